This design comes from an exercise in tuning for small area, a short achievable clock period and few clock cycles on the open sky130 flow, not from production work. The RTL was checked by simulation tests, not by an equivalence proof against the original design. Runs are listed by start time; runs that overlapped did not see each other's results, and the first one shown may already differ from the original design. Some runs may be left out. An edit can pass the tests and still lose a function that they never use.

### flow/run.sh
#!/bin/bash
# synth_recipe.tcl (not shown) runs the flow's synth.tcl, then flattens the netlist and writes it again
# the make line also repeats each setting of config.mk as NAME=value (left out here)
make -C /OpenROAD-flow-scripts/flow DESIGN_CONFIG=/design/flow/config.mk WORK_HOME=/design/flow/orfs CLKGATE_MAP_FILE= SYNTH_SCRIPT=/design/flow/synth_recipe.tcl finish
### flow/config.mk
export PLATFORM = sky130hd
export DESIGN_NAME = core
export DESIGN_NICKNAME = core
export VERILOG_FILES = /design/flow/design.v
export SDC_FILE = /design/flow/constraint.sdc
export NUM_CORES = 4
export LEC_CHECK = 0
export CAP_MARGIN = 20
export CELL_PAD_IN_SITES_DETAIL_PLACEMENT = 1
export CELL_PAD_IN_SITES_GLOBAL_PLACEMENT = 2
export CORE_MARGIN = 2
export CORE_UTILIZATION = 35
export PLACE_DENSITY = 0.55
export SETUP_SLACK_MARGIN = 1.0
export SLEW_MARGIN = 20
### flow/constraint.sdc
create_clock -name core_clock -period 11.0 [get_ports {clk_i}]
set_input_delay 2.2000 -clock core_clock [delete_from_list [all_inputs] [get_ports {clk_i}]]
set_output_delay 2.2000 -clock core_clock [all_outputs]
set_load 0.01 [all_outputs]
### flow/design.v
package rv32i_pkg;
  parameter REG_WIDTH = 32;
  parameter [6:0] OP_LUI     = 7'b0110111;  
  parameter [6:0] OP_AUIPC   = 7'b0010111;  
  parameter [6:0] OP_JAL     = 7'b1101111;  
  parameter [6:0] OP_BRANCH  = 7'b1100011;  
  parameter [6:0] OP_STORE   = 7'b0100011;  
  parameter [6:0] OP_ALU     = 7'b0110011;  
  parameter [6:0] OP_JALR    = 7'b1100111;  
  parameter [6:0] OP_LOAD    = 7'b0000011;  
  parameter [6:0] OP_ALUI    = 7'b0010011;  
  parameter [6:0] OP_FENCE   = 7'b0001111;  
  parameter [6:0] OP_SYSTEM  = 7'b1110011;  
  parameter [5:0] OP_ALU_NOP  = 6'b000000;
  parameter [5:0] OP_ALU_ADD  = 6'b011001;  
  parameter [5:0] OP_ALU_SUB  = 6'b011011;  
  parameter [5:0] OP_ALU_AND  = 6'b011101;  
  parameter [5:0] OP_ALU_OR   = 6'b011111;  
  parameter [5:0] OP_ALU_XOR  = 6'b100001;  
  parameter [5:0] OP_ALU_SLT  = 6'b100011;  
  parameter [5:0] OP_ALU_SLTU = 6'b100101;  
  parameter [5:0] OP_ALU_SLL  = 6'b100111;  
  parameter [5:0] OP_ALU_SRL  = 6'b101001;  
  parameter [5:0] OP_ALU_SRA  = 6'b101011;  
  parameter [2:0] BRANCH_BEQ      = 3'b000;  
  parameter [2:0] BRANCH_BNE      = 3'b001;  
  parameter [2:0] BRANCH_BLT      = 3'b100;  
  parameter [2:0] BRANCH_BGE      = 3'b101;  
  parameter [2:0] BRANCH_BLTU     = 3'b110;  
  parameter [2:0] BRANCH_BGEU     = 3'b111;  
  parameter [2:0] BRANCH_JAL_JALR = 3'b010;  
endpackage
import rv32i_pkg::*;
module alu (
    input   logic [5:0]           op_i,
    input   logic [REG_WIDTH-1:0] a_i,   
    input   logic [REG_WIDTH-1:0] b_i,   
    output  logic [REG_WIDTH-1:0] res_o
);
  always_comb begin : calculate_result
    case (op_i)
      OP_ALU_ADD: res_o = a_i           +   b_i;
      OP_ALU_SUB: res_o = a_i           -   b_i;
      OP_ALU_AND: res_o = a_i           &   b_i;
      OP_ALU_OR : res_o = a_i           |   b_i;
      OP_ALU_XOR: res_o = a_i           ^   b_i;
      OP_ALU_SLL: res_o = a_i           <<  b_i[4:0];
      OP_ALU_SRL: res_o = a_i           >>  b_i[4:0];
      OP_ALU_SRA: res_o = $signed(a_i)  >>> b_i[4:0];
      OP_ALU_SLT: res_o = ($signed(a_i) < $signed(b_i)) ? 32'd1 : 32'd0;
      OP_ALU_SLTU:res_o = (a_i          <         b_i)  ? 32'd1 : 32'd0;
      default:    res_o = {REG_WIDTH{1'b0}};
    endcase
  end
endmodule
import rv32i_pkg::*;
module branch_unit (
    input   logic [2:0]           op_i,
    input   logic                 branch,
    input   logic [REG_WIDTH-1:0] a_i,       
    input   logic [REG_WIDTH-1:0] b_i,       
    output  logic                 branch_o
);
  always_comb begin : calculate_result
    branch_o = 1'b0;
    if (branch) begin
      case (op_i)
        BRANCH_BEQ      : branch_o =         a_i  ==          b_i;
        BRANCH_BNE      : branch_o =         a_i  !=          b_i;
        BRANCH_BLT      : branch_o = $signed(a_i) <   $signed(b_i);
        BRANCH_BGE      : branch_o = $signed(a_i) >=  $signed(b_i);
        BRANCH_BLTU     : branch_o =         a_i  <           b_i;
        BRANCH_BGEU     : branch_o =         a_i  >=          b_i;
        BRANCH_JAL_JALR : branch_o = 1'b1;
        default         : branch_o = 1'b0;
      endcase
    end
  end
endmodule
import rv32i_pkg::*;
module controller (
    input   logic                 clk_i,
    input   logic                 rstn_i,
    input   logic [REG_WIDTH-1:0] inst_i,
    input   logic                 branch_taken_i,
    output  logic [2:0]           funct3_o,
    output  logic [REG_WIDTH-1:0] inst_o,
    output  logic                 read_inst,
    output  logic                 pc_en_o,
    output  logic [6:0]           op_o,
    output  logic                 branch_o,
    output  logic [1:0]           result_mux_o,  
    output  logic [2:0]           branch_op_o,
    output  logic                 mem_write_o,
    output  logic                 alu_src_a_o,   
    output  logic                 alu_src_b_o,   
    output  logic                 reg_write_o,
    output  logic [5:0]           alu_op_o,
    output  logic [4:0]           rs1_addr_o,
    output  logic [4:0]           rs2_addr_o,
    output  logic [4:0]           rd_addr_o
  );
  typedef enum logic [2:0] {
    STATE_FETCH,
    STATE_EXE_1,
    STATE_EXE_2,
    STATE_BOOT
  } state_t;
  state_t cur_state, nxt_state;
  always_ff @( posedge clk_i or negedge rstn_i ) begin
    if (!rstn_i) begin
      cur_state <= STATE_BOOT;
    end
    else begin
      cur_state <= nxt_state;
    end
  end
  always_comb begin
    nxt_state = STATE_FETCH;
    case (cur_state)
      STATE_FETCH : nxt_state = STATE_EXE_1;
      STATE_EXE_1 : begin
        if (op == OP_LOAD || op == OP_JAL || op == OP_JALR ||
            (op == OP_BRANCH && branch_taken_i)) begin
          nxt_state = STATE_EXE_2;
        end else begin
          nxt_state = STATE_FETCH;
        end
      end
      STATE_EXE_2 : nxt_state = STATE_FETCH;
      STATE_BOOT  : nxt_state = STATE_FETCH;
      default     : nxt_state = STATE_FETCH;
    endcase
  end
  logic [31:0] inst;
  logic [6:0] op;
  logic [2:0] funct3;
  logic [2:0] funct3_reg;
  /*verilator lint_off UNUSEDSIGNAL*/
  logic [6:0] funct7;
  /*verilator lint_on UNUSEDSIGNAL*/
  assign op         = inst[6:0];
  assign funct3     = inst[14:12];
  assign funct7     = inst[31:25];
  assign op_o       = op;
  assign rs2_addr_o = inst[24:20];
  assign rd_addr_o  = inst[11:7];
  assign funct3_o   = funct3_reg;
  always_ff @( posedge clk_i ) begin
    if (cur_state == STATE_FETCH) begin
      inst <= inst_i;
      funct3_reg <= inst_i[14:12];
    end
  end
  assign inst_o = inst;
  always_comb begin
    pc_en_o = 1'b0;
    read_inst = 1'b0;
    case (cur_state)
      STATE_FETCH:
      begin
        pc_en_o = 1'b0;
        read_inst = 1'b1;
      end
      STATE_EXE_1:
      begin
        if (op == OP_LOAD) begin
          pc_en_o = 1'b0;
        end
        else begin
          pc_en_o   = 1'b1;
        end
      end
      STATE_EXE_2:
      begin
        pc_en_o   = 1'b1;
      end
      STATE_BOOT:
      begin
        pc_en_o   = 1'b1;
      end
      default:
      begin
        pc_en_o = 1'b0;
      end
    endcase
  end
  always_comb begin
    branch_o      = '0;
    result_mux_o  = '0;
    branch_op_o   = '0;
    mem_write_o   = '0;
    alu_src_a_o   = '0;
    alu_src_b_o   = '0;
    reg_write_o   = '0;
    alu_op_o      = '0;
    rs1_addr_o    = inst[19:15];
    case (cur_state)
      STATE_FETCH:
      begin
        result_mux_o  = 2'b00;
        reg_write_o   = 1'b0;
        alu_src_a_o   = 1'b0;
        alu_src_b_o   = 1'b0;
        alu_op_o      = OP_ALU_ADD;
      end
      STATE_EXE_1:
      begin
        case (op)
          OP_ALU:
          begin
            result_mux_o  = 2'b00;  
            reg_write_o   = 1'b1;
            alu_src_a_o   = 1'b0;   
            alu_src_b_o   = 1'b0;   
            case ({funct7[5], funct3})
              4'b0000:  alu_op_o = OP_ALU_ADD;
              4'b1000:  alu_op_o = OP_ALU_SUB;
              4'b0001:  alu_op_o = OP_ALU_SLL;
              4'b0010:  alu_op_o = OP_ALU_SLT;
              4'b0011:  alu_op_o = OP_ALU_SLTU;
              4'b0100:  alu_op_o = OP_ALU_XOR;
              4'b0101:  alu_op_o = OP_ALU_SRL;
              4'b1101:  alu_op_o = OP_ALU_SRA;
              4'b0110:  alu_op_o = OP_ALU_OR;
              4'b0111:  alu_op_o = OP_ALU_AND;
              default:  alu_op_o = OP_ALU_NOP;
            endcase
          end
          OP_BRANCH:
          begin
            result_mux_o  = 2'b00;   
            alu_src_a_o   = 1'b1;    
            alu_src_b_o   = 1'b1;    
            branch_o      = 1'b1;
            alu_op_o      = OP_ALU_ADD;
            case (funct3)
              3'b000:   branch_op_o = BRANCH_BEQ;
              3'b001:   branch_op_o = BRANCH_BNE;
              3'b100:   branch_op_o = BRANCH_BLT;
              3'b101:   branch_op_o = BRANCH_BGE;
              3'b110:   branch_op_o = BRANCH_BLTU;
              3'b111:   branch_op_o = BRANCH_BGEU;
              default:  branch_op_o = BRANCH_BEQ;
            endcase
          end
        OP_STORE:
        begin
          mem_write_o = 1'b1;
          alu_src_a_o = 1'b0;  
          alu_src_b_o = 1'b1;  
          alu_op_o    = OP_ALU_ADD;
        end
        OP_JALR:
        begin
          result_mux_o  = 2'b01;   
          reg_write_o   = 1'b1;
          alu_src_a_o   = 1'b0;    
          alu_src_b_o   = 1'b1;    
          alu_op_o      = OP_ALU_ADD;
          branch_o      = 1'b1;
          branch_op_o   = BRANCH_JAL_JALR;
        end
        OP_JAL:
        begin
          result_mux_o  = 2'b01;   
          reg_write_o   = 1'b1;
          alu_src_a_o   = 1'b1;    
          alu_src_b_o   = 1'b1;    
          alu_op_o      = OP_ALU_ADD;
          branch_o      = 1'b1;
          branch_op_o   = BRANCH_JAL_JALR;
        end
        OP_LOAD:
        begin
          result_mux_o  = 2'b10;   
          reg_write_o   = 1'b0;
          alu_src_a_o   = 1'b0;    
          alu_src_b_o   = 1'b1;    
          alu_op_o      = OP_ALU_ADD;
        end
        OP_ALUI:
        begin
            result_mux_o  = 2'b00;  
            reg_write_o   = 1'b1;
            alu_src_a_o   = 1'b0;   
            alu_src_b_o   = 1'b1;   
            case (funct3)
              3'b000:   alu_op_o = OP_ALU_ADD;
              3'b010:   alu_op_o = OP_ALU_SLT;
              3'b011:   alu_op_o = OP_ALU_SLTU;
              3'b100:   alu_op_o = OP_ALU_XOR;
              3'b110:   alu_op_o = OP_ALU_OR;
              3'b111:   alu_op_o = OP_ALU_AND;
              3'b001:   alu_op_o = OP_ALU_SLL;
              3'b101: begin
                if (funct7[5] == 1'b0) begin
                  alu_op_o = OP_ALU_SRL;
                end else begin
                  alu_op_o = OP_ALU_SRA;
                end
              end
              default:  alu_op_o = OP_ALU_NOP;
            endcase
        end
        OP_FENCE:
        begin
          result_mux_o  = 2'b00;   
        end
        OP_LUI:
        begin
          result_mux_o  = 2'b00;   
          reg_write_o   = 1'b1;
          alu_src_a_o   = 1'b0;    
          alu_src_b_o   = 1'b1;    
          alu_op_o      = OP_ALU_ADD;
          rs1_addr_o    = '0;
        end
        OP_AUIPC:
        begin
          result_mux_o  = 2'b00;   
          reg_write_o   = 1'b1;
          alu_src_a_o   = 1'b1;    
          alu_src_b_o   = 1'b1;    
          alu_op_o      = OP_ALU_ADD;
        end
        OP_SYSTEM:
        begin
          result_mux_o  = 2'b00;
          reg_write_o   = 1'b0;
          alu_src_a_o   = 1'b0;
          alu_src_b_o   = 1'b0;
          alu_op_o      = OP_ALU_ADD;
        end
        default:
        begin
          result_mux_o  = 2'b00;
          reg_write_o   = 1'b0;
          alu_src_a_o   = 1'b0;
          alu_src_b_o   = 1'b0;
          alu_op_o      = OP_ALU_ADD;
        end
        endcase
      end
      STATE_EXE_2:
      begin
        if (op == OP_LOAD) begin
          result_mux_o  = 2'b10;   
          reg_write_o   = 1'b1;
          alu_src_a_o   = 1'b0;    
          alu_src_b_o   = 1'b1;    
          alu_op_o      = OP_ALU_ADD;
        end
        else begin
          result_mux_o  = 2'b00;
          reg_write_o   = 1'b0;
          alu_src_a_o   = 1'b0;
          alu_src_b_o   = 1'b0;
          alu_op_o      = OP_ALU_ADD;
        end
      end
      default:
      begin
        result_mux_o  = 2'b00;
        reg_write_o   = 1'b0;
        alu_src_a_o   = 1'b0;
        alu_src_b_o   = 1'b0;
        alu_op_o      = OP_ALU_ADD;
      end
    endcase
  end
endmodule
module rf (
    input   logic                     clk_i,
    input   logic                     rstn_i,
    input   logic                     chip_en_i,
    input   logic                     we_i,
    input   logic [31:0]              data_i,
    input   logic [4:0]               rd_addr_i,
    input   logic [4:0]               rs1_addr_i,
    input   logic [4:0]               rs2_addr_i,
    output  logic [31:0]              rs1_o,
    output  logic [31:0]              rs2_o
);
  localparam WIDTH = 32;
  localparam DEPTH = 32;
  logic [WIDTH-1:0] regs [DEPTH-1:0];
  logic [WIDTH-1:0] mux_out_1;
  logic [WIDTH-1:0] mux_out_2;
  always_ff @( posedge clk_i or negedge rstn_i ) begin : write_ff
    if (!rstn_i) begin
      for (int i = 0; i < DEPTH; i++) begin
        regs[i] <= 0;
      end
    end else begin
      if (we_i && chip_en_i) begin
        if (rd_addr_i != '0) begin
          regs[rd_addr_i] <= data_i;
        end
      end
    end
  end
  assign mux_out_1 = regs[rs1_addr_i];
  assign mux_out_2 = regs[rs2_addr_i];
  always_comb begin : output_comb
    rs1_o = '0;
    rs2_o = '0;
    if (chip_en_i) begin
      rs1_o = mux_out_1;
      rs2_o = mux_out_2;
    end
  end
endmodule
import rv32i_pkg::*;
module sign_ext_unit (
    /*verilator lint_off UNUSEDSIGNAL*/
    input   logic [REG_WIDTH-1:0] inst_i,
    /*verilator lint_on UNUSEDSIGNAL*/
    input   logic [6:0]           op_i,
    output  logic [REG_WIDTH-1:0] imm_ext_o
);
  always_comb begin
    imm_ext_o = 32'd0;
    case (op_i)
      OP_LUI, OP_AUIPC:
        imm_ext_o = {inst_i[31:12], 12'd0};
      OP_JAL:
        imm_ext_o =  {{11{inst_i[31]}},
                          inst_i[31],      
                          inst_i[19:12],   
                          inst_i[20],      
                          inst_i[30:21],   
                          1'b0};
      OP_BRANCH:
        imm_ext_o =  {{19{inst_i[31]}},
                          inst_i[31],      
                          inst_i[7],       
                          inst_i[30:25],   
                          inst_i[11:8],    
                          1'b0};
      OP_STORE:
        imm_ext_o = {{20{inst_i[31]}}, inst_i[31:25], inst_i[11:7]};
      OP_JALR, OP_LOAD, OP_ALUI:
        imm_ext_o = {{20{inst_i[31]}}, inst_i[31:20]};
      default:
        imm_ext_o = 32'd0;
    endcase
  end
endmodule
import rv32i_pkg::*;
module mem_ext_unit (
    input   logic [2:0]           op_i,    
    input   logic [REG_WIDTH-1:0] d_i,     
    input   logic [1:0]           addr_i,  
    output  logic [REG_WIDTH-1:0] d_o      
);
  always_comb begin : extend
    case (op_i)
      3'b000: begin
        case (addr_i)
          2'b00: d_o = {{24{d_i[7]}}, d_i[7:0]};      
          2'b01: d_o = {{24{d_i[15]}}, d_i[15:8]};    
          2'b10: d_o = {{24{d_i[23]}}, d_i[23:16]};   
          2'b11: d_o = {{24{d_i[31]}}, d_i[31:24]};   
        endcase
      end
      3'b001: begin
        case (addr_i[1])
          1'b0: d_o = {{16{d_i[15]}}, d_i[15:0]};     
          1'b1: d_o = {{16{d_i[31]}}, d_i[31:16]};    
        endcase
      end
      3'b010: begin
        d_o = d_i;
      end
      3'b100: begin
        case (addr_i)
          2'b00: d_o = {24'b0, d_i[7:0]};      
          2'b01: d_o = {24'b0, d_i[15:8]};     
          2'b10: d_o = {24'b0, d_i[23:16]};    
          2'b11: d_o = {24'b0, d_i[31:24]};    
        endcase
      end
      3'b101: begin
        case (addr_i[1])
          1'b0: d_o = {16'b0, d_i[15:0]};      
          1'b1: d_o = {16'b0, d_i[31:16]};     
        endcase
      end
      default: begin
        d_o = d_i;
      end
    endcase
  end
endmodule
import rv32i_pkg::*;
module mem_store_unit (
    input   logic [2:0]           op_i,      
    input   logic [REG_WIDTH-1:0] d_i,       
    input   logic [1:0]           addr_i,    
    input   logic                 we_i,
    output  logic [3:0]           we_o,      
    output  logic [REG_WIDTH-1:0] d_o        
);
  always_comb begin : store_alignment
    d_o = d_i;
    we_o = 4'b0000;
    if (we_i) begin
      case (op_i)
        3'b000: begin
          case (addr_i)
            2'b00: begin
              d_o = {24'h0, d_i[7:0]};
              we_o = 4'b0001;
            end
            2'b01: begin
              d_o = {16'h0, d_i[7:0], 8'h0};
              we_o = 4'b0010;
            end
            2'b10: begin
              d_o = {8'h0, d_i[7:0], 16'h0};
              we_o = 4'b0100;
            end
            2'b11: begin
              d_o = {d_i[7:0], 24'h0};
              we_o = 4'b1000;
            end
          endcase
        end
        3'b001: begin
          case (addr_i[1])
            1'b0: begin
              d_o = {16'h0, d_i[15:0]};
              we_o = 4'b0011;
            end
            1'b1: begin
              d_o = {d_i[15:0], 16'h0};
              we_o = 4'b1100;
            end
          endcase
        end
        3'b010: begin
          d_o = d_i;
          we_o = 4'b1111;
        end
        default: begin
          d_o = d_i;
          we_o = 4'b0000;
        end
      endcase
    end
  end
endmodule
module core (
    input   logic         clk_i,
    input   logic         rstn_i,
    output  logic [31:0]  imem_addr_o,
    input   logic [31:0]  imem_rdata_i,
    output  logic [31:0]  dmem_addr_o,
    output  logic [3:0]   dmem_we_o,
    output  logic [31:0]  dmem_wdata_o,
    input   logic [31:0]  dmem_rdata_i,
    output  logic [31:0]  reg_o
  );
  logic       mem_write;
  logic [3:0] mem_we;
  logic alu_src_a;
  logic alu_src_b;
  logic [5:0] alu_op;
  logic branch_en;
  logic branch;
  logic [2:0] branch_op;
  logic [6:0] op;
  logic [1:0] result_mux;
  logic reg_write;
  logic read_inst;
  logic [2:0] funct3;
  logic [31:0]  alu_result;
  logic [31:0]  rs1;
  logic [31:0]  rs2;
  logic [4:0]   rs1_addr;
  logic [4:0]   rs2_addr;
  logic [4:0]   rd_addr;
  logic [31:0]  result;
  logic [31:0]  res_mux_d [2:0];
  logic [31:0]  imm;
  logic [31:0]  pc;
  logic [31:0]  pc_next;
  logic [31:0]  pc_update;
  logic [31:0]  pc_last;
  logic [31:0]  inst;
  logic [31:0]  inst_mem;
  logic [31:0]  mem_raw;
  logic [31:0]  mem_ext;
  logic         pc_en;
  logic [31:0]  rs2_store;
  assign imem_addr_o  = pc;
  assign inst_mem     = imem_rdata_i;
  assign dmem_addr_o  = alu_result;
  assign dmem_we_o    = mem_we;
  assign dmem_wdata_o = rs2_store;
  assign mem_raw      = dmem_rdata_i;
  logic mem_sel_io;
  logic [31:0] out_reg;
  assign reg_o      = out_reg;
  assign mem_sel_io = (alu_result == 32'h10000);
  always_ff @(posedge clk_i or negedge rstn_i) begin
    if (!rstn_i) begin
      out_reg <= 32'd0;
    end
    else if (mem_write && mem_sel_io) begin
      out_reg <= rs2;
    end
  end
  assign res_mux_d[0] = pc;   
  assign res_mux_d[1] = mem_ext;
  assign res_mux_d[2] = alu_result;
  always_comb begin
    result = 32'd0;
    case (result_mux)
      2'b00: result = res_mux_d[2];  
      2'b01: result = res_mux_d[0];  
      2'b10: result = res_mux_d[1];  
      2'b11: result = res_mux_d[2];  
    endcase
  end
  assign pc_next    = pc + 32'd4;
  assign pc_update  = branch ? alu_result : pc_next;
  always_ff @( posedge clk_i or negedge rstn_i ) begin : program_counter
    if (!rstn_i) begin
      pc      <= 32'd0;
      pc_last <= 32'd0;
    end
    else begin
      if (pc_en) begin
        pc      <= pc_update;
        pc_last <= pc;
      end
    end
  end
  controller controller_0 (
    .clk_i        ( clk_i       ),
    .rstn_i       ( rstn_i      ),
    .inst_i       ( inst_mem    ),
    .branch_taken_i ( branch    ),
    .funct3_o     ( funct3      ),
    .inst_o       ( inst        ),
    .read_inst    ( read_inst   ),
    .pc_en_o      ( pc_en       ),
    .op_o         ( op          ),
    .branch_o     ( branch_en   ),
    .result_mux_o ( result_mux  ),
    .branch_op_o  ( branch_op   ),
    .mem_write_o  ( mem_write   ),
    .alu_src_a_o  ( alu_src_a   ),
    .alu_src_b_o  ( alu_src_b   ),
    .reg_write_o  ( reg_write   ),
    .alu_op_o     ( alu_op      ),
    .rs1_addr_o   ( rs1_addr    ),
    .rs2_addr_o   ( rs2_addr    ),
    .rd_addr_o    ( rd_addr     )
  );
  rf rf_0 (
    .clk_i      ( clk_i       ),
    .rstn_i     ( rstn_i      ),
    .chip_en_i  ( 1'b1        ),
    .we_i       ( reg_write   ),
    .data_i     ( result      ),
    .rd_addr_i  ( rd_addr     ),
    .rs1_addr_i ( rs1_addr    ),
    .rs2_addr_i ( rs2_addr    ),
    .rs1_o      ( rs1         ),
    .rs2_o      ( rs2         )
  );
  mem_store_unit mem_store_unit_0 (
    .op_i   ( funct3          ),   
    .d_i    ( rs2             ),    
    .addr_i ( alu_result[1:0] ),
    .we_i   ( mem_write       ),
    .we_o   ( mem_we          ),
    .d_o    ( rs2_store       )     
  );
  mem_ext_unit mem_ext_unit_0 (
    .op_i   ( funct3          ),
    .d_i    ( mem_raw         ),
    .addr_i ( alu_result[1:0] ),
    .d_o    ( mem_ext         )
  );
  alu alu_0 (
    .op_i       ( alu_op                      ),
    .a_i        ( alu_src_a ? pc_last   : rs1 ),
    .b_i        ( alu_src_b ? imm       : rs2 ),
    .res_o      ( alu_result                  )
  );
  branch_unit branch_unit_0 (
    .op_i       ( branch_op   ),
    .branch     ( branch_en   ),
    .a_i        ( rs1         ),
    .b_i        ( rs2         ),
    .branch_o   ( branch      )
  );
  sign_ext_unit sign_ext_unit_0 (
    .inst_i     ( inst        ),
    .op_i       ( op          ),
    .imm_ext_o  ( imm         )
  );
endmodule
==> results.sh, run 1 <==
export IMPL_dieHeight_um=468.0
export IMPL_cts_max_level=4
export IMPL_gr_total_overflow=0
export IMPL_timing_rr_start="controller_0.inst[16]"
export IMPL_critPathRequiredTime_ps=8800
export IMPL_dp_worst_setup_slack_ps=-146.7
export IMPL_slew_headroom_pct=10.97
export IMPL_cts_buffers=142
export IMPL_hp_class="register to register"
export IMPL_nets=8624
export IMPL_synth_cell_types=121
export IMPL_final_common_cell="dfrtp_1"
export IMPL_wl_per_cell_um=49.96
export IMPL_ant_nets=0
export IMPL_drc=0
export IMPL_finalClockSkew_ps=104.0
export IMPL_fill_cells=23720
export IMPL_ys_seq_area_share_pct=38.70
export IMPL_netlist_instances=8058
export IMPL_synthFlopType="dfrtp_1"
export IMPL_rsz0062_at_grt="true"
export IMPL_placementRows=170
export IMPL_die_area_um2=219000
export IMPL_timing_critical_path_fanout_max=18
export IMPL_cp_data_arrival_time_ps=8150
export IMPL_grt_usage_pct=50.59
export IMPL_fin_ws_ps=650.5
export IMPL_finalWirelength_um=571100
export IMPL_worstMarginPinSlew_ps=1325
export IMPL_core_area_um2=214400
export IMPL_synth_warnings=10
export IMPL_period_needed_ps=10350
export IMPL_fin_tns_setup_ps=0
export IMPL_rr_endpoint="rf_0.regs[27][13]"
export IMPL_postLayoutCoreUtil_pct=43.01
export IMPL_instances_no_fill=11430
export IMPL_ios=198
export IMPL_post_drt_via_cell_ratio=7.337
export IMPL_numClockSinks=1160
export IMPL_synth_async_reset_ratio_pct=96.72
export IMPL_cts_buffer_depth=3
export IMPL_min_from="rf_0.regs[0][24]"
export IMPL_holdBufCountCts=0
export IMPL_outcome="complete, no violations"
export IMPL_synth_top_cell_by_area="dfrtp_1"
export IMPL_cts_root_buffer="clkbuf_16"
export IMPL_grt_first_pass_wirelength_um=749200
export IMPL_cp_start_kind="register"
export IMPL_reg2reg_slack_ps=2000
export IMPL_finalHoldViolCount=0
export IMPL_grt_start_max_net_pins=162
export IMPL_die_width_um=468.0
export IMPL_synth_top_cell_area_share_pct=37.19
export IMPL_final_cell_mix="1120 x dfrtp_1, 784 x nand2_1, 721 x mux2_2"
export IMPL_maxSlewViolCount=0
export IMPL_drv_cap=0
export IMPL_gp_congestion=1.077
export IMPL_initial_utilization_pct=35.15
export IMPL_numPortBuffers=197
export IMPL_hold_path_depth=0
export IMPL_setup_viol_count_final=0
export IMPL_period_share_pct=94.09
export IMPL_synth_area_per_cell_um2=9.352
export IMPL_synth_area_leaders="dfrtp_1 37%, mux2_2 11%, nand2_1 4.0%, a22oi_1 3.6%, o21ai_0 3.1%"
export IMPL_holdPathEnd="rf_0.regs[0][24]"
export IMPL_drtPass1Iterations=8
export IMPL_cts_tree="yes"
export IMPL_antenna_found_initial=80
export IMPL_fmax_mhz=96.62
export IMPL_grt_pass1_vias=79740
export IMPL_rr_worst_depth=28
export IMPL_area_delta_synth_final_pct=22.38
export IMPL_largest_register="rf_0.regs"
export IMPL_largest_register_ffs=1024
export IMPL_path_clk_slew_ps=70
export IMPL_drtIter0Drc=12550
export IMPL_detailed_place_hpwl_um=404300
export IMPL_drive_gt1_share_pct=26.16
export IMPL_insertion_delay_ps=880
export IMPL_num_vias=83870
export IMPL_path_class="register to primary output"
export IMPL_synth_seq_cells=1160
export IMPL_end_kind="primary output"
export IMPL_syn_area_um2=75360
export IMPL_synth_edf_count=32
export IMPL_dp_cells=10860
worst max-delay path, cell delays in order (launching register included):
cell and delay, ps:
edfxtp_1 390, buf_4 190, buf_6 190, nand4bb_1 670, nor3_4 800, buf_4 380, a22oi_1 90, and4_1 270
a31oi_1 580, ha_1 490, nor2_1 170, nor2_1 50, o21ai_0 340, a2111oi_4 100, buf_4 170, o41ai_4 210
buf_4 210, a21oi_2 60, o211a_1 250, nor4_4 250, or2_4 210, nand2_4 70, nand2_2 120, buf_12 150
a21oi_4 70, buf_6 150, nor2_1 80, clkdlybuf4s50_1 540
kinds of logic after synthesis:
group,after synthesis,synth area share (%)
AO/OA/AOI/OAI,2627,25.04
AND/OR/NAND/NOR,2206,14.13
buffers and inverters,976,5.849
XOR/XNOR,10,0.1162
multiplexers,936,13.77
adder cells (fa/ha/maj),143,2.394
flip-flops,1160,38.70
cell usage after synthesis (31+ instances only):
| cell | number |
|---|---|
| a22o_1 | 148 |
| nand2_1 | 794 |
| a22oi_1 | 364 |
| o211ai_1 | 60 |
| nor2b_1 | 36 |
| nor2_1 | 493 |
| buf_1 | 33 |
| nor3_1 | 110 |
| mux2_1 | 31 |
| ha_1 | 141 |
| nand3_1 | 230 |
| edfxtp_1 | 32 |
| a2111oi_0 | 40 |
| a211oi_1 | 91 |
| inv_1 | 179 |
| o22ai_1 | 52 |
| nand4_1 | 87 |
| mux2i_1 | 177 |
| o21ai_0 | 464 |
| a32oi_1 | 44 |
| buf_6 | 53 |
| o31ai_1 | 121 |
| a31oi_1 | 295 |
| dfrtp_1 | 1120 |
| mux2_2 | 723 |
| nor4_1 | 47 |
| and3_1 | 117 |
| buf_4 | 36 |
| a21oi_1 | 319 |
| a221o_1 | 42 |
| a32o_1 | 39 |
| nand3b_1 | 35 |
| a21o_1 | 38 |
| nand2b_1 | 38 |
| buf_2 | 139 |
| a221oi_1 | 163 |
| clkbuf_1 | 516 |
worst max-delay path by stage:
stage / to / startpoint / slack, ps / cells after the start
5_1_grt: dmem_wdata_o[3] / controller_0.inst[3] / 740 / 32
3_3_place_gp: dmem_wdata_o[5] / controller_0.inst[23] / -220 / 30
2_1_floorplan: dmem_wdata_o[24] / controller_0.inst[24] / 1600 / 33
3_5_place_dp: dmem_wdata_o[6] / controller_0.cur_state[0] / -150 / 31
4_1_cts: dmem_wdata_o[3] / controller_0.inst[18] / 940 / 35
6_report: dmem_wdata_o[3] / controller_0.inst[16] / 650 / 27
layer usage:
metal	vias to the layer above	global-route usage (%)	part of all wire (%)
li1	31440	-	-
met1	43100	60.64	37
met2	7030	70.78	41
met4	38	42.34	10
met3	2262	19.70	12
met5	-	1.405	0.11
cell type report:
cell class / count / area, um^2 / share of cell area [%]
diodes: 68 / 170.2 / 0.1845
well taps: 2838 / 3551 / 3.850
multi-input cells: 5924 / 44450 / 48.20
flip-flops and latches: 1160 / 29160 / 31.62
inverters: 185 / 699.4 / 0.7584
repair buffers: 1002 / 9311 / 10.10
clock inverters: 50 / 817.0 / 0.8860
clock buffers: 204 / 4056 / 4.399
per-stage QoR:
step | instance area, um^2 | hold WS, ps
after global placement | 82660 | 367.5
after floorplan | 75360 | 429.0
after global routing | 92080 | 404.2
after CTS | 90780 | 388.7
final | 92220 | 388.6
after detailed placement | 82780 | 376.3
what timing repair did:
| item | 4_1_cts | 5_1_grt |
|---|---|---|
| cloned | 9 | 1 |
| pin swaps | 58 | 54 |
| buffers inserted | 188 | 46 |
| resized for setup | 284 | 194 |
| setup endpoints to repair | 68 | 62 |
Testbench counts, summed over its fixed seeds: cycles 656,029.
Power of run 1 is not shown: the default activity estimate is doubtful for this run.
==> run 2, diff against run 1 <==
==> flow/design.v (replaced) <==
module core (
    input   logic         clk_i,
    input   logic         rstn_i,
    output  logic [31:0]  imem_addr_o,
    input   logic [31:0]  imem_rdata_i,
    output  logic [31:0]  dmem_addr_o,
    output  logic [3:0]   dmem_we_o,
    output  logic [31:0]  dmem_wdata_o,
    input   logic [31:0]  dmem_rdata_i,
    output  logic [31:0]  reg_o
  );
  localparam logic [6:0] OP_LUI    = 7'b0110111;
  localparam logic [6:0] OP_AUIPC  = 7'b0010111;
  localparam logic [6:0] OP_JAL    = 7'b1101111;
  localparam logic [6:0] OP_JALR   = 7'b1100111;
  localparam logic [6:0] OP_BRANCH = 7'b1100011;
  localparam logic [6:0] OP_LOAD   = 7'b0000011;
  localparam logic [6:0] OP_STORE  = 7'b0100011;
  localparam logic [6:0] OP_ALUI   = 7'b0010011;
  localparam logic [6:0] OP_ALU    = 7'b0110011;
  logic [31:2] pc_d;         
  logic        d_valid;      
  logic [31:0] ex_a, ex_b, ex_c;
  logic        ex_cin;
  logic        ex_we, ex_load, ex_store, ex_branch, ex_jump, ex_jalr;
  logic [4:0]  ex_rd;
  logic [2:0]  ex_f3;
  logic        ex_sel_add, ex_sel_slt, ex_sel_sltu, ex_sel_xor, ex_sel_or, ex_sel_and;
  logic        ex_sel_sr, ex_sel_sl, ex_sel_link, ex_sra;
  logic        wb_we, wb_load;
  logic [4:0]  wb_rd;
  logic [2:0]  wb_f3;
  logic [31:0] wb_res;
  logic [31:0] rf_q [31:1];
  logic [31:1] rf_v;
  logic [32:0] sum;
  logic        eq, ltu, lt, cond, redirect;
  logic [31:0] shr, shl, alu_res, ex_res;
  logic [31:2] target;
  assign sum = {1'b0, ex_a} + {1'b0, ex_b} + {32'd0, ex_cin};
  assign eq  = &(ex_a ^ ex_b);                          
  assign ltu = ~sum[32];
  assign lt  = (ex_a[31] == ex_b[31]) ? ex_a[31] : ltu;
  assign cond     = (ex_f3[2] ? (ex_f3[1] ? ltu : lt) : eq) ^ ex_f3[0];
  assign redirect = ex_jump | (ex_branch & cond);
  assign target   = ex_jalr ? sum[31:2] : ex_c[31:2];
  assign shr = 32'($signed({ex_sra & ex_a[31], ex_a}) >>> ex_b[4:0]);
  always_comb
    for (int i = 0; i < 32; i++) shl[i] = shr[31-i];
  assign alu_res = ({32{ex_sel_add}}  & sum[31:0])
                 | ({32{ex_sel_slt}}  & {31'd0, lt})
                 | ({32{ex_sel_sltu}} & {31'd0, ltu})
                 | ({32{ex_sel_xor}}  & (ex_a ^ ex_b))
                 | ({32{ex_sel_or}}   & (ex_a | ex_b))
                 | ({32{ex_sel_and}}  & (ex_a & ex_b))
                 | ({32{ex_sel_sr}}   & shr)
                 | ({32{ex_sel_sl}}   & shl);
  assign ex_res  = ex_sel_link ? ex_c : alu_res;
  assign dmem_addr_o = sum[31:0];
  always_comb begin
    dmem_we_o = 4'b0000;
    if (ex_store && !ex_f3[2]) begin
      case (ex_f3[1:0])
        2'b00:   dmem_we_o = 4'b0001 << sum[1:0];
        2'b01:   dmem_we_o = sum[1] ? 4'b1100 : 4'b0011;
        2'b10:   dmem_we_o = 4'b1111;
        default: dmem_we_o = 4'b0000;
      endcase
    end
  end
  always_comb begin
    case (ex_f3[1:0])
      2'b00:   dmem_wdata_o = {4{ex_c[7:0]}};
      2'b01:   dmem_wdata_o = {2{ex_c[15:0]}};
      default: dmem_wdata_o = ex_c;
    endcase
  end
  always_ff @(posedge clk_i or negedge rstn_i) begin
    if (!rstn_i)
      reg_o <= 32'd0;
    else if (ex_store && sum[31:0] == 32'h00010000)
      reg_o <= ex_c;
  end
  logic [31:0] ld_word, wb_data;
  logic [15:0] ld_half;
  logic [7:0]  ld_byte;
  assign ld_half = wb_res[1] ? dmem_rdata_i[31:16] : dmem_rdata_i[15:0];
  assign ld_byte = wb_res[0] ? ld_half[15:8] : ld_half[7:0];
  always_comb begin
    case (wb_f3)
      3'b000:  ld_word = {{24{ld_byte[7]}}, ld_byte};
      3'b001:  ld_word = {{16{ld_half[15]}}, ld_half};
      3'b100:  ld_word = {24'd0, ld_byte};
      3'b101:  ld_word = {16'd0, ld_half};
      default: ld_word = dmem_rdata_i;
    endcase
  end
  assign wb_data = wb_load ? ld_word : wb_res;
  always_ff @(posedge clk_i)
    if (wb_we) rf_q[wb_rd] <= wb_data;
  always_ff @(posedge clk_i or negedge rstn_i) begin
    if (!rstn_i)
      rf_v <= '0;
    else if (wb_we)
      rf_v[wb_rd] <= 1'b1;
  end
  logic [31:0] inst;
  logic [6:0]  op;
  logic [2:0]  f3;
  logic [4:0]  rs1, rs2, rd;
  logic        is_lui, is_auipc, is_jal, is_jalr, is_branch, is_load, is_store, is_alui, is_alu;
  logic        uses_rs1, uses_rs2, writes_rd, stall, go;
  assign inst = imem_rdata_i;
  assign op   = inst[6:0];
  assign f3   = inst[14:12];
  assign rs1  = inst[19:15];
  assign rs2  = inst[24:20];
  assign rd   = inst[11:7];
  assign is_lui    = (op == OP_LUI);
  assign is_auipc  = (op == OP_AUIPC);
  assign is_jal    = (op == OP_JAL);
  assign is_jalr   = (op == OP_JALR);
  assign is_branch = (op == OP_BRANCH);
  assign is_load   = (op == OP_LOAD);
  assign is_store  = (op == OP_STORE);
  assign is_alui   = (op == OP_ALUI);
  assign is_alu    = (op == OP_ALU);
  assign uses_rs1  = is_jalr | is_branch | is_load | is_store | is_alui | is_alu;
  assign uses_rs2  = is_branch | is_store | is_alu;
  assign writes_rd = (is_lui | is_auipc | is_jal | is_jalr | is_load | is_alui | is_alu) &&
                     (rd != 5'd0);
  assign stall = ex_load && ex_we &&
                 ((uses_rs1 && rs1 == ex_rd) || (uses_rs2 && rs2 == ex_rd));
  assign go    = d_valid && !stall && !redirect;
  logic [31:0] r1, r2;
  always_comb begin
    if (ex_we && rs1 == ex_rd)
      r1 = ex_res;
    else if (wb_we && rs1 == wb_rd)
      r1 = wb_data;
    else if (rs1 != 5'd0 && rf_v[rs1])
      r1 = rf_q[rs1];
    else
      r1 = 32'd0;
  end
  always_comb begin
    if (ex_we && rs2 == ex_rd)
      r2 = ex_res;
    else if (wb_we && rs2 == wb_rd)
      r2 = wb_data;
    else if (rs2 != 5'd0 && rf_v[rs2])
      r2 = rf_q[rs2];
    else
      r2 = 32'd0;
  end
  logic [31:0] imm_i, imm_s, imm_b, imm_u, imm_j, imm;
  assign imm_i = {{20{inst[31]}}, inst[31:20]};
  assign imm_s = {{20{inst[31]}}, inst[31:25], inst[11:7]};
  assign imm_b = {{19{inst[31]}}, inst[31], inst[7], inst[30:25], inst[11:8], 1'b0};
  assign imm_u = {inst[31:12], 12'd0};
  assign imm_j = {{11{inst[31]}}, inst[31], inst[19:12], inst[20], inst[30:21], 1'b0};
  always_comb begin
    if (is_store)                imm = imm_s;
    else if (is_lui || is_auipc) imm = imm_u;
    else                         imm = imm_i;
  end
  logic sub, slt, sltu, xor_, or_, and_, sr, sl, sra, add;
  logic f7b5;
  assign f7b5 = inst[30];
  always_comb begin
    sub = 1'b0; slt = 1'b0; sltu = 1'b0; xor_ = 1'b0; or_ = 1'b0; and_ = 1'b0;
    sr = 1'b0; sl = 1'b0; sra = 1'b0;
    if (is_alu || is_alui) begin
      case (f3)
        3'b000: sub  = is_alu && f7b5;
        3'b001: sl   = 1'b1;
        3'b010: slt  = 1'b1;
        3'b011: sltu = 1'b1;
        3'b100: xor_ = 1'b1;
        3'b101: begin sr = 1'b1; sra = f7b5; end
        3'b110: or_  = 1'b1;
        3'b111: and_ = 1'b1;
      endcase
    end
  end
  assign add = !(slt || sltu || xor_ || or_ || and_ || sr || sl || is_jalr);
  logic        inv;
  logic [31:2] pc_inc, pc_tgt;
  logic [31:0] a_n, b_n, c_n, r1_rev;
  assign inv    = sub || slt || sltu || is_branch;
  assign pc_inc = pc_d + 30'd1;
  assign pc_tgt = pc_d + (is_jal ? imm_j[31:2] : imm_b[31:2]);
  always_comb
    for (int i = 0; i < 32; i++) r1_rev[i] = r1[31-i];
  always_comb begin
    if (is_lui)                 a_n = 32'd0;
    else if (is_auipc || is_jal) a_n = {pc_d, 2'b00};
    else if (sl)                a_n = r1_rev;
    else                        a_n = r1;
    if (is_jal)                 b_n = 32'd4;
    else if (is_alu || is_branch) b_n = r2 ^ {32{inv}};
    else                        b_n = imm ^ {32{inv}};
    if (is_store)               c_n = r2;
    else if (is_jalr)           c_n = {pc_inc, 2'b00};
    else                        c_n = {pc_tgt, 2'b00};
  end
  logic [31:2] fa;
  always_comb begin
    if (!d_valid)      fa = pc_d;
    else if (redirect) fa = target;
    else               fa = pc_inc;
  end
  assign imem_addr_o = {fa, 2'b00};
  always_ff @(posedge clk_i or negedge rstn_i) begin
    if (!rstn_i) begin
      pc_d      <= '0;
      d_valid   <= 1'b0;
      ex_we     <= 1'b0;
      ex_load   <= 1'b0;
      ex_store  <= 1'b0;
      ex_branch <= 1'b0;
      ex_jump   <= 1'b0;
      wb_we     <= 1'b0;
    end else begin
      if (!stall) pc_d <= fa;
      d_valid   <= !stall;
      ex_we     <= go && writes_rd;
      ex_load   <= go && is_load;
      ex_store  <= go && is_store;
      ex_branch <= go && is_branch;
      ex_jump   <= go && (is_jal || is_jalr);
      wb_we     <= ex_we;
    end
  end
  always_ff @(posedge clk_i) begin
    ex_a        <= a_n;
    ex_b        <= b_n;
    ex_c        <= c_n;
    ex_cin      <= inv;
    ex_rd       <= rd;
    ex_f3       <= f3;
    ex_jalr     <= is_jalr;
    ex_sel_add  <= add;
    ex_sel_slt  <= slt;
    ex_sel_sltu <= sltu;
    ex_sel_xor  <= xor_;
    ex_sel_or   <= or_;
    ex_sel_and  <= and_;
    ex_sel_sr   <= sr;
    ex_sel_sl   <= sl;
    ex_sel_link <= is_jalr;
    ex_sra      <= sra;
    wb_rd       <= ex_rd;
    wb_f3       <= ex_f3;
    wb_load     <= ex_load;
    wb_res      <= ex_res;
  end
endmodule
==> run 2 against run 1 <==
Compared with the run above: first-iteration DRC count decreased by 64%; sequential share of layout area is 13 points higher; global-route usage shrank 19 points; critical path depth fell by 14; clock-buffer cell count decreased by 10; synthesized area shrank 9.0%; hold slack got worse by 1.6 ps; non-clock buffer count is 624 lower.
==> results.sh, run 2 <==
export IMPL_synth_area_leaders="edfxtp_1 43%, mux4_2 18%, dfxtp_1 4.6%, mux2i_1 4.0%, dfrtp_1 3.6%"
export IMPL_numClockSinks=1248
export IMPL_syn_area_um2=68590
export IMPL_synth_seq_cells=1248
export IMPL_drtIter0Drc=4536
export IMPL_ant_nets=0
export IMPL_core_area_um2=194800
export IMPL_dieHeight_um=446.7
export IMPL_antenna_found_initial=18
export IMPL_crit_chain="buf_4, inv_1, ha_1, o21ai_0, a211oi_1, nand2_1, a211oi_2, nor4_1, nor3_1, a211oi_1, a31o_2, a21oi_1, clkdlybuf4s50_1"
export IMPL_outcome="complete, no violations"
export IMPL_insertion_delay_ps=820
export IMPL_fin_tns_setup_ps=0
export IMPL_nets=5414
export IMPL_grt_start_max_net_pins=99
export IMPL_detailed_place_hpwl_um=208000
export IMPL_cts_tree="yes"
export IMPL_drv_cap=0
export IMPL_period_needed_ps=8325
export IMPL_path_clk_slew_ps=60
export IMPL_num_vias=49200
export IMPL_cts_setup_buffers=0
export IMPL_synth_area_per_cell_um2=13.43
export IMPL_critPathRequiredTime_ps=8800
export IMPL_busiest_layer="met2"
export IMPL_grt_use_met3_pct=3.818
export IMPL_synth_async_reset_ratio_pct=8.013
export IMPL_initial_utilization_pct=35.21
export IMPL_grt_first_pass_wirelength_um=431500
export IMPL_netlist_instances=5107
export IMPL_met2_usage_pct=52.41
export IMPL_cts_buffers=151
export IMPL_timing_critical_path_fanout_max=33
export IMPL_numPortBuffers=195
export IMPL_cpPeakStageDelay_ps=940
export IMPL_finalWirelength_um=313700
export IMPL_worstMarginPinSlew_ps=1294
export IMPL_largest_register="rf_q"
export IMPL_ys_seq_area_share_pct=51.63
export IMPL_drtPass1Iterations=5
export IMPL_rsz0062_at_grt="false"
export IMPL_holdBufCountCts=0
export IMPL_ios=198
export IMPL_cpMostUsedCell="a211oi_1"
export IMPL_crit_buf_inv=3
export IMPL_fill_cells=19790
export IMPL_synthTopCellsByCount="992 x edfxtp_1, 553 x mux4_2, 337 x a21oi_1, 328 x nand2_1, 296 x nor2_1"
export IMPL_synth_top_cell_area_share_pct=43.43
export IMPL_area_delta_synth_final_pct=15.30
export IMPL_reg2reg_slack_ps=5090
export IMPL_synth_most_common_cell="edfxtp_1"
export IMPL_cp_data_arrival_time_ps=6120
export IMPL_post_drt_via_cell_ratio=6.162
export IMPL_drc=0
export IMPL_rr_endpoint="reg_o[29]"
export IMPL_path_class="register to primary output"
export IMPL_synthFlopType="edfxtp_1"
export IMPL_hold_ws_ps=387.1
export IMPL_slowest_stage="nor3_1"
export IMPL_met1_usage_pct=40.17
export IMPL_maxSlewViolCount=0
export IMPL_synth_cell_types=91
export IMPL_gr_total_overflow=0
export IMPL_crit_start="ex_b[4]"
export IMPL_cts_buffer_depth=3
export IMPL_wl_per_cell_um=39.29
export IMPL_hp_class="register to register"
export IMPL_drive_gt1_share_pct=21.89
export IMPL_grt_pass1_vias=50410
export IMPL_synth_warnings=1
export IMPL_finalHoldViolCount=0
export IMPL_die_area_um2=199500
export IMPL_gp_congestion=0.9324
export IMPL_final_cell_mix="992 x edfxtp_1, 553 x mux4_2, 335 x a21oi_1"
export IMPL_placementRows=162
export IMPL_post_cts_resized=0
export IMPL_end_kind="primary output"
export IMPL_path_depth=13
export IMPL_slew_headroom_pct=13.08
export IMPL_largest_register_ffs=992
export IMPL_rr_worst_depth=14
export IMPL_synth_top_cell_by_area="edfxtp_1"
export IMPL_fmax_mhz=120.1
export IMPL_cts_root_buffer="clkbuf_16"
export IMPL_postLayoutCoreUtil_pct=40.60
export IMPL_grt_usage_pct=31.40
export IMPL_timing_rr_start="ex_b[4]"
export IMPL_finalClockSkew_ps=33.13
export IMPL_setup_viol_count_final=0
export IMPL_synth_edf_count=992
export IMPL_cts_max_level=4
export IMPL_die_width_um=446.7
export IMPL_setup_worst_path_end="imem_addr_o[29]"
export IMPL_period_share_pct=75.68
export IMPL_cp_start_kind="register"
export IMPL_cp_top_family="compound AO/OA/AOI/OAI gates"
export IMPL_final_common_cell="edfxtp_1"
## run 2: routing by layer
layer  up-vias  share of wire (%)
met5         -             0.0080
met4         4                5.8
met3       502                4.8
met2      1745                 49
met1     26430                 41
li1      20530                  -
## run 2: worst reg2reg max path: stages (launching register included)
cell and delay (ps):
dfxtp_1 300, buf_4 350, inv_1 500, ha_1 560, a21oi_1 290, o221ai_1 180
a211oi_1 390, o2111ai_1 260, or4_1 440, or4b_1 550, nor4_2 350, nand4b_1 250
nor4_4 440, buf_4 570, mux2_4 380
## run 2: worst min-delay path by stage
| stage | from | to | slack, ps | depth (start not counted) |
|---|---|---|---|---|
| 5_1_grt | ex_load | wb_load | 390 | 0 |
| 3_5_place_dp | ex_load | wb_load | 370 | 0 |
| 6_report | ex_load | wb_load | 390 | 0 |
| 4_1_cts | ex_load | wb_load | 380 | 0 |
| 2_1_floorplan | ex_f3[1] | wb_f3[1] | 330 | 0 |
| 3_3_place_gp | ex_load | wb_load | 380 | 0 |
## run 2: kinds of logic after synthesis
logic type	share of synthesized area (%)
fa+ha+maj	2.058
compound gates	11.14
mux	23.83
simple gates	6.653
xor+xnor	1.354
flops	51.63
buf+inv	3.331
other cells	0.005467
## run 2: layout make-up
class | instances | area, um^2 | area share, %
clock buffers | 194 | 4106 | 5.192
flip-flops and latches | 1248 | 35420 | 44.78
inverters | 158 | 593.1 | 0.7499
repair buffers | 378 | 3485 | 4.406
multi-input cells | 3300 | 31270 | 39.54
well taps | 2624 | 3283 | 4.151
clock inverters | 75 | 908.4 | 1.149
diodes | 8 | 20.02 | 0.02531
## run 2: per-stage QoR
stage | instance area (um^2) | std cells | setup slack [ps]
after floorplan | 68590 | 5108 | 4151
after global placement | 73930 | 7703 | 3310
after detailed placement | 74010 | 7706 | 3325
after CTS | 79020 | 7975 | 2711
after global routing | 79070 | 7980 | 2540
final | 79080 | 7985 | 2675
Testbench counts for the RTL of run 2, summed over its fixed seeds: cycles 335,727.
Power of run 2 is not shown: the default activity estimate is doubtful for this run.
==> run 3, diff against run 2 <==
--- a/flow/design.v
+++ b/flow/design.v
@@ -134,2 +134,11 @@
   assign go    = d_valid && !stall && !redirect;
+  logic [31:0] rf1, rf2;
+  always_comb begin
+    rf1 = 32'd0;
+    rf2 = 32'd0;
+    for (int i = 1; i < 32; i++) begin
+      rf1 = rf1 | ({32{rf_v[i] && rs1 == 5'(i)}} & rf_q[i]);
+      rf2 = rf2 | ({32{rf_v[i] && rs2 == 5'(i)}} & rf_q[i]);
+    end
+  end
   logic [31:0] r1, r2;
@@ -140,6 +149,4 @@
       r1 = wb_data;
-    else if (rs1 != 5'd0 && rf_v[rs1])
-      r1 = rf_q[rs1];
     else
-      r1 = 32'd0;
+      r1 = rf1;
   end
@@ -150,6 +157,4 @@
       r2 = wb_data;
-    else if (rs2 != 5'd0 && rf_v[rs2])
-      r2 = rf_q[rs2];
     else
-      r2 = 32'd0;
+      r2 = rf2;
   end
--- a/flow/config.mk
+++ b/flow/config.mk
@@ -13,3 +13,3 @@
 export PLACE_DENSITY = 0.55
-export SETUP_SLACK_MARGIN = 1.0
+export SETUP_SLACK_MARGIN = 5.0
 export SLEW_MARGIN = 20
==> run 3 against run 2 <==
Compared with the run above: still clean on timing, DRC and antenna; non-clock buffer count increased by 276; sequential cell count unchanged; maximum frequency increased by 26%; synthesized area decreased by 4.7%; global-route usage increased by 14 points; clock-buffer cell count decreased by 11; cell count increased by 9.8%; synthesized cell count increased by 13%; clock skew decreased by 1.1 ps; sequential share of layout area decreased by 0.31 points; critical path depth increased by 1.
==> results.sh, run 3 <==
export IMPL_fmax_mhz=151.1
export IMPL_fin_ws_ps=4383
export IMPL_drtIter0Drc=10660
export IMPL_detailed_place_hpwl_um=293100
export IMPL_outcome="complete, no violations"
export IMPL_die_width_um=436.1
export IMPL_finalHoldViolCount=0
export IMPL_numClockSinks=1248
export IMPL_largest_register="rf_q"
export IMPL_final_cell_mix="992 x edfxtp_1, 718 x a22oi_1, 407 x buf_4"
export IMPL_gr_total_overflow=0
export IMPL_rsz0062_at_grt="true"
export IMPL_setup_viol_count_final=0
export IMPL_antenna_found_initial=46
export IMPL_nets=6304
export IMPL_gp_congestion=1.010
export IMPL_timing_critical_path_fanout_max=7
export IMPL_critPathRequiredTime_ps=8800
export IMPL_die_area_um2=190200
export IMPL_num_vias=63270
export IMPL_dieHeight_um=436.1
export IMPL_holdBufCountCts=0
export IMPL_finalClockSkew_ps=31.98
export IMPL_dp_worst_setup_slack_ps=3204
export IMPL_grt_usage_pct=45.57
export IMPL_drtPass1Iterations=9
export IMPL_cts_tree="yes"
export IMPL_cp_start_kind="register"
export IMPL_ant_nets=0
export IMPL_drive_gt1_share_pct=21.11
export IMPL_synth_area_per_cell_um2=11.29
export IMPL_largest_register_ffs=992
export IMPL_cp_data_arrival_time_ps=4420
export IMPL_fin_tns_setup_ps=0
export IMPL_maxSlewViolCount=0
export IMPL_hp_class="register to register"
export IMPL_area_delta_synth_final_pct=22.29
export IMPL_final_common_cell="edfxtp_1"
export IMPL_numPortBuffers=195
export IMPL_path_class="register to primary output"
export IMPL_core_area_um2=185400
export IMPL_synth_most_common_cell="edfxtp_1"
export IMPL_cts_root_buffer="clkbuf_16"
export IMPL_grt_pass1_vias=60860
export IMPL_synth_warnings=1
export IMPL_worstMarginPinSlew_ps=1366
export IMPL_ys_seq_area_share_pct=54.18
export IMPL_cts_max_level=4
export IMPL_synth_seq_cells=1248
export IMPL_synth_area_leaders="edfxtp_1 46%, a22oi_1 8.3%, dfxtp_1 4.8%, dfrtp_1 3.8%, nand3_1 2.5%"
export IMPL_placementRows=158
export IMPL_syn_area_um2=65360
export IMPL_synthTopCellsByCount="992 x edfxtp_1, 725 x a22oi_1, 360 x clkbuf_1, 358 x nand2_1, 332 x nand3_1"
export IMPL_grt_start_max_net_pins=61
export IMPL_cts_buffer_depth=3
export IMPL_wl_per_cell_um=50.90
export IMPL_netlist_instances=5791
export IMPL_synth_top_cell_by_area="edfxtp_1"
export IMPL_insertion_delay_ps=850
export IMPL_path_clk_slew_ps=60
export IMPL_drv_cap=0
export IMPL_period_needed_ps=6617
export IMPL_drc=0
export IMPL_cts_buffers=150
export IMPL_synth_async_reset_ratio_pct=8.013
export IMPL_slew_headroom_pct=8.551
export IMPL_synth_edf_count=992
export IMPL_post_drt_via_cell_ratio=7.219
export IMPL_synth_cell_types=103
export IMPL_synthFlopType="edfxtp_1"
export IMPL_ios=198
export IMPL_synth_top_cell_area_share_pct=45.57
export IMPL_grt_first_pass_wirelength_um=582800
export IMPL_end_kind="primary output"
export IMPL_period_share_pct=60.15
export IMPL_initial_utilization_pct=35.25
export IMPL_finalWirelength_um=446100
[run 3: cell types whose count changed after synthesis, moves of 53 or more]
| cell | delta |
|---|---|
| and2_1 | +55 |
| o21ai_0 | -82 |
| clkbuf_1 | +81 |
| a21oi_1 | -164 |
| nand4_1 | +93 |
| and3_1 | +184 |
| nor4_1 | +53 |
| nand3_1 | +269 |
| mux4_2 | -502 |
| mux2i_1 | -167 |
| a22oi_1 | +665 |
[run 3: kinds of logic after synthesis]
group,synth area share (%)
AO/OA/AOI/OAI,19.61
AND/OR/NAND/NOR,13.76
flip-flops,54.18
buffers and inverters,3.769
multiplexers,5.360
adder cells (fa/ha/maj),2.121
XOR/XNOR,1.193
other,0.005737
[run 3: layout make-up]
type                    instances  area (um^2)
flip-flops and latches       1248        35550
repair buffers                654         6002
fillers                     19620       105500
diodes                         31        77.57
repair inverters                2        10.01
inverters                     141        551.8
well taps                    2480         3103
multi-input cells            3932        29510
clock inverters                93         1089
clock buffers                 183         4041
[run 3: per-layer routing]
layer	vias up	wire length (um)	track usage (%)
met5	-	518	0.9325
met4	44	42810	36.04
met3	1630	51180	13.49
met2	5467	193800	68.80
met1	32430	157800	54.07
li1	23700	-	-
[run 3: timing repair]
item	in CTS	in global routing
gates cloned	13	1
buffers inserted	85	40
setup endpoints to repair	107	84
pin swaps	36	33
gates resized for setup	466	135
[run 3: stage by stage]
step	std cells	hold WS (ps)	utilization (%)	area, um^2
2_1_floorplan	5792	329.0	-	65370
3_3_place_gp	8309	389.8	38.54	71460
3_5_place_dp	8317	392.8	38.63	71630
4_1_cts	8691	401.4	42.56	78920
5_1_grt	8741	406.2	43.08	79880
6_report	8764	403.2	43.11	79930
[run 3: final timing paths]
kind	from	to	slack, ps	cells after the start
worst max-delay path	ex_a[9]	imem_addr_o[13]	4380	14
max in group asynchronous	rstn_i	pc_d[2]	8200	2
worst max register to register	ex_b[0]	ex_b[7]	5820	12
worst min-delay path	ex_rd[0]	wb_rd[0]	400	0
worst min register to register	ex_rd[0]	wb_rd[0]	400	0
min in group asynchronous	rstn_i	reg_o[2]	1400	1
[run 3: critical path, stage by stage, from the launching register on]
cell and delay, ps:
dfxtp_4 470, inv_4 60, ha_4 260, and4_4 190, and4_4 200, or4_4 450
o21ai_4 190, o21ai_4 100, or4b_4 520, nand3_4 130, buf_12 150, buf_16 140
mux2_4 320, a22oi_2 180, buf_2 180
Testbench counts for the RTL of run 3, summed over its fixed seeds: cycles 335,727.
Power of run 3 is not shown: the default activity estimate is doubtful for this run.
==> run 4, diff against run 3 <==
--- a/flow/design.v
+++ b/flow/design.v
@@ -21,2 +21,3 @@
   logic [31:2] pc_d;         
+  logic [31:2] pc_seq;       
   logic        d_valid;      
@@ -24,6 +25,7 @@
   logic        ex_cin;
-  logic        ex_we, ex_load, ex_store, ex_branch, ex_jump, ex_jalr;
+  logic        ex_we, ex_load, ex_store, ex_jal, ex_jalr;
+  logic        ex_t_eq, ex_t_ne, ex_t_lt, ex_t_ge;
   logic [4:0]  ex_rd;
   logic [2:0]  ex_f3;
-  logic        ex_sel_add, ex_sel_slt, ex_sel_sltu, ex_sel_xor, ex_sel_or, ex_sel_and;
+  logic        ex_sel_add, ex_sel_slt, ex_sel_xor, ex_sel_or, ex_sel_and;
   logic        ex_sel_sr, ex_sel_sl, ex_sel_link, ex_sra;
@@ -35,26 +37,46 @@
   logic [31:1] rf_v;
-  logic [32:0] sum;
-  logic        eq, ltu, lt, cond, redirect;
-  logic [31:0] shr, shl, alu_res, ex_res;
-  logic [31:2] target;
-  assign sum = {1'b0, ex_a} + {1'b0, ex_b} + {32'd0, ex_cin};
-  assign eq  = &(ex_a ^ ex_b);                          
-  assign ltu = ~sum[32];
-  assign lt  = (ex_a[31] == ex_b[31]) ? ex_a[31] : ltu;
-  assign cond     = (ex_f3[2] ? (ex_f3[1] ? ltu : lt) : eq) ^ ex_f3[0];
-  assign redirect = ex_jump | (ex_branch & cond);
-  assign target   = ex_jalr ? sum[31:2] : ex_c[31:2];
-  assign shr = 32'($signed({ex_sra & ex_a[31], ex_a}) >>> ex_b[4:0]);
+  logic [31:0] g0, p0, gk, pk, gn, pn;
+  logic [32:0] cy;
+  logic [31:0] sum;
+  assign g0 = ex_a & ex_b;
+  assign p0 = ex_a ^ ex_b;
+  always_comb begin
+    gk = g0;
+    pk = p0;
+    gk[0] = g0[0] | (p0[0] & ex_cin);
+    for (int d = 1; d < 32; d = d * 2) begin
+      gn = gk;
+      pn = pk;
+      for (int i = d; i < 32; i++) begin
+        gn[i] = gk[i] | (pk[i] & gk[i-d]);
+        pn[i] = pk[i] & pk[i-d];
+      end
+      gk = gn;
+      pk = pn;
+    end
+    cy = {gk, ex_cin};
+  end
+  assign sum = p0 ^ cy[31:0];
+  logic eq, ltu, taken, redirect;
+  assign eq  = &p0;
+  assign ltu = ~cy[32];
+  assign taken    = ex_jal | (ex_t_eq & eq) | (ex_t_ne & ~eq) | (ex_t_lt & ltu) | (ex_t_ge & ~ltu);
+  assign redirect = taken | ex_jalr;
+  logic [31:0] a_rev, sh_in, shr, shl;
+  always_comb
+    for (int i = 0; i < 32; i++) a_rev[i] = ex_a[31-i];
+  assign sh_in = ex_sel_sl ? a_rev : ex_a;
+  assign shr   = 32'($signed({ex_sra & ex_a[31], sh_in}) >>> ex_b[4:0]);
   always_comb
     for (int i = 0; i < 32; i++) shl[i] = shr[31-i];
-  assign alu_res = ({32{ex_sel_add}}  & sum[31:0])
-                 | ({32{ex_sel_slt}}  & {31'd0, lt})
-                 | ({32{ex_sel_sltu}} & {31'd0, ltu})
-                 | ({32{ex_sel_xor}}  & (ex_a ^ ex_b))
-                 | ({32{ex_sel_or}}   & (ex_a | ex_b))
-                 | ({32{ex_sel_and}}  & (ex_a & ex_b))
-                 | ({32{ex_sel_sr}}   & shr)
-                 | ({32{ex_sel_sl}}   & shl);
-  assign ex_res  = ex_sel_link ? ex_c : alu_res;
-  assign dmem_addr_o = sum[31:0];
+  logic [31:0] ex_res;
+  assign ex_res = ({32{ex_sel_add}}  & sum)
+                | ({32{ex_sel_slt}}  & {31'd0, ltu})
+                | ({32{ex_sel_xor}}  & p0)
+                | ({32{ex_sel_or}}   & (ex_a | ex_b))
+                | ({32{ex_sel_and}}  & g0)
+                | ({32{ex_sel_sr}}   & shr)
+                | ({32{ex_sel_sl}}   & shl)
+                | ({32{ex_sel_link}} & ex_c);
+  assign dmem_addr_o = sum;
   always_comb begin
@@ -80,3 +102,3 @@
       reg_o <= 32'd0;
-    else if (ex_store && sum[31:0] == 32'h00010000)
+    else if (ex_store && sum == 32'h00010000)
       reg_o <= ex_c;
@@ -131,3 +153,3 @@
                      (rd != 5'd0);
-  assign stall = ex_load && ex_we &&
+  assign stall = d_valid && ex_load && ex_we &&
                  ((uses_rs1 && rs1 == ex_rd) || (uses_rs2 && rs2 == ex_rd));
@@ -145,16 +167,8 @@
   always_comb begin
-    if (ex_we && rs1 == ex_rd)
-      r1 = ex_res;
-    else if (wb_we && rs1 == wb_rd)
-      r1 = wb_data;
-    else
-      r1 = rf1;
-  end
-  always_comb begin
-    if (ex_we && rs2 == ex_rd)
-      r2 = ex_res;
-    else if (wb_we && rs2 == wb_rd)
-      r2 = wb_data;
-    else
-      r2 = rf2;
+    if (ex_we && rs1 == ex_rd)      r1 = ex_res;
+    else if (wb_we && rs1 == wb_rd) r1 = wb_data;
+    else                            r1 = rf1;
+    if (ex_we && rs2 == ex_rd)      r2 = ex_res;
+    else if (wb_we && rs2 == wb_rd) r2 = wb_data;
+    else                            r2 = rf2;
   end
@@ -191,21 +205,25 @@
   assign add = !(slt || sltu || xor_ || or_ || and_ || sr || sl || is_jalr);
+  logic br_eq, br_ne, br_lt, br_ge, scmp;
+  assign br_eq = is_branch && f3[2:1] == 2'b00 && !f3[0];
+  assign br_ne = is_branch && f3[2:1] == 2'b00 &&  f3[0];
+  assign br_lt = is_branch && f3[2] && !f3[0];
+  assign br_ge = is_branch && f3[2] &&  f3[0];
+  assign scmp  = slt || (is_branch && f3[2] && !f3[1]);
   logic        inv;
-  logic [31:2] pc_inc, pc_tgt;
-  logic [31:0] a_n, b_n, c_n, r1_rev;
+  logic [31:2] pc_tgt;
+  logic [31:0] a_n, b_n, c_n;
   assign inv    = sub || slt || sltu || is_branch;
-  assign pc_inc = pc_d + 30'd1;
   assign pc_tgt = pc_d + (is_jal ? imm_j[31:2] : imm_b[31:2]);
-  always_comb
-    for (int i = 0; i < 32; i++) r1_rev[i] = r1[31-i];
-  always_comb begin
-    if (is_lui)                 a_n = 32'd0;
-    else if (is_auipc || is_jal) a_n = {pc_d, 2'b00};
-    else if (sl)                a_n = r1_rev;
-    else                        a_n = r1;
-    if (is_jal)                 b_n = 32'd4;
+  always_comb begin
+    if (is_lui)                   a_n = 32'd0;
+    else if (is_auipc || is_jal)  a_n = {pc_d, 2'b00};
+    else                          a_n = r1;
+    a_n[31] = a_n[31] ^ scmp;
+    if (is_jal)                   b_n = 32'd4;
     else if (is_alu || is_branch) b_n = r2 ^ {32{inv}};
-    else                        b_n = imm ^ {32{inv}};
-    if (is_store)               c_n = r2;
-    else if (is_jalr)           c_n = {pc_inc, 2'b00};
-    else                        c_n = {pc_tgt, 2'b00};
+    else                          b_n = imm ^ {32{inv}};
+    b_n[31] = b_n[31] ^ scmp;
+    if (is_store)                 c_n = r2;
+    else if (is_jalr)             c_n = {pc_seq, 2'b00};
+    else                          c_n = {pc_tgt, 2'b00};
   end
@@ -213,5 +231,5 @@
   always_comb begin
-    if (!d_valid)      fa = pc_d;
-    else if (redirect) fa = target;
-    else               fa = pc_inc;
+    if (taken)                         fa = ex_c[31:2];
+    else if (ex_jalr)                  fa = sum[31:2];
+    else                               fa = pc_seq;
   end
@@ -220,3 +238,3 @@
     if (!rstn_i) begin
-      pc_d      <= '0;
+      pc_seq    <= '0;
       d_valid   <= 1'b0;
@@ -225,7 +243,11 @@
       ex_store  <= 1'b0;
-      ex_branch <= 1'b0;
-      ex_jump   <= 1'b0;
+      ex_jal    <= 1'b0;
+      ex_jalr   <= 1'b0;
+      ex_t_eq   <= 1'b0;
+      ex_t_ne   <= 1'b0;
+      ex_t_lt   <= 1'b0;
+      ex_t_ge   <= 1'b0;
       wb_we     <= 1'b0;
     end else begin
-      if (!stall) pc_d <= fa;
+      pc_seq    <= stall ? pc_d : fa + 30'd1;
       d_valid   <= !stall;
@@ -234,4 +256,8 @@
       ex_store  <= go && is_store;
-      ex_branch <= go && is_branch;
-      ex_jump   <= go && (is_jal || is_jalr);
+      ex_jal    <= go && is_jal;
+      ex_jalr   <= go && is_jalr;
+      ex_t_eq   <= go && br_eq;
+      ex_t_ne   <= go && br_ne;
+      ex_t_lt   <= go && br_lt;
+      ex_t_ge   <= go && br_ge;
       wb_we     <= ex_we;
@@ -240,2 +266,3 @@
   always_ff @(posedge clk_i) begin
+    if (!stall) pc_d <= fa;
     ex_a        <= a_n;
@@ -246,6 +273,4 @@
     ex_f3       <= f3;
-    ex_jalr     <= is_jalr;
     ex_sel_add  <= add;
-    ex_sel_slt  <= slt;
-    ex_sel_sltu <= sltu;
+    ex_sel_slt  <= slt || sltu;
     ex_sel_xor  <= xor_;
==> run 4 against run 3 <==
Compared with the run above: cell count shrank 4.7%; first-iteration DRC count down 16%; still clean on timing, DRC and antenna; largest cell class unchanged; critical endpoint is now imem_addr_o[19]; maximum frequency up 4.7%.
==> results.sh, run 4 <==
export IMPL_placementRows=157
export IMPL_drive_gt1_share_pct=21.56
export IMPL_core_area_um2=182700
export IMPL_ys_seq_area_share_pct=56.73
export IMPL_period_needed_ps=6317
export IMPL_gp_congestion=0.9538
export IMPL_synthFlopType="edfxtp_1"
export IMPL_period_share_pct=57.43
export IMPL_dieHeight_um=432.1
export IMPL_area_delta_synth_final_pct=22.77
export IMPL_insertion_delay_ps=850
export IMPL_synth_cell_types=109
export IMPL_antenna_found_initial=17
export IMPL_gr_total_overflow=0
export IMPL_die_width_um=432.1
export IMPL_cts_max_level=4
export IMPL_synth_top_cell_by_area="edfxtp_1"
export IMPL_maxSlewViolCount=0
export IMPL_synthTopCellsByCount="1022 x edfxtp_1, 385 x clkbuf_1, 367 x a22oi_1, 320 x nand2_1, 288 x a221oi_1"
export IMPL_critPathRequiredTime_ps=8800
export IMPL_nets=5998
export IMPL_fill_cells=18870
export IMPL_postLayoutCoreUtil_pct=43.12
export IMPL_grt_usage_pct=42.12
export IMPL_fmax_mhz=158.3
export IMPL_cp_data_arrival_time_ps=4120
export IMPL_detailed_place_hpwl_um=255700
export IMPL_wl_per_cell_um=48.38
export IMPL_timing_rr_start="ex_b[0]"
export IMPL_cts_tree="yes"
export IMPL_cts_root_buffer="clkbuf_16"
export IMPL_setup_viol_count_final=0
export IMPL_drc=0
export IMPL_path_clk_slew_ps=70
export IMPL_grt_pass1_vias=57310
export IMPL_slew_headroom_pct=17.45
export IMPL_cp_start_kind="register"
export IMPL_end_kind="primary output"
export IMPL_grt_first_pass_wirelength_um=531000
export IMPL_synth_area_leaders="edfxtp_1 48%, dfxtp_1 4.8%, a22oi_1 4.3%, dfrtp_1 4.1%, a221oi_1 3.9%"
export IMPL_min_from="ex_f3[2]"
export IMPL_fin_tns_setup_ps=0
export IMPL_drv_cap=0
export IMPL_holdBufCountCts=0
export IMPL_reg2reg_slack_ps=5140
export IMPL_finalClockSkew_ps=84.87
export IMPL_synth_area_per_cell_um2=11.74
export IMPL_synth_top_cell_area_share_pct=47.84
export IMPL_numClockSinks=1281
export IMPL_final_cell_mix="1022 x edfxtp_1, 403 x buf_4, 367 x a22oi_1"
export IMPL_synth_seq_cells=1281
export IMPL_grt_start_max_net_pins=64
export IMPL_netlist_instances=5463
export IMPL_path_class="register to primary output"
export IMPL_post_drt_via_cell_ratio=7.042
export IMPL_rr_worst_depth=16
export IMPL_cts_buffers=152
export IMPL_hold_path_depth=0
export IMPL_ant_nets=0
export IMPL_num_vias=58790
export IMPL_drtPass1Iterations=7
export IMPL_rsz0062_at_grt="true"
export IMPL_outcome="complete, no violations"
export IMPL_numPortBuffers=195
export IMPL_largest_register_ffs=992
export IMPL_drtIter0Drc=8906
export IMPL_hp_class="register to register"
export IMPL_synth_warnings=1
export IMPL_rr_endpoint="reg_o[24]"
export IMPL_holdPathEnd="wb_f3[2]"
export IMPL_synth_most_common_cell="edfxtp_1"
export IMPL_syn_area_um2=64160
export IMPL_timing_critical_path_fanout_max=6
export IMPL_synth_async_reset_ratio_pct=8.119
export IMPL_finalWirelength_um=403900
export IMPL_final_common_cell="edfxtp_1"
export IMPL_largest_register="rf_q"
export IMPL_die_area_um2=186700
export IMPL_initial_utilization_pct=35.12
export IMPL_finalHoldViolCount=0
export IMPL_worstMarginPinSlew_ps=1238
export IMPL_cts_buffer_depth=3
export IMPL_ios=198
export IMPL_synth_edf_count=1022
export IMPL_hold_ws_ps=355.4
run 4: stage by stage:
| stage | std cells | instance area [um^2] | setup slack, ps |
|---|---|---|---|
| after floorplan | 5464 | 64180 | 4999 |
| after global placement | 7835 | 69720 | 2802 |
| after detailed placement | 7836 | 69750 | 2736 |
| after CTS | 8290 | 77900 | 4619 |
| after global routing | 8337 | 78740 | 4549 |
| final | 8349 | 78770 | 4683 |
run 4: critical path, cell delays in order (launching register included):
cell and delay, ps:
dfxtp_4 350, buf_12 130, fa_2 360, inv_2 70, fa_2 200, nand2b_4 140
a211oi_4 60, buf_6 150, o21a_4 190, o311a_4 410, or3_4 490, nand2_8 160
buf_12 130, mux2i_4 230, inv_2 80, buf_6 120
run 4: final cells by class:
type	count	area (um^2)	area share [%]
tap	2385	2984	3.789
sequential	1281	36510	46.35
clock inverter	95	1096	1.392
timing repair inverter	2	10.01	0.01271
inverter	172	660.6	0.8387
antenna	12	30.03	0.03812
multi-input combinational	3543	27350	34.72
clock buffer	188	4083	5.183
timing repair buffer	671	6050	7.680
run 4: what timing repair did:
| action | 4_1_cts | 5_1_grt |
|---|---|---|
| buffers inserted | 161 | 46 |
| pin swaps | 83 | 52 |
| resized for setup | 545 | 128 |
| setup endpoints to repair | 159 | 75 |
| cloned | 10 | 0 |
run 4: how the worst max path moves through the flow:
stage	startpoint	endpoint	slack, ps	cells past startpoint
floorplan	ex_b[3]	imem_addr_o[2]	5000	17
global placement	ex_b[4]	imem_addr_o[14]	2800	12
detailed placement	ex_b[4]	imem_addr_o[14]	2740	12
CTS	ex_b[0]	imem_addr_o[28]	4620	16
global route	ex_a[10]	imem_addr_o[25]	4550	15
finish	ex_b[0]	imem_addr_o[19]	4680	15
run 4: cell families after synthesis:
group | Yosys count | synth area share [%]
AO/OA/AOI/OAI | 1878 | 21.99
adder cells (fa/ha/maj) | 109 | 2.161
other | 1 | 0.005845
multiplexers | 190 | 4.047
XOR/XNOR | 101 | 1.391
AND/OR/NAND/NOR | 1259 | 9.640
flip-flops | 1281 | 56.73
buffers and inverters | 644 | 4.037
run 4: metal layers:
layer	wire, um	GRT usage, %	vias to the layer above
met1	148500	50.72	30570
met3	38800	9.779	1277
met4	34850	30.51	10
li1	-	-	22600
met2	181700	66.17	4341
met5	57	0	-
Testbench counts for the RTL of run 4, summed over its fixed seeds: cycles 335,727.
Power of run 4 is not shown: the default activity estimate is doubtful for this run.
==> run 5, diff against run 4 <==
--- a/flow/config.mk
+++ b/flow/config.mk
@@ -12,2 +12,4 @@
 export CORE_UTILIZATION = 35
+export CTS_CLUSTER_DIAMETER = 80
+export CTS_CLUSTER_SIZE = 30
 export PLACE_DENSITY = 0.55
==> run 5 against run 4 <==
Compared with the run above: still clean; wire length shrank 0.47%; hold slack gained 2.1 ps; synthesized cell count is the same.
==> results.sh, run 5 <==
export IMPL_outcome="complete, no violations"
export IMPL_num_vias=58290
export IMPL_min_from="ex_f3[2]"
export IMPL_cts_buffers=98
export IMPL_numClockSinks=1281
export IMPL_initial_utilization_pct=35.12
export IMPL_fmax_mhz=157.5
export IMPL_synthTopCellsByCount="1022 x edfxtp_1, 385 x clkbuf_1, 367 x a22oi_1, 320 x nand2_1, 288 x a221oi_1"
export IMPL_worstMarginPinSlew_ps=1224
export IMPL_ys_seq_area_share_pct=56.73
export IMPL_core_area_um2=182700
export IMPL_numPortBuffers=195
export IMPL_syn_area_um2=64160
export IMPL_slew_headroom_pct=18.39
export IMPL_finalHoldViolCount=0
export IMPL_ant_nets=0
export IMPL_placementRows=157
export IMPL_multi_input_area_um2=27050
export IMPL_period_needed_ps=6348
export IMPL_synth_most_common_cell="edfxtp_1"
export IMPL_cts_root_buffer="clkbuf_16"
export IMPL_post_drt_via_cell_ratio=7.066
export IMPL_rr_worst_depth=21
export IMPL_synth_cell_types=109
export IMPL_detailed_place_hpwl_um=255700
export IMPL_holdPathEnd="wb_f3[2]"
export IMPL_synthFlopType="edfxtp_1"
export IMPL_cts_max_level=3
export IMPL_finalClockSkew_ps=52.63
export IMPL_grt_pass1_vias=56550
export IMPL_fill_cells=18950
export IMPL_ios=198
export IMPL_fin_tns_setup_ps=0
export IMPL_setup_viol_count_final=0
export IMPL_drive_gt1_share_pct=20.86
export IMPL_grt_first_pass_wirelength_um=528400
export IMPL_die_width_um=432.1
export IMPL_drtPass1Iterations=8
export IMPL_dieHeight_um=432.1
export IMPL_cts_buffer_depth=3
export IMPL_insertion_delay_ps=810
export IMPL_drc=0
export IMPL_netlist_instances=5463
export IMPL_cpPeakStageDelay_ps=560
export IMPL_synth_warnings=1
export IMPL_path_clk_slew_ps=80
export IMPL_drv_cap=0
export IMPL_synth_seq_cells=1281
export IMPL_reg2reg_slack_ps=5200
export IMPL_maxSlewViolCount=0
export IMPL_rsz0062_at_grt="true"
export IMPL_grt_usage_pct=41.88
export IMPL_critPathRequiredTime_ps=8800
export IMPL_finalWirelength_um=402000
export IMPL_postLayoutCoreUtil_pct=42.12
export IMPL_cp_data_arrival_time_ps=4150
export IMPL_synth_area_per_cell_um2=11.74
export IMPL_period_share_pct=57.71
export IMPL_antenna_found_initial=20
export IMPL_drtIter0Drc=8945
export IMPL_synth_async_reset_ratio_pct=8.119
export IMPL_final_cell_mix="1022 x edfxtp_1, 415 x buf_4, 367 x a22oi_1"
export IMPL_wl_per_cell_um=48.73
export IMPL_synth_top_cell_by_area="edfxtp_1"
export IMPL_synth_edf_count=1022
export IMPL_crit_chain="buf_12, fa_2, inv_2, fa_2, nand2b_4, a211oi_4, buf_12, o21a_4, o31ai_2, a21oi_1, nor2_2, inv_1, clkdlybuf4s50_1"
export IMPL_slowest_stage="clkdlybuf4s50_1"
export IMPL_nets=5949
export IMPL_path_class="register to primary output"
export IMPL_cp_start_kind="register"
export IMPL_timing_rr_start="ex_b[0]"
export IMPL_cts_tree="yes"
export IMPL_final_common_cell="edfxtp_1"
export IMPL_rr_endpoint="reg_o[24]"
export IMPL_gp_congestion=0.9538
export IMPL_synth_top_cell_area_share_pct=47.84
export IMPL_largest_register="rf_q"
export IMPL_end_kind="primary output"
export IMPL_largest_register_ffs=992
export IMPL_grt_start_max_net_pins=64
export IMPL_gr_total_overflow=0
export IMPL_area_delta_synth_final_pct=19.93
export IMPL_seqCellArea_um2=36530
export IMPL_die_area_um2=186700
export IMPL_timing_critical_path_fanout_max=4
export IMPL_hold_path_depth=0
export IMPL_synth_area_leaders="edfxtp_1 48%, dfxtp_1 4.8%, a22oi_1 4.3%, dfrtp_1 4.1%, a221oi_1 3.9%"
export IMPL_hp_class="register to register"
==> run 5: kinds of logic after synthesis <==
family	synth area share [%]
compound gates	21.99
xor+xnor	1.391
fa+ha+maj	2.161
buf+inv	4.037
flops	56.73
mux	4.047
other cells	0.005845
simple gates	9.640
==> run 5: layer usage <==
| layer | wire (um) | GRT usage, % | share of wire [%] | vias up |
|---|---|---|---|---|
| li1 | - | - | - | 22430 |
| met5 | 80 | 0 | 0.020 | - |
| met1 | 148500 | 50.55 | 37 | 30360 |
| met4 | 34720 | 30.28 | 8.6 | 10 |
| met2 | 181600 | 66.36 | 45 | 4244 |
| met3 | 37150 | 8.804 | 9.2 | 1250 |
==> run 5: worst max path at each step <==
stage / start / endpoint / slack (ps) / depth (start not counted)
after CTS: ex_b[0] / imem_addr_o[22] / 4590 / 17
after global routing: ex_b[0] / imem_addr_o[14] / 4610 / 15
final: ex_b[0] / dmem_addr_o[16] / 4650 / 13
after global placement: ex_b[4] / imem_addr_o[14] / 2800 / 12
after detailed placement: ex_b[4] / imem_addr_o[14] / 2740 / 12
after floorplan: ex_b[3] / imem_addr_o[2] / 5000 / 17
==> run 5: critical path, delay by kind of cell (launching register included) <==
family | cells | cell delay (ps)
buffers and inverters | 5 | 990
and+or+nand+nor | 2 | 460
adders and majority gates | 2 | 560
DFF | 1 | 360
AOI/OAI and AO/OA | 4 | 990
==> run 5: stage by stage <==
stage | setup WS (ps) | cells | instance area (um^2) | hold WS [ps]
2_1_floorplan | 4999 | 5464 | 64180 | 322.4
3_3_place_gp | 2802 | 7835 | 69720 | 343.4
3_5_place_dp | 2736 | 7836 | 69750 | 340.8
4_1_cts | 4591 | 8183 | 76090 | 357.4
5_1_grt | 4614 | 8245 | 76930 | 358.5
6_report | 4652 | 8250 | 76950 | 357.5
==> run 5: area by class of cell <==
cell class                      count  area share [%]
Tap cell                         2385           3.878
Clock inverter                     81           1.468
Clock buffer                      103           3.267
Timing Repair Buffer              676           7.857
Antenna cell                        7         0.02277
Timing Repair inverter              2         0.01301
Sequential cell                  1281           47.48
Multi-Input combinational cell   3543           35.16
Inverter                          172          0.8586
==> run 5: repair_timing <==
action                                  in CTS  in global routing
buffers inserted                           153                 59
endpoints found under the setup margin     161                 78
hold buffers                                 0                  0
cloned                                      10                  0
resized for setup                          493                106
pin swaps                                   67                 47
Power of run 5 is not shown: the default activity estimate is doubtful for this run.
==> run 6, diff against run 5 <==
--- a/flow/config.mk
+++ b/flow/config.mk
@@ -11,6 +11,6 @@
 export CORE_MARGIN = 2
-export CORE_UTILIZATION = 35
+export CORE_UTILIZATION = 50
 export CTS_CLUSTER_DIAMETER = 80
 export CTS_CLUSTER_SIZE = 30
-export PLACE_DENSITY = 0.55
+export PLACE_DENSITY = 0.65
 export SETUP_SLACK_MARGIN = 5.0
==> run 6 against run 5 <==
Compared with the run above: synthesized cell count unchanged; synthesized area did not move; cell count fell by 9.9%; clock-buffer cell count decreased by 30; hold slack is essentially flat; non-clock buffer count down 42; sequential share of layout area increased by 1.2 points; setup slack better by 110 ps; via count grew 5.1%; critical endpoint is now ex_a[15].
==> results.sh, run 6 <==
export IMPL_grt_first_pass_wirelength_um=487100
export IMPL_end_kind="register"
export IMPL_crit_start="imem_rdata_i[15]"
export IMPL_detailed_place_hpwl_um=226700
export IMPL_grt_pass1_vias=59330
export IMPL_num_vias=61240
export IMPL_slew_headroom_pct=11.40
export IMPL_ios=198
export IMPL_instances_no_fill=7437
export IMPL_synthFlopType="edfxtp_1"
export IMPL_dieHeight_um=362.2
export IMPL_dp_cells=7080
export IMPL_cts_root_buffer="clkbuf_16"
export IMPL_drtIter0Drc=12750
export IMPL_netlist_instances=5463
export IMPL_reg2reg_slack_ps=5840
export IMPL_numPortBuffers=195
export IMPL_synth_compound_area_share_pct=21.99
export IMPL_final_common_cell="edfxtp_1"
export IMPL_insertion_delay_ps=770
export IMPL_synth_async_reset_ratio_pct=8.119
export IMPL_path_clk_slew_ps=100
export IMPL_ant_nets=0
export IMPL_setup_worst_path_end="ex_a[15]"
export IMPL_syn_area_um2=64160
export IMPL_placementRows=131
export IMPL_largest_register="rf_q"
export IMPL_numClockSinks=1281
export IMPL_fin_tns_setup_ps=0
export IMPL_timing_rr_start="ex_b[0]"
export IMPL_synth_cell_types=109
export IMPL_synth_seq_cells=1281
export IMPL_cts_buffers=70
export IMPL_die_area_um2=131200
export IMPL_ys_seq_area_share_pct=56.73
export IMPL_synth_edf_count=1022
export IMPL_holdBufCountCts=0
export IMPL_synth_area_per_cell_um2=11.74
export IMPL_drc=0
export IMPL_drtPass1Iterations=10
export IMPL_critPathRequiredTime_ps=11590
export IMPL_synth_top_family_by_area="compound AO/OA/AOI/OAI gates"
export IMPL_initial_utilization_pct=50.31
export IMPL_gp_congestion=1.030
export IMPL_yosys_area_share_xor_xnor_pct=1.391
export IMPL_grt_start_max_net_pins=66
export IMPL_maxSlewViolCount=0
export IMPL_synthSimpleGateAreaFrac_pct=9.640
export IMPL_largest_register_ffs=992
export IMPL_finalClockSkew_ps=80.88
export IMPL_area_delta_synth_final_pct=16.89
export IMPL_worstMarginPinSlew_ps=1319
export IMPL_nets=5874
export IMPL_synth_warnings=1
export IMPL_rr_worst_depth=17
export IMPL_core_area_um2=127500
export IMPL_synthTopCellsByCount="1022 x edfxtp_1, 385 x clkbuf_1, 367 x a22oi_1, 320 x nand2_1, 288 x a221oi_1"
export IMPL_synth_most_common_cell="edfxtp_1"
export IMPL_rr_endpoint="reg_o[7]"
export IMPL_hp_class="register to register"
export IMPL_synthAdderAreaFrac_pct=2.161
export IMPL_path_class="input port to register"
export IMPL_cp_start_kind="input port"
export IMPL_antenna_found_initial=22
export IMPL_wl_per_cell_um=48.78
export IMPL_cp_data_arrival_time_ps=6840
export IMPL_drv_cap=0
export IMPL_rsz0062_at_grt="true"
export IMPL_hold_ws_ps=357.2
export IMPL_postLayoutCoreUtil_pct=58.81
export IMPL_synthMuxAreaShare_pct=4.047
export IMPL_cts_max_level=3
export IMPL_synth_top_cell_area_share_pct=47.84
export IMPL_synth_top_cell_by_area="edfxtp_1"
export IMPL_setup_viol_count_final=0
export IMPL_gr_total_overflow=0
export IMPL_finalWirelength_um=362800
export IMPL_final_cell_mix="1022 x edfxtp_1, 395 x buf_4, 367 x a22oi_1"
export IMPL_fmax_mhz=160.2
export IMPL_die_width_um=362.2
export IMPL_cts_buffer_depth=3
export IMPL_grt_usage_pct=53.89
export IMPL_cts_tree="yes"
export IMPL_period_share_pct=56.75
export IMPL_finalHoldViolCount=0
export IMPL_timing_critical_path_fanout_max=17
export IMPL_post_drt_via_cell_ratio=8.234
export IMPL_synth_area_leaders="edfxtp_1 48%, dfxtp_1 4.8%, a22oi_1 4.3%, dfrtp_1 4.1%, a221oi_1 3.9%"
export IMPL_period_needed_ps=6242
export IMPL_drive_gt1_share_pct=19.66
export IMPL_outcome="complete, no violations"
run 6: per-layer routing:
| layer | GRT usage, % | part of all wire (%) |
|---|---|---|
| met2 | 77.73 | 41 |
| met5 | 0.4440 | 0.099 |
| met1 | 61.98 | 32 |
| met4 | 47.93 | 12 |
| met3 | 21.23 | 15 |
run 6: worst min-delay path by stage:
stage | startpoint | to | depth (start not counted)
floorplan | ex_f3[2] | wb_f3[2] | 0
global placement | ex_f3[1] | wb_f3[1] | 0
detailed placement | ex_f3[1] | wb_f3[1] | 0
CTS | ex_f3[1] | wb_f3[1] | 0
global route | ex_f3[1] | wb_f3[1] | 0
finish | ex_f3[1] | wb_f3[1] | 0
run 6: cell families (layout without fill, tap and decap cells):
group           after synthesis  count (layout)
mux                         190             190
buf+inv                     644             929
fa+ha+maj                   109             109
compound gates             1878            1878
xor+xnor                    101             101
simple gates               1259            1259
flops                      1281            1281
other cells                   1              28
run 6: what timing repair did:
item,in CTS,in global routing
setup endpoints to repair,128,105
gates resized for setup,523,128
buffers inserted,156,40
pin swaps,81,50
cloned,12,0
run 6: metrics by stage:
step	setup slack, ps	instance area, um^2
2_1_floorplan	4999	64180
3_3_place_gp	3236	68480
3_5_place_dp	3194	68500
4_1_cts	4809	74050
5_1_grt	4691	74940
6_report	4758	74990
run 6: layout make-up:
class | count | area [um^2]
clock buffers | 73 | 1763
multi-input cells | 3539 | 27360
inverters | 172 | 665.6
repair inverters | 1 | 5.005
flip-flops and latches | 1281 | 36540
well taps | 1662 | 2079
fillers | 12640 | 52530
diodes | 26 | 65.06
clock inverters | 49 | 716.9
repair buffers | 634 | 5799
run 6: critical path, stage by stage:
cell and delay [ps]:
clkdlybuf4s50_1 860, nor2b_1 720, and3_2 290, buf_4 500, buf_4 550, a221oi_1 250
nand4_1 180, nor3_2 100, a21oi_1 440, a21oi_1 190, a211oi_1 500
Power of run 6 is not shown: the default activity estimate is doubtful for this run.
==> run 7, diff against run 6 <==
--- a/flow/design.v
+++ b/flow/design.v
@@ -156,19 +156,15 @@
   assign go    = d_valid && !stall && !redirect;
-  logic [31:0] rf1, rf2;
-  always_comb begin
-    rf1 = 32'd0;
-    rf2 = 32'd0;
+  logic        hx1, hw1, hx2, hw2;
+  logic [31:0] r1, r2;
+  assign hx1 = ex_we && rs1 == ex_rd;
+  assign hw1 = wb_we && rs1 == wb_rd && !hx1;
+  assign hx2 = ex_we && rs2 == ex_rd;
+  assign hw2 = wb_we && rs2 == wb_rd && !hx2;
+  always_comb begin
+    r1 = ({32{hx1}} & ex_res) | ({32{hw1}} & wb_data);
+    r2 = ({32{hx2}} & ex_res) | ({32{hw2}} & wb_data);
     for (int i = 1; i < 32; i++) begin
-      rf1 = rf1 | ({32{rf_v[i] && rs1 == 5'(i)}} & rf_q[i]);
-      rf2 = rf2 | ({32{rf_v[i] && rs2 == 5'(i)}} & rf_q[i]);
-    end
-  end
-  logic [31:0] r1, r2;
-  always_comb begin
-    if (ex_we && rs1 == ex_rd)      r1 = ex_res;
-    else if (wb_we && rs1 == wb_rd) r1 = wb_data;
-    else                            r1 = rf1;
-    if (ex_we && rs2 == ex_rd)      r2 = ex_res;
-    else if (wb_we && rs2 == wb_rd) r2 = wb_data;
-    else                            r2 = rf2;
+      r1 = r1 | ({32{rf_v[i] && rs1 == 5'(i) && !hx1 && !hw1}} & rf_q[i]);
+      r2 = r2 | ({32{rf_v[i] && rs2 == 5'(i) && !hx2 && !hw2}} & rf_q[i]);
+    end
   end
@@ -216,10 +212,11 @@
   assign pc_tgt = pc_d + (is_jal ? imm_j[31:2] : imm_b[31:2]);
-  always_comb begin
-    if (is_lui)                   a_n = 32'd0;
-    else if (is_auipc || is_jal)  a_n = {pc_d, 2'b00};
-    else                          a_n = r1;
+  logic use_pc, use_r1, use_r2, use_imm;
+  assign use_pc  = is_auipc || is_jal;
+  assign use_r1  = !(is_lui || use_pc);
+  assign use_r2  = is_alu || is_branch;
+  assign use_imm = !(use_r2 || is_jal);
+  always_comb begin
+    a_n = ({32{use_pc}} & {pc_d, 2'b00}) | ({32{use_r1}} & r1);
     a_n[31] = a_n[31] ^ scmp;
-    if (is_jal)                   b_n = 32'd4;
-    else if (is_alu || is_branch) b_n = r2 ^ {32{inv}};
-    else                          b_n = imm ^ {32{inv}};
+    b_n = (({32{use_r2}} & r2) | ({32{use_imm}} & imm) | {29'd0, is_jal, 2'b00}) ^ {32{inv}};
     b_n[31] = b_n[31] ^ scmp;
--- a/flow/config.mk
+++ b/flow/config.mk
@@ -12,4 +12,4 @@
 export CORE_UTILIZATION = 50
-export CTS_CLUSTER_DIAMETER = 80
-export CTS_CLUSTER_SIZE = 30
+export CTS_CLUSTER_DIAMETER = 70
+export CTS_CLUSTER_SIZE = 26
 export PLACE_DENSITY = 0.65
==> run 7 against run 6 <==
Compared with the run above: critical endpoint is now imem_addr_o[28]; via count fell by 0.95%; largest cell class unchanged; setup slack got worse by 79 ps; still clean; cell count shrank 1.3%; hold slack gained 33 ps.
==> results.sh, run 7 <==
export IMPL_crit_buf_inv=5
export IMPL_insertion_delay_ps=820
export IMPL_gp_congestion=1.046
export IMPL_path_class="register to primary output"
export IMPL_cts_tree="yes"
export IMPL_fin_tns_setup_ps=0
export IMPL_ant_nets=0
export IMPL_dp_worst_setup_slack_ps=3006
export IMPL_largest_register_ffs=992
export IMPL_numClockSinks=1281
export IMPL_synth_most_common_cell="edfxtp_1"
export IMPL_slowest_stage="or4_4"
export IMPL_cp_data_arrival_time_ps=4120
export IMPL_setup_viol_count_final=0
export IMPL_cp_top_family="simple AND/OR/NAND/NOR gates"
export IMPL_fmax_mhz=158.2
export IMPL_synth_top_cell_area_share_pct=48.26
export IMPL_fin_area_um2=75220
export IMPL_period_share_pct=57.46
export IMPL_synth_seq_cells=1281
export IMPL_post_drt_via_cell_ratio=8.263
export IMPL_period_needed_ps=6321
export IMPL_cp_start_kind="register"
export IMPL_maxSlewViolCount=0
export IMPL_wl_per_cell_um=48.90
export IMPL_cts_buffer_depth=3
export IMPL_detailed_place_hpwl_um=224100
export IMPL_cts_max_level=3
export IMPL_synthFlopType="edfxtp_1"
export IMPL_finalHoldViolCount=0
export IMPL_path_clk_slew_ps=80
export IMPL_final_common_cell="edfxtp_1"
export IMPL_ys_seq_area_share_pct=57.23
export IMPL_drive_gt1_share_pct=20.48
export IMPL_grt_start_max_net_pins=56
export IMPL_gr_total_overflow=0
export IMPL_drtIter0Drc=13590
export IMPL_fin_ws_ps=4679
export IMPL_worstMarginPinSlew_ps=1244
export IMPL_finalClockSkew_ps=110.1
export IMPL_cts_root_buffer="clkbuf_16"
export IMPL_grt_pass1_vias=57920
export IMPL_outcome="complete, no violations"
export IMPL_die_area_um2=130100
export IMPL_instances_no_fill=7340
export IMPL_finalWirelength_um=358900
export IMPL_synth_warnings=1
export IMPL_crit_chain="fa_2, fa_2, nand3_4, a21oi_4, or4_4, and3_4, o21a_4, nor2_4, buf_12, buf_6, buf_8, mux2i_4, inv_2, buf_6"
export IMPL_initial_utilization_pct=50.51
export IMPL_numPortBuffers=195
export IMPL_dp_cells=6971
export IMPL_synth_area_leaders="edfxtp_1 48%, dfxtp_1 4.9%, a22oi_1 4.7%, dfrtp_1 4.1%, a221oi_1 3.7%"
export IMPL_synth_cell_types=97
export IMPL_end_kind="primary output"
export IMPL_synthTopCellsByCount="1022 x edfxtp_1, 394 x a22oi_1, 366 x nand2_1, 305 x clkbuf_1, 266 x a221oi_1"
export IMPL_num_vias=60650
export IMPL_path_depth=14
export IMPL_placementRows=130
export IMPL_critPathRequiredTime_ps=8800
export IMPL_slew_headroom_pct=16.42
export IMPL_ios=198
export IMPL_core_area_um2=125900
export IMPL_final_cell_mix="1022 x edfxtp_1, 392 x a22oi_1, 377 x buf_4"
export IMPL_hold_path_depth=0
export IMPL_drtPass1Iterations=10
export IMPL_drv_cap=0
export IMPL_cpPeakStageDelay_ps=540
export IMPL_rr_worst_depth=20
export IMPL_rsz0062_at_grt="true"
export IMPL_synth_edf_count=1022
export IMPL_placed_cell_area_um2=68270
export IMPL_dieHeight_um=360.6
export IMPL_hp_class="register to register"
export IMPL_die_width_um=360.6
export IMPL_synth_async_reset_ratio_pct=8.119
export IMPL_fill_cells=12380
export IMPL_syn_area_um2=63590
export IMPL_synth_top_cell_by_area="edfxtp_1"
export IMPL_nets=5772
export IMPL_synth_area_per_cell_um2=11.99
export IMPL_antenna_found_initial=16
export IMPL_largest_register="rf_q"
export IMPL_drc=0
export IMPL_grt_first_pass_wirelength_um=479800
export IMPL_holdBufCountCts=0
export IMPL_cts_buffers=91
export IMPL_area_delta_synth_final_pct=18.29
export IMPL_timing_critical_path_fanout_max=6
export IMPL_grt_usage_pct=53.48
export IMPL_netlist_instances=5302
## run 7: final timing paths
path                          from         endpoint  slack (ps)
max in group asynchronous   rstn_i          ex_jalr        8180
min in group asynchronous   rstn_i       pc_seq[25]        1500
min                        ex_load          wb_load         390
max                        ex_b[0]  imem_addr_o[28]        4680
max reg2reg                ex_b[0]       pc_seq[30]        5180
min reg2reg                ex_load          wb_load         390
## run 7: timing repair
item	in CTS	in global routing
buffers inserted	109	60
pin swaps	45	56
setup endpoints to repair	201	90
resized for setup	468	174
gates cloned	9	3
## run 7: cell type report
| type | count | area (um^2) | share of cell area [%] |
|---|---|---|---|
| Multi-Input combinational cell | 3452 | 26960 | 35.84 |
| Timing Repair Buffer | 628 | 5714 | 7.597 |
| Clock buffer | 96 | 2306 | 3.066 |
| Timing Repair inverter | 2 | 13.76 | 0.01830 |
| Tap cell | 1650 | 2064 | 2.745 |
| Antenna cell | 16 | 40.04 | 0.05323 |
| Inverter | 141 | 563.0 | 0.7485 |
| Sequential cell | 1281 | 36500 | 48.52 |
| Clock inverter | 74 | 1062 | 1.412 |
## run 7: cells by family (layout without fill, tap and decap cells)
group / Yosys count / count (layout) / share of synthesized area [%]
buffers and inverters: 570 / 941 / 3.599
flip-flops: 1281 / 1281 / 57.23
other: 1 / 18 / 0.005897
AO/OA/AOI/OAI: 1808 / 1808 / 21.30
AND/OR/NAND/NOR: 1216 / 1216 / 9.790
XOR/XNOR: 129 / 129 / 1.777
adder cells (fa/ha/maj): 109 / 109 / 2.180
multiplexers: 188 / 188 / 4.116
## run 7: routing by layer
metal / part of all wire (%) / up-vias / global-route usage (%)
met1: 31 / 29630 / 60.94
met4: 12 / 13 / 46.35
met5: 0.094 / - / 1.147
li1: - / 21920 / -
met3: 16 / 2412 / 24.01
met2: 41 / 6684 / 76.03
## run 7: stage by stage
step           hold WS (ps)  util [%]
2_1_floorplan         331.8         -
3_3_place_gp          375.7     54.23
3_5_place_dp          372.0     54.23
4_1_cts               391.5     58.75
5_1_grt               404.4     59.72
6_report              390.2     59.75
Testbench counts for the RTL of run 7, summed over its fixed seeds: cycles 335,727.
Power of run 7 is not shown: the default activity estimate is doubtful for this run.
==> run 8, diff against run 7 <==
--- a/flow/design.v
+++ b/flow/design.v
@@ -156,15 +156,19 @@
   assign go    = d_valid && !stall && !redirect;
-  logic        hx1, hw1, hx2, hw2;
+  logic [31:0] rf1, rf2;
+  always_comb begin
+    rf1 = 32'd0;
+    rf2 = 32'd0;
+    for (int i = 1; i < 32; i++) begin
+      rf1 = rf1 | ({32{rf_v[i] && rs1 == 5'(i)}} & rf_q[i]);
+      rf2 = rf2 | ({32{rf_v[i] && rs2 == 5'(i)}} & rf_q[i]);
+    end
+  end
   logic [31:0] r1, r2;
-  assign hx1 = ex_we && rs1 == ex_rd;
-  assign hw1 = wb_we && rs1 == wb_rd && !hx1;
-  assign hx2 = ex_we && rs2 == ex_rd;
-  assign hw2 = wb_we && rs2 == wb_rd && !hx2;
-  always_comb begin
-    r1 = ({32{hx1}} & ex_res) | ({32{hw1}} & wb_data);
-    r2 = ({32{hx2}} & ex_res) | ({32{hw2}} & wb_data);
-    for (int i = 1; i < 32; i++) begin
-      r1 = r1 | ({32{rf_v[i] && rs1 == 5'(i) && !hx1 && !hw1}} & rf_q[i]);
-      r2 = r2 | ({32{rf_v[i] && rs2 == 5'(i) && !hx2 && !hw2}} & rf_q[i]);
-    end
+  always_comb begin
+    if (ex_we && rs1 == ex_rd)      r1 = ex_res;
+    else if (wb_we && rs1 == wb_rd) r1 = wb_data;
+    else                            r1 = rf1;
+    if (ex_we && rs2 == ex_rd)      r2 = ex_res;
+    else if (wb_we && rs2 == wb_rd) r2 = wb_data;
+    else                            r2 = rf2;
   end
@@ -212,11 +216,10 @@
   assign pc_tgt = pc_d + (is_jal ? imm_j[31:2] : imm_b[31:2]);
-  logic use_pc, use_r1, use_r2, use_imm;
-  assign use_pc  = is_auipc || is_jal;
-  assign use_r1  = !(is_lui || use_pc);
-  assign use_r2  = is_alu || is_branch;
-  assign use_imm = !(use_r2 || is_jal);
-  always_comb begin
-    a_n = ({32{use_pc}} & {pc_d, 2'b00}) | ({32{use_r1}} & r1);
+  always_comb begin
+    if (is_lui)                   a_n = 32'd0;
+    else if (is_auipc || is_jal)  a_n = {pc_d, 2'b00};
+    else                          a_n = r1;
     a_n[31] = a_n[31] ^ scmp;
-    b_n = (({32{use_r2}} & r2) | ({32{use_imm}} & imm) | {29'd0, is_jal, 2'b00}) ^ {32{inv}};
+    if (is_jal)                   b_n = 32'd4;
+    else if (is_alu || is_branch) b_n = r2 ^ {32{inv}};
+    else                          b_n = imm ^ {32{inv}};
     b_n[31] = b_n[31] ^ scmp;
==> run 8 against run 7 <==
Compared with the run above: via count increased by 2.2%; setup slack better by 2.0 ps; register-to-register slack better by 210 ps; maximum frequency barely moved; core utilization down 0.45 points; wire length grew 1.8%; hold slack got worse by 36 ps; sequential share of layout area shrank 0.20 points.
==> results.sh, run 8 <==
export IMPL_numPortBuffers=195
export IMPL_timing_rr_start="ex_a[0]"
export IMPL_drive_gt1_share_pct=20.11
export IMPL_grt_pass1_vias=59380
export IMPL_dp_cells=7080
export IMPL_synth_async_reset_ratio_pct=8.119
export IMPL_drv_cap=0
export IMPL_synth_seq_cells=1281
export IMPL_grt_first_pass_wirelength_um=488300
export IMPL_postLayoutCoreUtil_pct=59.30
export IMPL_antenna_found_initial=32
export IMPL_setup_viol_count_final=0
export IMPL_finalWirelength_um=365300
export IMPL_synth_most_common_cell="edfxtp_1"
export IMPL_hp_class="register to register"
export IMPL_post_drt_via_cell_ratio=8.294
export IMPL_numClockSinks=1281
export IMPL_ant_nets=0
export IMPL_netlist_instances=5463
export IMPL_drtIter0Drc=13250
export IMPL_fill_cells=12570
export IMPL_cts_buffer_depth=3
export IMPL_outcome="complete, no violations"
export IMPL_synth_cell_types=109
export IMPL_critPathRequiredTime_ps=8800
export IMPL_wl_per_cell_um=48.88
export IMPL_holdBufCountCts=0
export IMPL_cp_start_kind="register"
export IMPL_synth_area_leaders="edfxtp_1 48%, dfxtp_1 4.8%, a22oi_1 4.3%, dfrtp_1 4.1%, a221oi_1 3.9%"
export IMPL_cp_data_arrival_time_ps=4120
export IMPL_die_width_um=362.2
export IMPL_period_needed_ps=6319
export IMPL_largest_register="rf_q"
export IMPL_largest_register_ffs=992
export IMPL_cts_buffers=89
export IMPL_period_share_pct=57.45
export IMPL_num_vias=61990
export IMPL_rsz0062_at_grt="true"
export IMPL_cts_max_level=3
export IMPL_drtPass1Iterations=10
export IMPL_grt_usage_pct=54.03
export IMPL_end_kind="primary output"
export IMPL_fmax_mhz=158.3
export IMPL_synth_top_cell_by_area="edfxtp_1"
export IMPL_synth_top_cell_area_share_pct=47.84
export IMPL_nets=5891
export IMPL_placementRows=131
export IMPL_timing_critical_path_fanout_max=5
export IMPL_gp_congestion=1.030
export IMPL_reg2reg_slack_ps=5390
export IMPL_instances_no_fill=7474
export IMPL_rr_worst_depth=16
export IMPL_synthTopCellsByCount="1022 x edfxtp_1, 385 x clkbuf_1, 367 x a22oi_1, 320 x nand2_1, 288 x a221oi_1"
export IMPL_placed_cell_area_um2=68500
export IMPL_fin_tns_setup_ps=0
export IMPL_setup_worst_path_end="imem_addr_o[27]"
export IMPL_crit_start="ex_a[31]"
export IMPL_cts_root_buffer="clkbuf_16"
export IMPL_grt_start_max_net_pins=66
export IMPL_path_clk_slew_ps=80
export IMPL_final_cell_mix="1022 x edfxtp_1, 394 x buf_4, 367 x a22oi_1"
export IMPL_die_area_um2=131200
export IMPL_cts_tree="yes"
export IMPL_multi_input_area_um2=27290
export IMPL_finalHoldViolCount=0
export IMPL_syn_area_um2=64160
export IMPL_synth_area_per_cell_um2=11.74
export IMPL_rr_endpoint="reg_o[23]"
export IMPL_slew_headroom_pct=13.70
export IMPL_worstMarginPinSlew_ps=1283
export IMPL_maxSlewViolCount=0
export IMPL_synthFlopType="edfxtp_1"
export IMPL_area_delta_synth_final_pct=17.87
export IMPL_initial_utilization_pct=50.31
export IMPL_core_area_um2=127500
export IMPL_ys_seq_area_share_pct=56.73
export IMPL_ios=198
export IMPL_finalClockSkew_ps=63.13
export IMPL_hold_path_depth=0
export IMPL_synth_warnings=1
export IMPL_gr_total_overflow=0
export IMPL_final_common_cell="edfxtp_1"
export IMPL_insertion_delay_ps=780
export IMPL_dieHeight_um=362.2
export IMPL_seqCellArea_um2=36540
export IMPL_drc=0
export IMPL_fin_area_um2=75620
export IMPL_synth_edf_count=1022
export IMPL_detailed_place_hpwl_um=226700
export IMPL_path_class="register to primary output"
## run 8: cell types whose count changed after synthesis, moves of 27 or more
cell	delta
a22oi_1	-27
and3_1	+39
and4_1	-37
buf_2	-44
clkbuf_1	+80
inv_1	+27
nand2_1	-46
nand4_1	-34
nor2_1	+81
nor3_1	+65
o211ai_1	+41
## run 8: area by class of cell
cell class / instances / area share, %
inverters: 172 / 0.8852
diodes: 25 / 0.08273
well taps: 1662 / 2.750
clock inverters: 68 / 1.248
repair buffers: 631 / 7.573
multi-input cells: 3539 / 36.08
clock buffers: 94 / 3.039
flip-flops and latches: 1281 / 48.32
repair inverters: 2 / 0.01820
## run 8: worst max-delay path, stage by stage, from the launching register on
cell        delay, ps
dfxtp_4           390
clkinvlp_4        170
ha_4              340
nand4_1           150
nor4_2            310
buf_4             170
a31oi_4           100
or4_4             490
nor3_4            220
nor2_4             70
buf_12            140
buf_16            130
buf_6             110
a221o_1           420
buf_6             170
## run 8: repair_timing
item,in CTS,in global routing
pin swaps,75,44
gates cloned,11,0
resized for setup,508,121
setup endpoints to repair,133,106
setup buffers,149,47
## run 8: worst min path at each step
| stage | from | endpoint | slack (ps) |
|---|---|---|---|
| after CTS | ex_f3[1] | wb_f3[1] | 350 |
| after detailed placement | ex_f3[1] | wb_f3[1] | 350 |
| after global placement | ex_f3[1] | wb_f3[1] | 340 |
| after global routing | ex_f3[1] | wb_f3[1] | 360 |
| final | ex_f3[1] | wb_f3[1] | 350 |
| after floorplan | ex_f3[2] | wb_f3[2] | 320 |
## run 8: stage by stage
step / setup slack, ps / hold WS (ps)
after floorplan: 4999 / 322.4
after global placement: 3236 / 338.5
after detailed placement: 3194 / 347.1
after CTS: 4747 / 354.2
after global routing: 4610 / 361.0
final: 4681 / 354.7
## run 8: layer usage
layer  part of all wire [%]  routed length, um  track usage (%)
met1                     32             116100            62.01
met5                  0.092                337          0.07399
met4                     12              43640            48.39
met2                     41             150100            77.91
met3                     15              55130            21.36
## run 8: cell families (layout without fill, tap and decap cells)
group,count (synthesis),count (layout),synth area share [%]
AOI/OAI and AO/OA,1878,1878,21.99
xor gates and xnor gates,101,101,1.391
adders and majority gates,109,109,2.161
buffers and inverters,644,967,4.037
DFF,1281,1281,56.73
muxes,190,190,4.047
other,1,27,0.005845
and+or+nand+nor,1259,1259,9.640
Testbench counts for the RTL of run 8, summed over its fixed seeds: cycles 335,727.
Power of run 8 is not shown: the default activity estimate is doubtful for this run.
==> run 9, diff against run 8 <==
--- a/flow/config.mk
+++ b/flow/config.mk
@@ -11,6 +11,6 @@
 export CORE_MARGIN = 2
-export CORE_UTILIZATION = 50
-export CTS_CLUSTER_DIAMETER = 70
-export CTS_CLUSTER_SIZE = 26
-export PLACE_DENSITY = 0.65
+export CORE_UTILIZATION = 45
+export CTS_CLUSTER_DIAMETER = 80
+export CTS_CLUSTER_SIZE = 30
+export PLACE_DENSITY = 0.6
 export SETUP_SLACK_MARGIN = 5.0
==> run 9 against run 8 <==
Compared with the run above: wire length rose by 0.78%; highest routed layer unchanged; global-route usage fell by 5.1 points; via count fell by 3.4%; still clean on timing, DRC and antenna; critical path depth rose by 1.
==> results.sh, run 9 <==
export IMPL_drv_cap=0
export IMPL_period_share_pct=57.38
export IMPL_fin_tns_setup_ps=0
export IMPL_drc=0
export IMPL_holdBufCountCts=0
export IMPL_timing_rr_start="ex_a[0]"
export IMPL_finalClockSkew_ps=85.48
export IMPL_setup_viol_count_final=0
export IMPL_synthTopCellsByCount="1022 x edfxtp_1, 385 x clkbuf_1, 367 x a22oi_1, 320 x nand2_1, 288 x a221oi_1"
export IMPL_rr_endpoint="reg_o[26]"
export IMPL_synth_area_per_cell_um2=11.74
export IMPL_path_clk_slew_ps=110
export IMPL_largest_register="rf_q"
export IMPL_dieHeight_um=381.6
export IMPL_outcome="complete, no violations"
export IMPL_gp_congestion=1.022
export IMPL_grt_start_max_net_pins=64
export IMPL_rsz0062_at_grt="true"
export IMPL_cp_top_family="simple AND/OR/NAND/NOR gates"
export IMPL_hold_ws_ps=411.3
export IMPL_routed_top_layer="met5"
export IMPL_crit_buf_inv=7
export IMPL_cts_tree="yes"
export IMPL_synthFlopType="edfxtp_1"
export IMPL_grt_first_pass_wirelength_um=490300
export IMPL_path_class="register to primary output"
export IMPL_syn_area_um2=64160
export IMPL_drtPass1Iterations=14
export IMPL_core_area_um2=141600
export IMPL_synth_seq_cells=1281
export IMPL_ios=198
export IMPL_hp_class="register to register"
export IMPL_die_width_um=381.6
export IMPL_area_delta_synth_final_pct=17.78
export IMPL_cpMostUsedCell="buf_6"
export IMPL_numPortBuffers=195
export IMPL_hold_path_depth=0
export IMPL_rr_worst_depth=19
export IMPL_holdPathEnd="wb_load"
export IMPL_synth_edf_count=1022
export IMPL_synth_area_leaders="edfxtp_1 48%, dfxtp_1 4.8%, a22oi_1 4.3%, dfrtp_1 4.1%, a221oi_1 3.9%"
export IMPL_grt_usage_pct=48.95
export IMPL_post_drt_via_cell_ratio=7.800
export IMPL_worstMarginPinSlew_ps=1286
export IMPL_placementRows=138
export IMPL_drtIter0Drc=10730
export IMPL_ys_seq_area_share_pct=56.73
export IMPL_grt_pass1_vias=57550
export IMPL_synth_async_reset_ratio_pct=8.119
export IMPL_synth_cell_types=109
export IMPL_final_common_cell="edfxtp_1"
export IMPL_synth_top_cell_by_area="edfxtp_1"
export IMPL_wl_per_cell_um=47.97
export IMPL_num_vias=59870
export IMPL_critPathRequiredTime_ps=8800
export IMPL_cpPeakStageDelay_ps=560
export IMPL_ant_nets=0
export IMPL_synth_warnings=1
export IMPL_gr_total_overflow=0
export IMPL_end_kind="primary output"
export IMPL_cts_buffers=80
export IMPL_slowest_stage="or4_4"
export IMPL_timing_critical_path_fanout_max=5
export IMPL_finalWirelength_um=368200
export IMPL_wl_met2_um=155100
export IMPL_cts_max_level=3
export IMPL_min_from="ex_load"
export IMPL_slew_headroom_pct=13.63
export IMPL_detailed_place_hpwl_um=234600
export IMPL_crit_chain="inv_4, ha_4, nand4_1, nor4_2, buf_4, buf_6, and4_4, or4_4, or3_4, nand2_8, buf_12, buf_6, mux2i_4, inv_2, buf_6"
export IMPL_reg2reg_slack_ps=5220
export IMPL_fin_ws_ps=4688
export IMPL_maxSlewViolCount=0
export IMPL_numClockSinks=1281
export IMPL_die_area_um2=145600
export IMPL_largest_register_ffs=992
export IMPL_initial_utilization_pct=45.31
export IMPL_final_cell_mix="1022 x edfxtp_1, 384 x buf_4, 367 x a22oi_1"
export IMPL_wl_met1_um=123900
export IMPL_cts_root_buffer="clkbuf_16"
export IMPL_insertion_delay_ps=780
export IMPL_synth_top_cell_area_share_pct=47.84
export IMPL_netlist_instances=5463
export IMPL_drive_gt1_share_pct=19.82
export IMPL_synth_most_common_cell="edfxtp_1"
export IMPL_cp_start_kind="register"
export IMPL_antenna_found_initial=19
export IMPL_cp_data_arrival_time_ps=4110
export IMPL_cts_buffer_depth=3
export IMPL_dp_worst_setup_slack_ps=3443
export IMPL_finalHoldViolCount=0
export IMPL_nets=5887
export IMPL_period_needed_ps=6312
export IMPL_wl_met3_um=49960
export IMPL_fmax_mhz=158.4
==> run 9: metrics by stage <==
stage               utilization (%)  cells  cell area, um^2
floorplan                         -   5464            64180
global placement              48.71   7333            68960
detailed placement            48.73   7334            69000
CTS                           52.67   7611            74580
global route                  53.36   7667            75540
finish                        53.37   7675            75560
==> run 9: worst max-delay path by stage <==
stage	start	end	slack (ps)	depth (start not counted)
after floorplan	ex_b[3]	imem_addr_o[2]	5000	17
after global placement	ex_a[14]	imem_addr_o[11]	3430	12
after detailed placement	ex_a[14]	imem_addr_o[11]	3440	12
after CTS	ex_b[28]	imem_addr_o[9]	4610	14
after global routing	ex_b[0]	imem_addr_o[28]	4620	18
final	ex_a[29]	imem_addr_o[9]	4690	15
==> run 9: cell families after synthesis <==
kind of cell | count (synthesis) | synth area share (%)
simple gates | 1259 | 9.640
fa+ha+maj | 109 | 2.161
other cells | 1 | 0.005845
buf+inv | 644 | 4.037
flops | 1281 | 56.73
compound gates | 1878 | 21.99
xor+xnor | 101 | 1.391
mux | 190 | 4.047
==> run 9: what timing repair did <==
item	CTS	global route
resized for setup	506	123
pin swaps	62	46
setup endpoints to repair	110	63
gates cloned	11	2
setup buffers	119	53
==> run 9: final cells by class <==
type / count / area (um^2)
diodes: 8 / 20.02
inverters: 172 / 663.1
flip-flops and latches: 1281 / 36530
well taps: 1890 / 2365
clock buffers: 86 / 2067
repair buffers: 636 / 5856
fillers: 14340 / 66020
repair inverters: 2 / 10.01
multi-input cells: 3539 / 27190
clock inverters: 61 / 864.6
==> run 9: layer usage <==
| metal | track usage [%] | vias up |
|---|---|---|
| met5 | 0 | - |
| met4 | 39.71 | 22 |
| met3 | 16.88 | 1866 |
| met2 | 72.33 | 5884 |
| met1 | 57.85 | 29780 |
| li1 | - | 22310 |
Power of run 9 is not shown: the default activity estimate is doubtful for this run.

[afterwards: timing with drivers on the ports]
How much do the figures lean on ideal ports? The routed layouts below were timed once more, with nothing changed but the port constraints.
Step 1: set_driving_cell puts a clkbuf_16 on clk_i and a buf_2 on each other input, an assumption about the parent block.
Step 2 also shifts input and output timing later by t, the mid clock arrival at the registers, as if the neighbouring blocks saw the same clock.
a / b / c = no drivers / after step 1 / after step 2; a / b = the first two.
| run | t, ns | setup slack, ns | worst setup path at the end | worst data-port slew with drivers (ns) |
|---|---|---|---|---|
| run 1 | 0.929 | 0.650 / 0.550 / 1.479 | register to output | 0.12 |
| run 2 | 0.893 | 2.675 / 2.587 / 3.330 | input to register | 0.18 |
| run 3 | 0.923 | 4.383 / 4.295 / 3.883 | input to register | 0.08 |
| run 4 | 0.901 | 4.683 / 4.588 / 4.053 | input to register | 0.05 |
| run 5 | 0.874 | 4.652 / 4.559 / 4.022 | input to register | 0.05 |
| run 6 | 0.815 | 4.758 / 4.694 / 3.995 | input to register | 0.09 |
| run 7 | 0.859 | 4.679 / 4.581 / 4.117 | input to register | 0.12 |
| run 8 | 0.839 | 4.681 / 4.594 / 3.945 | input to register | 0.09 |
| run 9 | 0.825 | 4.688 / 4.603 / 4.101 | input to register | 0.05 |
After both steps every run listed still meets setup and hold. The setup slack of run 6, which loses most, moves by -0.064 ns with the drivers and by -0.763 ns with both steps.
